What follows belongs to an exercise in optimizing a design on an open flow for small area; a production flow would make more cautious choices. Where RTL was checked, it was by simulation tests only, not by an equivalence proof against the original. Order is by start time. A run may have started before the one above it ended, and the first run may already hold edits. Some runs may be left out. An edit can pass the tests and still lose a function that they never use. For runs 4 to 6, only the layout was checked, not whether the RTL still works. No activity file was given, so power comes from the tool's default toggle rates.

--- design/flow/config.mk ---
export PLATFORM = sky130hd
export DESIGN_NAME = P14_Pong
export DESIGN_NICKNAME = P14_Pong
export VERILOG_FILES = /design/flow/design.v
export SDC_FILE = /design/flow/constraint.sdc
export NUM_CORES = 4
export LEC_CHECK = 0
export CAP_MARGIN = 20
export CORE_MARGIN = 2
export CORE_UTILIZATION = 40
export SLEW_MARGIN = 20
--- design/flow/constraint.sdc ---
create_clock -name core_clock -period 10.0 [get_ports {CLK}]
set_input_delay 2.0000 -clock core_clock [delete_from_list [all_inputs] [get_ports {CLK}]]
set_output_delay 2.0000 -clock core_clock [all_outputs]
set_load 0.01 [all_outputs]
--- design/flow/design.v ---
module hvsync_generator(clk, rst, vga_h_sync, vga_v_sync, inDisplayArea, CounterX, CounterY);
input clk;   
input rst;   
output vga_h_sync, vga_v_sync;
output inDisplayArea;
output [9:0] CounterX;
output [8:0] CounterY;
reg [9:0] CounterX;
reg [8:0] CounterY;
wire CounterXmaxed = (CounterX == 10'h2FF);  
always @(posedge clk)
if(rst)
	CounterX <= 0;
else if(CounterXmaxed)       
	CounterX <= 0;
else
	CounterX <= CounterX + 1;  
always @(posedge clk)
	if(rst) CounterY <= 0;
	else if(CounterXmaxed) CounterY <= CounterY + 1;  
reg	vga_HS, vga_VS;
always @(posedge clk)
if(rst)
begin
	vga_HS <= 1'b0;
	vga_VS <= 1'b0;
end
else
begin
	vga_HS <= (CounterX[9:4] == 6'h28);  
	vga_VS <= (CounterY == 479);  
end
reg inDisplayArea;
always @(posedge clk)
if(rst)
	inDisplayArea <= 1'b0;
else if(inDisplayArea == 0)
	inDisplayArea <= (CounterXmaxed) && (CounterY < 480);  
else
	inDisplayArea <= !(CounterX == 639);  
assign vga_h_sync = ~vga_HS;  
assign vga_v_sync = ~vga_VS;
endmodule
module P14_Pong(
    output VGA_RED,
    output VGA_GREEN,
    output VGA_BLUE,
    output VGA_HSYNC,
    output VGA_VSYNC,
	 output LED_0,
	 output LED_1,
	 output LED_2,
	 output LED_3,
	 output LED_4,
	 output LED_5,
	 output LED_6,
	 output LED_7,
	 input  ROT_A,
	 input  ROT_B,
	 input  SW_0,
	 input  SW_1,
	 input  SW_2,
	 input  SW_3,
	 input  RST,
	 input  CLK
);
wire clk = CLK;
wire inDisplayArea;
wire [9:0] CounterX;
wire [8:0] CounterY;
hvsync_generator syncgen(.clk(clk), .rst(RST), .vga_h_sync(VGA_HSYNC), .vga_v_sync(VGA_VSYNC), 
  .inDisplayArea(inDisplayArea), .CounterX(CounterX), .CounterY(CounterY));
reg [9:0] BouncerPosition, AutoBouncerPosition;
reg [2:0] quadAr, quadBr;
always @(posedge clk) if(RST) quadAr <= 3'b000; else quadAr <= {quadAr[1:0], ROT_A};
always @(posedge clk) if(RST) quadBr <= 3'b000; else quadBr <= {quadBr[1:0], ROT_B};
always @(posedge clk)
if(RST)
	BouncerPosition <= 10'd256;
else if(quadAr[2] ^ quadAr[1] ^ quadBr[2] ^ quadBr[1])
begin
	if(quadAr[2] ^ quadBr[1])
	begin
		if(~&BouncerPosition)         
			BouncerPosition <= BouncerPosition + 1;
	end
	else
	begin
		if(|BouncerPosition)         
			BouncerPosition <= BouncerPosition - 1;
	end
end
reg [9:0] ballX;
reg [8:0] ballY;
reg ball_inX, ball_inY;
always @(posedge clk)
if(RST) ball_inX <= 1'b0;
else if(ball_inX==0) ball_inX <= (CounterX==ballX) & ball_inY; else ball_inX <= !(CounterX==ballX+16);
always @(posedge clk)
if(RST) ball_inY <= 1'b0;
else if(ball_inY==0) ball_inY <= (CounterY==ballY); else ball_inY <= !(CounterY==ballY+16);
wire ball = ball_inX & ball_inY;
wire border = (CounterX[9:3]==0) || (CounterX[9:3]==72) || (CounterY[8:3]==0) || (CounterY[8:3]==59);
wire manualBouncer = (CounterX>=BouncerPosition+8) && (CounterX<=BouncerPosition+120) && (CounterY[8:4]==27);
wire autoBouncer = (CounterX>=(AutoBouncerPosition-60)+8) && (CounterX<=(AutoBouncerPosition-60)+120) && (CounterY[8:4]==27);
wire Bouncer = (SW_0 ? (autoBouncer) : manualBouncer);  
wire BouncingObject = border | Bouncer;  
reg ball_dirX, ball_dirY;
reg ResetCollision;
always @(posedge clk) if(RST) ResetCollision <= 1'b0; else ResetCollision <= (CounterY==500) & (CounterX==0);   
reg CollisionX1, CollisionX2, CollisionY1, CollisionY2;
always @(posedge clk) if(RST | ResetCollision) CollisionX1<=0; else if(BouncingObject & (CounterX==ballX   ) & (CounterY==ballY+ 8)) CollisionX1<=1;
always @(posedge clk) if(RST | ResetCollision) CollisionX2<=0; else if(BouncingObject & (CounterX==ballX+16) & (CounterY==ballY+ 8)) CollisionX2<=1;
always @(posedge clk) if(RST | ResetCollision) CollisionY1<=0; else if(BouncingObject & (CounterX==ballX+ 8) & (CounterY==ballY   )) CollisionY1<=1;
always @(posedge clk) if(RST | ResetCollision) CollisionY2<=0; else if(BouncingObject & (CounterX==ballX+ 8) & (CounterY==ballY+16)) CollisionY2<=1;
assign LED_0 = CollisionX1;
assign LED_1 = CollisionX2;
assign LED_2 = CollisionY1;
assign LED_3 = CollisionY2;
assign LED_7 = ROT_A;
assign LED_6 = ROT_B;
assign LED_5 = ball_dirX;
assign LED_4 = ball_dirY;
wire UpdateBallPosition = ResetCollision;   
always @(posedge clk)
if(RST)
begin
	ballX <= 10'd536;
	ballY <= 9'd400;
	ball_dirX <= 1'b0;
	ball_dirY <= 1'b0;
	AutoBouncerPosition <= 10'd60;
end
else if(UpdateBallPosition & SW_3)  
begin
	if(~(CollisionX1 & CollisionX2))         
	begin
		ballX <= ballX + (ball_dirX ? (SW_1 ? -3 : -1) : (SW_1 ? 3 : 1));   
		if(CollisionX2) ball_dirX <= 1; else if(CollisionX1) ball_dirX <= 0;
	end
	if(~(CollisionY1 & CollisionY2))         
	begin
		ballY <= ballY + (ball_dirY ? (SW_1 ? -3 : -1) : (SW_1 ? 3 : 1));  
		if(CollisionY2) ball_dirY <= 1; else if(CollisionY1) ball_dirY <= 0;
	end
	AutoBouncerPosition <= ((ballX<=60) ? 60 : (ballX>=520) ? 520 : ballX);   
end 
wire R = ((~SW_2 & (border | Bouncer | ball)) | (SW_2 & (border | Bouncer)));
wire G = ((~SW_2 & (border | Bouncer | ball)) | (SW_2 & (border)));
wire B = ((~SW_2 & (border | Bouncer | ball)) | (SW_2 & (ball)));
reg VGA_R, VGA_G, VGA_B;
assign VGA_RED   = VGA_R;
assign VGA_GREEN = VGA_G;
assign VGA_BLUE  = VGA_B;
always @(posedge clk)
if(RST)
begin
  VGA_R <= 1'b0;
  VGA_G <= 1'b0;
  VGA_B <= 1'b0;
end
else
begin
  VGA_R <= R & inDisplayArea;
  VGA_G <= G & inDisplayArea;
  VGA_B <= B & inDisplayArea;
end
endmodule
--- design/flow/run.sh ---
#!/bin/bash
# synth_recipe.tcl (not shown) runs the flow's synth.tcl, then flattens the netlist and writes it again
# the make line also repeats each setting of config.mk as NAME=value (left out here)
make -C /OpenROAD-flow-scripts/flow DESIGN_CONFIG=/design/flow/config.mk WORK_HOME=/design/flow/orfs CLKGATE_MAP_FILE= SYNTH_SCRIPT=/design/flow/synth_recipe.tcl finish
==> key figures, run 1 <==
Critical path
  • Crit path cell chain: clkdlybuf4s50_1, clkdlybuf4s50_1
  • Top cell by count, worst path: clkdlybuf4s50_1
  • CP top delay family: buffers and inverters
  • Setup Crit Path Kind: in -> out
  • CP bufs+invs: 2
  • CP arrival: 3.00 ns
  • Crit path max fanout: 2
  • Critical Path Sink Type: primary output
  • Critical path's slowest cell: clkdlybuf4s50_1
  • Max incr delay on CP: 0.53 ns
  • R2R depth: 14
  • Critical path startpoint: ROT_A
  • CP required: approximately 8.0 ns
  • Reg2reg start: AutoBouncerPosition[2]
  • Startpoint Class: input port
  • Worst path depth: 2

Synth
  • Yosys warns: 2
  • Synth Area in Compound Gates: 17.6%
  • EDFF count, synth: 0
  • Distinct cells, synth: 66
  • Top cell type's share of synthesized area: about a quarter
  • Flops & latches, synth: between 70 and 80
  • Post-synthesis xor/xnor area fraction: 12.9%
  • Dominant cell type by area after synthesis: dfxtp_1
  • Sequential share of the synthesized area: between 20% and 30%
  • Synth Area in Simple Gates: 23.3%
  • Synth area leaders: dfxtp_1 (24%), ha_1 (15%), xnor2_1 (7.1%)
  • Primary FF master, synth: dfxtp_1
  • Asr flop ratio synth: 0%
  • Syn Area/Cell: between 8 and 9 sq um
  • Main combinational cell family by area after synthesis: simple AND/OR/NAND/NOR gates
  • Mux contribution to synthesized area: under 10%
  • Post-Syn Area: 0.00651 sq mm
  • Post-Synth Adder-Cell Area: 15.9%
  • Syn nets: 899
  • Mapped Cells: slightly above 800

Placed design
  • Routability cong.: 0.804
  • Hpwl dp: approximately 11000 microns
  • I/O Buffers: 20

Min path
  • Hold Crit Start: quadBr[0]
  • Hold Crit Depth: 1
  • Hold Path Class: reg -> reg

Final layout
  • Area Overhead vs Synth: 9.49%
  • Most frequent cells in the layout: dfxtp_1 (79), ha_1 (78), nand2_1 (71), nor2_1 (71), xnor2_1 (53)
  • Multi-input logic area: 0.00463 sq mm
  • Commonest non-fill, non-tap cell in the layout: dfxtp_1
  • Sequential cell area: 0.00158 sq mm
  • Nets: 891
  • Filler instances: 1656
  • Finished Core Util: 44.9%
  • Diode count: 0
  • Share of post-route cells with drive strength above 1: 3.85%

Drt
  • Vias/cell: around 5.4
  • 1st-iter DRT viols: 420
  • Wire per inst: 14.0 microns
  • Top sig layer: met4
  • # DRC: 0
  • Detailed Routing Iterations Pass 1: 5
  • Vias: 5499
  • Routed Antenna Nets: 0
  • Met1 Wirelength: 7250 microns
  • WL final: 14300 microns
  • Met3 WL: 411 microns
  • Met2 WL: 6490 microns

Clocking
  • H-tree depth: 3
  • Post-CTS Resized: 0
  • Clk latency of the worst-skew pair: 0.34 ns
  • CTS Buf Count: 9
  • CTS tree: built
  • CTS root buf: clkbuf_16
  • Clk buf depth: 2
  • CTS clk-pin slew, worst paths: 0.06 ns
  • Post-CTS Setup Inserts: 0
  • Clock sinks: 79
  • Cts hold-fix bufs: 0

Timing
  • Final hold vios: 0
  • # setup viols final: 0
  • Worst slew pin tran: roughly 0.75 ns
  • Final period util: 50.0%
  • Worst slew margin: 49.5%
  • Achievable Freq: 0.200 GHz
  • Clock skew: 0.00719 ns
  • Max Slew Vio Count: 0
  • RSZ-0062 raised after global routing: no
  • Tmin final: 5.00 ns
  • WHS: roughly 0.44 ns
  • Setup TNS Final: 0 ns

Power
  • Max VDD drop: 0.0880 mV
  • Leakage: approximately 2.8 nW
  • Final Power: around 0.86 mW
  • Pwr/cell area: 120 mW/mm^2

Global routing
  • Vias in the first global route: 5017
  • First-pass GRT wire length: 24300 microns
  • Pin count of the biggest net entering global routing: 66
  • Grt total ovfl: 0
  • Initial antenna violation count: 0
  • GRT Overall Usage: 16.8%

Status
  • Status: timing/DRC/antenna clean

Floorplan
  • Die Wd: around 130 microns
  • Top Ports: 21
  • Starting Density: 41.0%
  • Die ar.: 0.0173 sq mm
  • CORE AREA: 0.0159 sq mm
  • Row count: 46
  • Die Height: 132 microns

Flow run
  • Max cap viols: 0
-- power breakdown --
part | internal (mW) | switching, mW | leakage (nW)
Combinational | 0.0785 | 0.0821 | 2.02
Sequential | 0.325 | 0.0219 | 0.640
Clock | 0.217 | 0.134 | 0.151
Total | 0.620 | 0.238 | 2.81
-- cells in the mapped netlist, types with 12 or more instances --
library cell,count
a21o_1,12
xor2_1,41
nor2b_1,20
ha_1,78
nor2_1,71
o21ai_0,26
a21oi_1,52
nor3_1,16
clkbuf_1,31
nand3_1,33
nand2_1,71
nand4_1,13
dfxtp_1,79
nand2b_1,17
xnor2_1,53
inv_1,34
-- worst paths after layout --
path                  to  slack [ns]
max                LED_7        5.00
min            quadBr[1]        0.44
max reg2reg  CollisionY2        5.63
min reg2reg    quadBr[1]        0.44
-- area by class of cell --
type,instances,share of cell area [%]
Sequential cell,79,22.2
Timing Repair Buffer,22,2.95
Clock inverter,6,1.21
Inverter,34,1.79
Clock buffer,9,3.16
Tap cell,216,3.79
Multi-Input combinational cell,656,64.9
-- per-layer routing --
layer	vias up	global-route usage, %
met4	0	5.13
met1	2549	22.8
li1	2859	-
met5	-	0
met3	14	2.04
met2	77	27.8
-- state kept, by name, indices dropped and copies added (netlist names) --
register and flops:
AutoBouncerPosition 10, BouncerPosition 10, CollisionX1 1, CollisionX2 1, CollisionY1 1, CollisionY2 1, ResetCollision 1, VGA_B 1
VGA_G 1, VGA_R 1, ballX 10, ballY 9, ball_dirX 1, ball_dirY 1, ball_inX 1, ball_inY 1
quadAr 3, quadBr 3, syncgen.CounterX 10, syncgen.CounterY 9, syncgen.inDisplayArea 1, syncgen.vga_HS 1, syncgen.vga_VS 1
-- metrics by stage --
step	cells	instance area [sq um]	worst slack [ns]
5_1_grt	1022	7130	4.96
4_1_cts	1022	7130	5.00
6_report	1022	7130	5.00
3_3_place_gp	1007	6820	5.00
2_1_floorplan	810	6510	5.79
3_5_place_dp	1007	6820	5.00
-- cell families after synthesis --
logic type | Yosys count
buf+inv | 75
fa+ha+maj | 81
mux | 9
compound gates | 169
simple gates | 302
flops | 79
xor+xnor | 95
==> inputs of run 2 (changes only) <==
==> design/flow/design.v (replaced) <==
module hvsync_generator(clk, rst, vga_h_sync, vga_v_sync, inDisplayArea, CounterX, CounterY, CounterXmaxed);
input clk;   
input rst;   
output vga_h_sync, vga_v_sync;
output inDisplayArea;
output [9:0] CounterX;
output [8:0] CounterY;
output CounterXmaxed;
reg [9:0] CounterX;
reg [8:0] CounterY;
assign CounterXmaxed = CounterX[9] & (&CounterX[7:0]);
always @(posedge clk)
if(rst | CounterXmaxed)
	CounterX <= 0;
else
	CounterX <= CounterX + 1;
always @(posedge clk)
	if(rst) CounterY <= 0;
	else if(CounterXmaxed) CounterY <= CounterY + 1;
reg vga_HS, vga_VS;
always @(posedge clk)
if(rst)
begin
	vga_HS <= 1'b0;
	vga_VS <= 1'b0;
end
else
begin
	vga_HS <= CounterX[9] & CounterX[7] & ~|CounterX[6:4];   
	vga_VS <= (CounterY == 479);
end
assign inDisplayArea = ~(CounterX[9] & CounterX[7]) & (|CounterY) &
                       ~((&CounterY[8:5]) & (|CounterY[4:0]));
assign vga_h_sync = ~vga_HS;
assign vga_v_sync = ~vga_VS;
endmodule
module P14_Pong(
    output VGA_RED,
    output VGA_GREEN,
    output VGA_BLUE,
    output VGA_HSYNC,
    output VGA_VSYNC,
	 output LED_0,
	 output LED_1,
	 output LED_2,
	 output LED_3,
	 output LED_4,
	 output LED_5,
	 output LED_6,
	 output LED_7,
	 input  ROT_A,
	 input  ROT_B,
	 input  SW_0,
	 input  SW_1,
	 input  SW_2,
	 input  SW_3,
	 input  RST,
	 input  CLK
);
wire clk = CLK;
wire inDisplayArea;
wire [9:0] CounterX;
wire [8:0] CounterY;
wire CounterXmaxed;
hvsync_generator syncgen(.clk(clk), .rst(RST), .vga_h_sync(VGA_HSYNC), .vga_v_sync(VGA_VSYNC),
  .inDisplayArea(inDisplayArea), .CounterX(CounterX), .CounterY(CounterY), .CounterXmaxed(CounterXmaxed));
reg [9:0] BouncerPosition;
reg [2:0] quadAr, quadBr;
always @(posedge clk) if(RST) quadAr <= 3'b000; else quadAr <= {quadAr[1:0], ROT_A};
always @(posedge clk) if(RST) quadBr <= 3'b000; else quadBr <= {quadBr[1:0], ROT_B};
always @(posedge clk)
if(RST)
	BouncerPosition <= 10'd256;
else if(quadAr[2] ^ quadAr[1] ^ quadBr[2] ^ quadBr[1])
begin
	if(quadAr[2] ^ quadBr[1])
	begin
		if(~&BouncerPosition)
			BouncerPosition <= BouncerPosition + 1;
	end
	else
	begin
		if(|BouncerPosition)
			BouncerPosition <= BouncerPosition - 1;
	end
end
reg [10:0] relX;
reg [8:0]  relY;
wire xAt0  = &relX;              
wire xAt8  = (relX == 11'd7);    
wire xAt16 = (relX == 11'd15);   
wire yAt0  = (relY == 9'd0);     
wire yAt8  = (relY == 9'd8);
wire yAt16 = (relY == 9'd16);
wire ball = (relX[10:4] == 0) & (relY[8:4] == 0);
reg [8:0] AutoBouncerOfs;
wire [9:0] bpos = SW_0 ? {1'b0, AutoBouncerOfs} : BouncerPosition;
wire [10:0] bd = {1'b0, CounterX} - {1'b0, bpos};    
wire Bouncer = ~bd[10] & (bd[9:7] == 0) & (|bd[6:3]) & ~((&bd[6:3]) & (|bd[2:0])) & (CounterY[8:4] == 27);
wire border = (CounterX[9:3]==0) || (CounterX[9:3]==72) || (CounterY[8:3]==0) || (CounterY[8:3]==59);
wire BouncingObject = border | Bouncer;
reg ball_dirX, ball_dirY;
wire ResetCollision = (CounterX == 10'd1) & (CounterY == 9'd500);
reg CollisionX1, CollisionX2, CollisionY1, CollisionY2;
always @(posedge clk) if(RST | ResetCollision) CollisionX1<=0; else if(BouncingObject & xAt0  & yAt8 ) CollisionX1<=1;
always @(posedge clk) if(RST | ResetCollision) CollisionX2<=0; else if(BouncingObject & xAt16 & yAt8 ) CollisionX2<=1;
always @(posedge clk) if(RST | ResetCollision) CollisionY1<=0; else if(BouncingObject & xAt8  & yAt0 ) CollisionY1<=1;
always @(posedge clk) if(RST | ResetCollision) CollisionY2<=0; else if(BouncingObject & xAt8  & yAt16) CollisionY2<=1;
assign LED_0 = CollisionX1;
assign LED_1 = CollisionX2;
assign LED_2 = CollisionY1;
assign LED_3 = CollisionY2;
assign LED_7 = ROT_A;
assign LED_6 = ROT_B;
assign LED_5 = ball_dirX;
assign LED_4 = ball_dirY;
wire UpdateBallPosition = ResetCollision & SW_3;
wire moveX = UpdateBallPosition & ~(CollisionX1 & CollisionX2);
wire moveY = UpdateBallPosition & ~(CollisionY1 & CollisionY2);
wire [10:0] stepX = ball_dirX ? (SW_1 ? -11'd3 : -11'd1) : (SW_1 ? 11'd3 : 11'd1);
wire [8:0]  stepY = ball_dirY ? (SW_1 ? -9'd3 : -9'd1) : (SW_1 ? 9'd3 : 9'd1);
wire [10:0] kX = CounterXmaxed ? -11'd767 : moveX ? 11'd1 - stepX : 11'd1;
wire [8:0]  kY = CounterXmaxed ? 9'd1 : moveY ? -stepY : 9'd0;
always @(posedge clk)
if(RST) begin
	relX <= 11'd1511;    
	relY <= 9'd112;      
end else begin
	relX <= relX + kX;
	relY <= relY + kY;
end
wire [10:0] ballX = -relX;
wire [10:0] bx60 = ballX - 11'd60;
always @(posedge clk)
if(RST)
begin
	ball_dirX <= 1'b0;
	ball_dirY <= 1'b0;
	AutoBouncerOfs <= 9'd0;
end
else if(UpdateBallPosition)
begin
	if(~(CollisionX1 & CollisionX2))
	begin
		if(CollisionX2) ball_dirX <= 1; else if(CollisionX1) ball_dirX <= 0;
	end
	if(~(CollisionY1 & CollisionY2))
	begin
		if(CollisionY2) ball_dirY <= 1; else if(CollisionY1) ball_dirY <= 0;
	end
	AutoBouncerOfs <= (ballX[9:0]<=60) ? 9'd0 : (ballX[9:0]>=520) ? 9'd460 : bx60[8:0];
end
wire R = ((~SW_2 & (border | Bouncer | ball)) | (SW_2 & (border | Bouncer)));
wire G = ((~SW_2 & (border | Bouncer | ball)) | (SW_2 & (border)));
wire B = ((~SW_2 & (border | Bouncer | ball)) | (SW_2 & (ball)));
reg VGA_R, VGA_G, VGA_B;
assign VGA_RED   = VGA_R;
assign VGA_GREEN = VGA_G;
assign VGA_BLUE  = VGA_B;
always @(posedge clk)
if(RST)
begin
  VGA_R <= 1'b0;
  VGA_G <= 1'b0;
  VGA_B <= 1'b0;
end
else
begin
  VGA_R <= R & inDisplayArea;
  VGA_G <= G & inDisplayArea;
  VGA_B <= B & inDisplayArea;
end
endmodule
==> run 2 against run 1 <==
Compared with the run above: still clean on timing, DRC and antenna; via count is 26% lower; clock-buffer cell count increased by 4; first-iteration DRC count is 66% lower; sequential share of layout area is 5.5 points higher; worst setup slack got worse by 0.14 ns; routed wire length is 23% lower; combinational power increased by 7%; synthesized cell count decreased by 28%; power shrank 6.6%; global-route usage grew 1.4 points; area after synthesis down 26%; largest cell class unchanged; largest power group is now sequential cells.
==> key figures, run 2 <==
Status
  • Status: timing/DRC/antenna clean

Synth
  • Dominant cell type by area after synthesis: dfxtp_1
  • Distinct cells, synth: 61 (-7.6%)
  • Post-Syn Area: 0.00484 sq mm (-26%)
  • Top-count cell post-synth: dfxtp_1
  • EDFF count, synth: 0 (unchanged)
  • Syn Area/Cell: 8.27 sq um (+2.8%)
  • Asr flop ratio synth: 0% (unchanged)
  • Synth cell count leaders: dfxtp_1 (75), nor2_1 (61), nand2_1 (59)
  • Flops & latches, synth: 75 (-5.1%)
  • Top cell type's share of synthesized area: 31.0% (+6.7 points)
  • Sequential share of the synthesized area: 31.0% (+6.7 points)
  • Synth area leaders: dfxtp_1 (31%), ha_1 (12%), xor2_1 (5.4%)
  • Primary FF master, synth: dfxtp_1
  • Yosys warns: 2 (unchanged)
  • Syn nets: 646 (-28%)
  • Mapped Cells: 586 (-28%)

Min path
  • Hold Path Class: reg -> reg
  • Hold Crit Depth: 1 (unchanged)
  • Hold Crit Start: quadAr[0]
  • Hold EP: quadAr[1]

Clocking
  • H-tree depth: 3 (unchanged)
  • Clk latency of the worst-skew pair: 0.35 ns (about the same)
  • Post-CTS Resized: 0 (unchanged)
  • CTS clk-pin slew, worst paths: 0.06 ns (about the same)
  • Clock sinks: 75 (-5.1%)
  • CTS tree: built
  • Clk buf depth: 2 (unchanged)
  • Post-CTS Setup Inserts: 0 (unchanged)
  • Cts hold-fix bufs: 0 (unchanged)
  • CTS Buf Count: 9 (unchanged)
  • CTS root buf: clkbuf_16

Timing
  • # setup viols final: 0 (unchanged)
  • RSZ-0062 raised after global routing: no
  • Achievable Freq: 0.195 GHz (-2.7%)
  • Final hold vios: 0 (unchanged)
  • Max Slew Vio Count: 0 (unchanged)
  • Setup TNS Final: 0 ns (unchanged)
  • Tmin final: 5.13 ns (+0.139 ns)
  • Worst slew margin: 37.0% (-12 points)
  • Clock skew: 0.0103 ns (+0.00315 ns)
  • Final WS setup: 4.87 ns (-0.139 ns)
  • Worst slew pin tran: 0.937 ns (+0.183 ns)
  • Final period util: 51.3% (+1.4 points)

Final layout
  • Max FFs per register: 11
  • Sequential cell area: 0.00150 sq mm (-5.1%)
  • Commonest non-fill, non-tap cell in the layout: dfxtp_1
  • Most flops, register: relX
  • Share of post-route cells with drive strength above 1: 4.28% (+0.44 points)
  • Most frequent cells in the layout: dfxtp_1 (75), nor2_1 (61), nand2_1 (59), ha_1 (48)
  • Area Overhead vs Synth: 12.2%
  • Diode count: 0 (unchanged)
  • Filler instances: 1208 (-27%)
  • Multi-input logic area: 0.00315 sq mm (-32%)
  • Nets: 663 (-26%)
  • Largest regs: relX: 11 flops, BouncerPosition: 10 flops, syncgen.CounterX: 10 flops

Flow run
  • Max cap viols: 0 (unchanged)

Global routing
  • GRT Overall Usage: 18.2% (+1.4 points)
  • Grt total ovfl: 0 (unchanged)
  • Vias in the first global route: 3983 (-21%)
  • Initial antenna violation count: 0 (unchanged)
  • First-pass GRT wire length: 19000 microns (-22%)
  • Pin count of the biggest net entering global routing: 43 (-35%)

Drt
  • WL final: 11000 microns (-23%)
  • Routed Antenna Nets: 0 (unchanged)
  • Detailed Routing Iterations Pass 1: 4 (-1)
  • Vias: 4083 (-26%)
  • Wire per inst: 14.6 microns (+3.7%)
  • Vias/cell: 5.42 (+0.64%)
  • 1st-iter DRT viols: 142 (-66%)
  • # DRC: 0 (unchanged)

Critical path
  • Setup Crit Path Kind: in -> reg
  • Reg2reg start: syncgen.CounterY[0]
  • Startpoint Class: input port
  • R2R Path End: relX[10]
  • Crit path max fanout: 11 (+9)
  • R2R depth: 15 (+1)
  • CP required: 10.26 ns (+2.26 ns)
  • Critical Path Sink Type: flop
  • CP arrival: 5.40 ns (+2.40 ns)
  • FF-to-FF setup slack: 5.68 ns (+0.05 ns)
  • Critical path startpoint: SW_0

Floorplan
  • Die ar.: 0.0130 sq mm (-25%)
  • Die Height: 114 microns (-13%)
  • Row count: 40 (-13%)
  • Top Ports: 21 (unchanged)
  • Die Wd: 114 microns (-13%)
  • CORE AREA: 0.0119 sq mm (-25%)
  • Starting Density: 40.7% (-0.33 points)

Power
  • Pwr/cell area: 147 mW/mm^2 (+23%)
  • Leakage: 2.16 nW (-23%)
  • Max VDD drop: 0.0612 mV (-31%)

Placed design
  • Pre-CTS setup slack: 4.55 ns (-0.449 ns)
  • I/O Buffers: 20 (unchanged)
  • Hpwl dp: 8210 microns (-22%)
  • Routability cong.: 0.819 (+1.9%)
run 2: final cells by class:
class,count,area share [%]
Clock buffer,13,4.61
Clock inverter,2,0.230
Inverter,33,2.28
Multi-Input combinational cell,463,58.0
Sequential cell,75,27.6
Tap cell,147,3.39
Timing Repair Buffer,21,3.82
run 2: how the worst max path moves through the flow:
stage,end,slack (ns),cells past startpoint
2_1_floorplan,VGA_G,5.20,10
3_3_place_gp,VGA_G,4.62,13
3_5_place_dp,VGA_G,4.55,13
4_1_cts,VGA_G,4.90,13
5_1_grt,VGA_G,4.66,13
6_report,VGA_G,4.87,13
run 2: stage by stage:
step / instance area [sq um] / cells / utilization, % / hold WS (ns) / power, mW
4_1_cts: 5430 / 754 / 45.6 / 0.442 / 0.808
2_1_floorplan: 4840 / 586 / - / 0.414 / 0.471
5_1_grt: 5430 / 754 / 45.6 / 0.463 / 0.848
3_3_place_gp: 5170 / 739 / 43.4 / 0.435 / 0.505
6_report: 5430 / 754 / 45.6 / 0.439 / 0.801
3_5_place_dp: 5170 / 739 / 43.4 / 0.430 / 0.508
run 2: power by group:
group,internal [mW],total [mW],switching (mW),leakage (nW)
registers,0.311,0.332,0.0208,0.609
clock network,0.173,0.297,0.124,0.126
logic,0.0771,0.172,0.0947,1.43
run 2: layer usage:
metal / GRT usage, % / vias to the layer above / wire, microns
li1: - / 2105 / -
met1: 22.8 / 1932 / 5130
met2: 30.8 / 33 / 5390
met3: 3.77 / 13 / 236
met4: 6.99 / 0 / 212
met5: 0 / - / 0
run 2: worst max-delay path, stage by stage:
cell and delay [ns]:
clkdlybuf4s50_1 0.82, nand2_1 0.12, o21ai_0 0.11, ha_1 0.20, inv_1 0.05, fa_1 0.41
a211oi_1 0.28, o21ai_0 0.14, a31oi_1 0.21, xor2_1 0.17, nand4_1 0.09, o41a_1 0.55
a221oi_2 0.24
run 2: kinds of logic after synthesis:
kind of cell,Yosys count,share of synthesized area [%]
AO/OA/AOI/OAI,115,15.8
buffers and inverters,48,3.90
adder cells (fa/ha/maj),52,14.1
XOR/XNOR,54,9.76
flip-flops,75,31.0
multiplexers,11,2.30
AND/OR/NAND/NOR,231,23.2
==> inputs of run 3 (changes only) <==
==> design/flow/flow/run.sh (new file) <==
#!/bin/bash
# Own layout flow: the standard flow (standard.sh) with an area-oriented
# synthesis: ABC maps with flow/area.abc, adders are left to ABC instead of
# being mapped to full/half-adder cells, and the Kogge-Stone carry lookahead
# map is not used. Everything after synthesis is the standard flow.
set -euo pipefail
W=$(pwd)
export AREA_ABC_SCRIPT=$W/flow/area.abc
bash standard.sh SYNTH_SCRIPT=$W/flow/area_synth.tcl ADDER_MAP_FILE= SYNTH_OPERATIONS_ARGS=-booth finish > $W/standard.log 2>&1
==> design/flow/flow/area.abc (new file) <==
strash
dc2
dch -f
amap
mfs2 -a
strash
dc2
dch -f
amap
mfs2 -a
strash
dch -f
amap
topo
==> design/flow/flow/area_synth.tcl (new file) <==
# The standard flow's synthesis (synth_recipe.tcl, unchanged) with ABC's cell-mapping script
# replaced by an area-oriented one. Only the mapping of combinational logic
# changes: the registers, their names and their cell types stay as in the
# standard synthesis.
proc abc {args} {
  set i [lsearch -exact $args -script]
  if { $i >= 0 } {
    set args [lreplace $args $i [expr {$i + 1}] -script $::env(AREA_ABC_SCRIPT)]
  }
  yosys abc {*}$args
}
source [file join [file dirname $::env(FLOW_CONFIG)] synth_recipe.tcl]
==> design/flow/standard.sh (new file) <==
#!/bin/bash
# synth_recipe.tcl (not shown) runs the flow's synth.tcl, then flattens the netlist and writes it again
# the make line also repeats each setting of config.mk as NAME=value (left out here)
make -C /OpenROAD-flow-scripts/flow DESIGN_CONFIG=/design/flow/config.mk WORK_HOME=/design/flow/orfs CLKGATE_MAP_FILE= SYNTH_SCRIPT=/design/flow/synth_recipe.tcl "${@:-finish}"
removed: design/flow/run.sh
==> run 3 against run 2 <==
Compared with the run above: first-iteration DRC count grew 4.2%; core utilization grew 1.5 points; highest routed layer unchanged; sequential cell count is the same; design area shrank 17%; worst setup slack lost 1.1 ns; register-to-register slack lost 0.49 ns; power shrank 9.6%; hold slack lost 0.0018 ns; via count shrank 7.0%; clock power grew 5%; largest power group unchanged.
==> key figures, run 3 <==
Critical path
  • Startpoint Class: input port
  • R2R depth: 22 (+7)
  • Top cell by count, worst path: o21ai_0
  • Critical path's slowest cell: clkdlybuf4s50_1
  • Crit path cell chain: clkdlybuf4s50_1, clkinv_1, o22ai_1, nor2b_1, nor2_1, a21oi_1, nand2_1, o21ai_0, nand2_1, o21ai_0, nand2_1, o21ai_0, o21ai_0, and4b_1, nor4_1, o211ai_1, o21bai_1, nor2_1, a2111oi_0, o21a_1
  • CP arrival: 6.52 ns (+1.12 ns)
  • Setup Crit Path Kind: in -> reg
  • Crit path max fanout: 13 (+2)
  • Worst path depth: 20 (+7)
  • Max incr delay on CP: 0.73 ns (-0.09 ns)
  • CP bufs+invs: 2 (unchanged)
  • Critical Path Sink Type: flop
  • CP top delay family: compound AO/OA/AOI/OAI gates
  • CP required: 10.29 ns (+0.03 ns)

Clocking
  • H-tree depth: 3 (unchanged)
  • CTS clk-pin slew, worst paths: 0.08 ns (+0.02 ns)
  • CTS Buf Count: 9 (unchanged)
  • Clk buf depth: 2 (unchanged)
  • Cts hold-fix bufs: 0 (unchanged)
  • CTS root buf: clkbuf_8
  • Clk latency of the worst-skew pair: 0.35 ns (about the same)
  • Clock sinks: 75 (unchanged)
  • CTS tree: built
  • Post-CTS Resized: 0 (unchanged)
  • Post-CTS Setup Inserts: 0 (unchanged)

Synth
  • Synth cell count leaders: nor2_1 (118), dfxtp_1 (75), clkinv_1 (71)
  • Mapped Cells: 556 (-5.1%)
  • Distinct cells, synth: 41 (-33%)
  • Primary FF master, synth: dfxtp_1
  • Flops & latches, synth: 75 (unchanged)
  • Syn nets: 564 (-13%)
  • Top cell type's share of synthesized area: 38.6% (+7.6 points)
  • Sequential share of the synthesized area: 38.6% (+7.6 points)
  • Yosys warns: 2 (unchanged)
  • Top-count cell post-synth: nor2_1
  • Dominant cell type by area after synthesis: dfxtp_1
  • Synth area leaders: dfxtp_1 (39%), nor2_1 (11%), clkinv_1 (6.8%)
  • Asr flop ratio synth: 0% (unchanged)
  • Post-Syn Area: 0.00389 sq mm (-20%)
  • EDFF count, synth: 0 (unchanged)
  • Syn Area/Cell: 7.00 sq um (-15%)

Placed design
  • I/O Buffers: 20 (unchanged)
  • Hpwl dp: 6800 microns (-17%)
  • Cell Area, Placed: 0.00426 sq mm (-18%)
  • Routability cong.: 0.842 (+2.8%)

Final layout
  • Finished Core Util: 47.1% (+1.5 points)
  • Most frequent cells in the layout: nor2_1 (118), dfxtp_1 (75), clkinv_1 (71), o21ai_0 (49), nand2_1 (46)
  • Share of post-route cells with drive strength above 1: 3.04% (-1.2 points)
  • Largest regs: relX: 11 flops, BouncerPosition: 10 flops, syncgen.CounterX: 10 flops
  • Area Overhead vs Synth: 16.1%
  • Nets: 595 (-10%)
  • Max FFs per register: 11 (unchanged)
  • Diode count: 0 (unchanged)
  • Most flops, register: relX
  • Post-route cell area: 0.00452 sq mm (-17%)
  • Commonest non-fill, non-tap cell in the layout: nor2_1

Timing
  • Final period util: 62.3% (+11 points)
  • Tmin final: 6.23 ns (+1.10 ns)
  • Worst slew pin tran: 0.864 ns (-0.0727 ns)
  • RSZ-0062 raised after global routing: no
  • Setup TNS Final: 0 ns (unchanged)
  • Clock skew: 0.0124 ns (+0.00202 ns)
  • Worst slew margin: 40.9% (+3.8 points)
  • Achievable Freq: 0.160 GHz (-18%)
  • Final hold vios: 0 (unchanged)
  • # setup viols final: 0 (unchanged)
  • Max Slew Vio Count: 0 (unchanged)

Global routing
  • GRT Overall Usage: 18.7% (+0.52 points)
  • Pin count of the biggest net entering global routing: 48 (+12%)
  • Grt total ovfl: 0 (unchanged)
  • First-pass GRT wire length: 15500 microns (-18%)
  • Initial antenna violation count: 0 (unchanged)
  • Vias in the first global route: 3355 (-16%)

Drt
  • # DRC: 0 (unchanged)
  • Wire per inst: 12.9 microns (-11%)
  • WL final: 9370 microns (-15%)
  • Detailed Routing Iterations Pass 1: 5 (+1)
  • Vias: 3797 (-7.0%)
  • Vias/cell: 5.24 (-3.3%)
  • 1st-iter DRT viols: 148 (+4.2%)
  • Routed Antenna Nets: 0 (unchanged)

Power
  • Max VDD drop: 0.0669 mV (+9.3%)
  • Leakage: 1.54 nW (-29%)
  • Pwr/cell area: 160 mW/mm^2 (+8.6%)

Floorplan
  • Die Height: 103 microns (-10%)
  • Starting Density: 40.6% (-0.078 points)
  • Die ar.: 0.0105 sq mm (-19%)
  • Top Ports: 21 (unchanged)
  • Row count: 36 (-10%)
  • Die Wd: 103 microns (-10%)
  • CORE AREA: 0.00959 sq mm (-19%)

Min path
  • Hold Path Class: reg -> reg
  • Hold Crit Depth: 1 (unchanged)

Flow run
  • Max cap viols: 0 (unchanged)

Status
  • Status: timing/DRC/antenna clean
[run 3: cell type report]
type	count	area [sq um]
Sequential cell	75	1500
Timing Repair Buffer	22	210
Fill cell	949	5070
Tap cell	133	166
Clock inverter	6	136
Multi-Input combinational cell	408	2110
Inverter	71	267
Clock buffer	10	128
[run 3: cell families (layout without fill, tap and decap cells)]
group	count (synthesis)	count (layout)	share of synthesized area [%]
AND/OR/NAND/NOR	234	234	26.4
AO/OA/AOI/OAI	173	173	27.6
flip-flops	75	75	38.6
XOR/XNOR	1	1	0.225
buffers and inverters	73	109	7.23
[run 3: path summary, 6_finish.rpt]
path                                          start        end  slack [ns]
worst max-delay path                           SW_0      VGA_G        3.77
worst min-delay path                      quadAr[0]  quadAr[1]        0.44
worst max register to register  syncgen.CounterX[9]   relX[10]        5.19
worst min register to register            quadAr[0]  quadAr[1]        0.44
[run 3: power by group]
group	internal, mW	total, mW	switching [mW]
combinational	0.0355	0.0920	0.0565
sequential	0.308	0.320	0.0118
clock	0.192	0.312	0.120
[run 3: per-layer routing]
metal | track usage (%) | up-vias | part of all wire, %
met2 | 29.5 | 63 | 45
met4 | 6.97 | 0 | 1.4
met3 | 4.14 | 10 | 2.8
met1 | 25.2 | 1679 | 51
li1 | - | 2045 | -
met5 | 0 | - | 0
[run 3: metrics by stage]
step           power, mW  setup WS [ns]  hold WS (ns)  instances
6_report           0.724           3.77         0.437        725
5_1_grt            0.761           3.45         0.456        725
4_1_cts            0.731           3.87         0.441        725
3_5_place_dp       0.418           3.51         0.424        709
3_3_place_gp       0.416           3.91         0.417        709
2_1_floorplan      0.393           5.08         0.414        556
==> inputs of run 4 (changes only) <==
--- a/design/flow/design.v
+++ b/design/flow/design.v
@@ -94,8 +94,17 @@
 wire yAt16 = (relY == 9'd16);
 wire ball = (relX[10:4] == 0) & (relY[8:4] == 0);
-reg [8:0] AutoBouncerOfs;
-wire [9:0] bpos = SW_0 ? {1'b0, AutoBouncerOfs} : BouncerPosition;
-wire [10:0] bd = {1'b0, CounterX} - {1'b0, bpos};    
-wire Bouncer = ~bd[10] & (bd[9:7] == 0) & (|bd[6:3]) & ~((&bd[6:3]) & (|bd[2:0])) & (CounterY[8:4] == 27);
+wire [10:0] bd = {1'b0, CounterX} - {1'b0, BouncerPosition};
+wire manualBouncer = ~bd[10] & (bd[9:7] == 0) & (|bd[6:3]) & ~((&bd[6:3]) & (|bd[2:0]));
+reg abLo, abHi;
+reg [2:0] abT;
+wire relMid = ((relX[10:6] == 5'b11111) & (relX[5:4] != 2'b00)) |
+              ((relX[10:6] == 5'b11111) & (relX[5:3] == 3'b010)) |
+              ((relX[10:6] == 5'b00000) & (relX[5:3] != 3'b111));
+wire relLo  = (relX[10:3] == 8'b11111001) & (relX[2:0] >= abT);
+wire relHi  = (relX[10:3] == 8'b00000111) & (relX[2:0] <= abT);
+wire xIn8   = (CounterX[9:7] == 0) & (|CounterX[6:3]) & ~((&CounterX[6:3]) & (|CounterX[2:0]));   
+wire xIn468 = (CounterX >= 10'd468) & (CounterX <= 10'd580);
+wire autoBouncer = abLo ? xIn8 : abHi ? xIn468 : (relMid | relLo | relHi);
+wire Bouncer = (SW_0 ? autoBouncer : manualBouncer) & (CounterY[8:4] == 27);
 wire border = (CounterX[9:3]==0) || (CounterX[9:3]==72) || (CounterY[8:3]==0) || (CounterY[8:3]==59);
 wire BouncingObject = border | Bouncer;
@@ -130,6 +139,4 @@
 	relY <= relY + kY;
 end
-wire [10:0] ballX = -relX;
-wire [10:0] bx60 = ballX - 11'd60;
 always @(posedge clk)
 if(RST)
@@ -137,5 +144,7 @@
 	ball_dirX <= 1'b0;
 	ball_dirY <= 1'b0;
-	AutoBouncerOfs <= 9'd0;
+	abLo <= 1'b1;    
+	abHi <= 1'b0;
+	abT  <= 3'd3;
 end
 else if(UpdateBallPosition)
@@ -149,5 +158,7 @@
 		if(CollisionY2) ball_dirY <= 1; else if(CollisionY1) ball_dirY <= 0;
 	end
-	AutoBouncerOfs <= (ballX[9:0]<=60) ? 9'd0 : (ballX[9:0]>=520) ? 9'd460 : bx60[8:0];
+	abLo <= ($signed(relX) >= -11'sd60);     
+	abHi <= ($signed(relX) <= -11'sd520);    
+	abT  <= ~moveX ? 3'd3 : ball_dirX ? (SW_1 ? 3'd6 : 3'd4) : (SW_1 ? 3'd0 : 3'd2);
 end
 wire R = ((~SW_2 & (border | Bouncer | ball)) | (SW_2 & (border | Bouncer)));
==> design/flow/flow/run.sh (replaced) <==
#!/bin/bash
# Own layout flow: the standard flow (standard.sh) with
#  - an area-oriented synthesis: ABC maps with flow/area.abc, adders are left
#    to ABC instead of full/half-adder cells, no Kogge-Stone carry lookahead;
#  - port buffers of the smallest buffer cell;
#  - a clock tree of small clock buffers without dummy loads.
# Each tool's output is in standard.log and in orfs/logs/.
set -euo pipefail
W=$(pwd)
export AREA_ABC_SCRIPT=$W/flow/area.abc
export BUFFER_PORTS_ARGS="-buffer_cell sky130_fd_sc_hd__buf_1"
export CTS_ARGS="-sink_clustering_enable -repair_clock_nets -dont_use_dummy_load -buf_list sky130_fd_sc_hd__clkbuf_4 -sink_clustering_size 16 -sink_clustering_max_diameter 100"
bash standard.sh SYNTH_SCRIPT=$W/flow/area_synth.tcl ADDER_MAP_FILE= SYNTH_OPERATIONS_ARGS=-booth finish > $W/standard.log 2>&1
==> run 4 against run 3 <==
Compared with the run above: still clean; global-route usage rose by 1.1 points; clock power down 57%; synthesized cell count fell by 4.0%; combinational power rose by 5.3%; die area decreased by 3.1%; power shrank 26%; critical path type unchanged.
==> key figures, run 4 <==
Status
  • Status: timing/DRC/antenna clean

Global routing
  • Grt met1 use: 27.4% (+2.2 points)
  • Initial antenna violation count: 0 (unchanged)
  • Grt peak-use layer: met2
  • Grt total ovfl: 0 (unchanged)
  • Met3 usage: 3.95% (-0.18 points)
  • Pin count of the biggest net entering global routing: 37 (-23%)
  • Met2 Resource Use GR: 30.9% (+1.4 points)
  • Vias in the first global route: 3449 (+2.8%)
  • First-pass GRT wire length: 16100 microns (+4.0%)
  • GRT Overall Usage: 19.9% (+1.1 points)

Clocking
  • Clk buf depth: 2 (unchanged)
  • Clk latency of the worst-skew pair: 0.43 ns (+0.08 ns)
  • CTS tree: built
  • H-tree depth: 3 (unchanged)
  • Cts hold-fix bufs: 0 (unchanged)
  • Post-CTS Setup Inserts: 0 (unchanged)
  • Clock sinks: 71 (-5.3%)
  • CTS clk-pin slew, worst paths: 0.10 ns (+0.02 ns)
  • CTS Buf Count: 9 (unchanged)
  • CTS root buf: clkbuf_4
  • Post-CTS Resized: 0 (unchanged)

Power
  • Max VDD drop: 0.0557 mV (-17%)
  • Leakage: 1.35 nW (-12%)
  • Pwr/cell area: 132 mW/mm^2 (-17%)

Critical path
  • CP required: 10.30 ns (about the same)
  • Crit path max fanout: 8 (-5)
  • Setup Crit Path Kind: in -> reg
  • CP arrival: 6.31 ns (-0.21 ns)
  • Reg2reg start: syncgen.CounterY[5]
  • Startpoint Class: input port
  • Critical Path Sink Type: flop
  • Critical path startpoint: SW_3
  • R2R depth: 25 (+14%)

Final layout
  • Most flops, register: relX
  • Area Overhead vs Synth: 7.27%
  • Max FFs per register: 11 (unchanged)
  • Share of post-route cells with drive strength above 1: 1.78% (-1.3 points)
  • Nets: 572 (-3.9%)
  • Largest regs: relX: 11 flops, BouncerPosition: 10 flops, syncgen.CounterX: 10 flops
  • Filler instances: 980 (+3.3%)
  • Non-filler cells, final: 673 (-7.2%)
  • Most frequent cells in the layout: nor2_1 (104), clkinv_1 (76), dfxtp_1 (71), o21ai_0 (44), nand2_1 (39)
  • Commonest non-fill, non-tap cell in the layout: nor2_1
  • Diode count: 0 (unchanged)

Synth
  • EDFF count, synth: 0 (unchanged)
  • Top cell type's share of synthesized area: 37.7% (-0.83 points)
  • Post-Syn Area: 0.00377 sq mm (-3.2%)
  • Asr flop ratio synth: 0% (unchanged)
  • Syn nets: 542 (-3.9%)
  • Flops & latches, synth: 71 (-5.3%)
  • Dominant cell type by area after synthesis: dfxtp_1
  • Top-count cell post-synth: nor2_1
  • Post-Synth Adder-Cell Area: 0% (unchanged)
  • Synth area leaders: dfxtp_1 (38%), nor2_1 (10%), clkinv_1 (7.6%)
  • Synth Area in Compound Gates: 28.1% (+0.53 points)
  • Main combinational cell family by area after synthesis: compound AO/OA/AOI/OAI gates
  • Yosys warns: 2 (unchanged)
  • Syn Area/Cell: 7.05 sq um (+0.74%)
  • Primary FF master, synth: dfxtp_1
  • Distinct cells, synth: 35 (-15%)
  • Post-synthesis xor/xnor area fraction: 0% (-0.22 points)
  • Sequential share of the synthesized area: 37.7% (-0.83 points)
  • Synth Area in Simple Gates: 26.2% (-0.21 points)
  • Synth cell count leaders: nor2_1 (104), clkinv_1 (76), dfxtp_1 (71)
  • Mapped Cells: 534 (-4.0%)
  • Mux contribution to synthesized area: 0% (unchanged)

Timing
  • RSZ-0062 raised after global routing: no
  • Final hold vios: 0 (unchanged)
  • Achievable Freq: 0.167 GHz (+3.8%)
  • Tmin final: 6.00 ns (-0.230 ns)
  • Worst slew pin tran: 1.00 ns (+0.140 ns)
  • Clock skew: 0.0303 ns (+0.0180 ns)
  • Setup TNS Final: 0 ns (unchanged)
  • Final period util: 60.0% (-2.3 points)
  • Max Slew Vio Count: 0 (unchanged)
  • Worst slew margin: 33.0% (-7.8 points)
  • WHS: 0.455 ns (+0.0175 ns)
  • # setup viols final: 0 (unchanged)

Drt
  • 1st-iter DRT viols: 232 (+57%)
  • Detailed Routing Iterations Pass 1: 5 (unchanged)
  • Vias/cell: 5.74 (+9.6%)
  • Wire per inst: 14.2 microns (+9.5%)
  • # DRC: 0 (unchanged)
  • WL final: 9530 microns (+1.6%)
  • Routed Antenna Nets: 0 (unchanged)
  • Vias: 3862 (+1.7%)

Min path
  • Hold Path Class: reg -> reg
  • Hold Crit Depth: 2 (+1)
  • Hold Crit Start: quadBr[1]

Floorplan
  • Die Wd: 101 microns (-1.6%)
  • Row count: 35 (-2.8%)
  • CORE AREA: 0.00920 sq mm (-4.1%)
  • Die Height: 101 microns (-1.6%)
  • Die ar.: 0.0102 sq mm (-3.1%)
  • Starting Density: 41.0% (+0.38 points)
  • Top Ports: 21 (unchanged)

Placed design
  • I/O Buffers: 20 (unchanged)
  • Hpwl dp: 7040 microns (+3.5%)
  • Routability cong.: 0.871 (+3.5%)
  • Placed insts: 664 (-6.3%)

Flow run
  • Max cap viols: 0 (unchanged)
==> run 4: cell types whose count changed in the layout (fill, tap and decap cells not counted), sizes merged, moves of 5 or more <==
cell and change:
o21ai -5, clkinv +5, clkdlybuf4s50 -19, nor2 -14
nand3 -8, a21oi -8, buf +19, nor4 +6
nand4 +6, nand2 -7
==> run 4: layout make-up <==
type	count	area, sq um	share of cell area (%)
Clock buffer	9	67.6	1.67
Timing Repair Buffer	21	82.6	2.04
Inverter	76	285	7.06
Tap cell	111	139	3.44
Sequential cell	71	1420	35.2
Multi-Input combinational cell	385	2050	50.6
==> run 4: through the flow <==
stage,util [%],cell area (sq um),worst slack [ns],total power [mW]
after floorplan,-,3770,4.29,0.383
after global placement,43.2,3970,3.78,0.404
after detailed placement,43.2,3970,3.64,0.406
after CTS,43.9,4040,4.07,0.539
after global routing,43.9,4040,3.38,0.571
final,43.9,4040,4.00,0.534
==> run 4: worst paths after layout <==
check	slack, ns	end
worst min register to register	0.45	quadBr[2]
worst max register to register	4.69	relX[10]
worst max-delay path	4.00	relX[10]
worst min-delay path	0.45	quadBr[2]
==> run 4: logic make-up (layout without fill, tap and decap cells) <==
group	Yosys count	count (layout)
flip-flops	71	71
AO/OA/AOI/OAI	166	166
AND/OR/NAND/NOR	219	219
buffers and inverters	78	106
==> run 4: per-layer routing <==
| metal | routed length, microns | vias up | share of wire [%] |
|---|---|---|---|
| met1 | 4630 | 1770 | 49 |
| met4 | 179 | 0 | 1.9 |
| met2 | 4300 | 99 | 45 |
| met3 | 417 | 15 | 4.4 |
| met5 | 0 | - | 0 |
| li1 | - | 1978 | - |
==> run 4: critical path: stages <==
cell	delay, ns
buf_1	0.09
clkinv_1	0.09
or3_1	0.35
or2_0	0.26
nor2_1	0.20
clkinv_1	0.17
nor2_1	0.18
clkinv_1	0.08
nor2_1	0.40
a21oi_1	0.14
a22oi_1	0.22
nand2_1	0.10
o21ai_0	0.11
nand2_1	0.10
o21ai_0	0.15
clkinv_1	0.11
o22ai_1	0.19
and2_0	0.21
nand2_1	0.08
o311ai_0	0.39
nand2_1	0.12
o21ai_0	0.16
o22ai_1	0.15
a21oi_1	0.14
o21ai_0	0.09
==> run 4: where the power goes <==
| part | internal, mW | switching [mW] |
|---|---|---|
| logic | 0.0360 | 0.0608 |
| registers | 0.292 | 0.0126 |
| clock network | 0.0419 | 0.0913 |
| total | 0.370 | 0.165 |
==> inputs of run 5 (changes only) <==
--- a/design/flow/flow/run.sh
+++ b/design/flow/flow/run.sh
@@ -10,4 +10,4 @@
 export AREA_ABC_SCRIPT=$W/flow/area.abc
 export BUFFER_PORTS_ARGS="-buffer_cell sky130_fd_sc_hd__buf_1"
-export CTS_ARGS="-sink_clustering_enable -repair_clock_nets -dont_use_dummy_load -buf_list sky130_fd_sc_hd__clkbuf_4 -sink_clustering_size 16 -sink_clustering_max_diameter 100"
+export CTS_ARGS="-sink_clustering_enable -repair_clock_nets -dont_use_dummy_load -buf_list sky130_fd_sc_hd__clkbuf_8 -sink_clustering_size 40 -sink_clustering_max_diameter 200"
 bash standard.sh SYNTH_SCRIPT=$W/flow/area_synth.tcl ADDER_MAP_FILE= SYNTH_OPERATIONS_ARGS=-booth finish > $W/standard.log 2>&1
==> run 5 against run 4 <==
Compared with the run above: still clean; sequential share of layout area decreased by 0.48 points; routed wire length decreased by 0.10%; via count decreased by 0.54%; final cell count unchanged; sequential cell count unchanged; synthesized cell count unchanged; critical path type unchanged; critical endpoint unchanged; largest cell class unchanged; largest power group unchanged.
==> key figures, run 5 <==
Status
  • Status: timing/DRC/antenna clean

Final layout
  • Nets: 572 (unchanged)
  • Most flops, register: relX
  • Commonest non-fill, non-tap cell in the layout: nor2_1
  • Largest regs: relX: 11 flops, BouncerPosition: 10 flops, syncgen.CounterX: 10 flops
  • Most frequent cells in the layout: nor2_1 (104), clkinv_1 (76), dfxtp_1 (71), o21ai_0 (44), nand2_1 (39)
  • Area Overhead vs Synth: 8.77%
  • Diode count: 0 (unchanged)
  • Share of post-route cells with drive strength above 1: 1.78% (unchanged)
  • Max FFs per register: 11 (unchanged)
  • Filler instances: 980 (unchanged)

Clocking
  • CTS Buf Count: 9 (unchanged)
  • Clock sinks: 71 (unchanged)
  • Clk buf depth: 2 (unchanged)
  • Post-CTS Resized: 0 (unchanged)
  • H-tree depth: 3 (unchanged)
  • CTS clk-pin slew, worst paths: 0.06 ns (-0.04 ns)
  • Cts hold-fix bufs: 0 (unchanged)
  • CTS tree: built
  • Post-CTS Setup Inserts: 0 (unchanged)
  • CTS root buf: clkbuf_8
  • Clk latency of the worst-skew pair: 0.34 ns (-0.09 ns)

Drt
  • 1st-iter DRT viols: 251 (+8.2%)
  • WL final: 9520 microns (-0.10%)
  • Routed Antenna Nets: 0 (unchanged)
  • # DRC: 0 (unchanged)
  • Vias/cell: 5.71 (-0.54%)
  • Detailed Routing Iterations Pass 1: 5 (unchanged)
  • Vias: 3841 (-0.54%)
  • Wire per inst: 14.1 microns (-0.10%)

Critical path
  • Reg2reg start: syncgen.CounterY[5]
  • R2R Path End: relX[10]
  • Setup Crit Path Kind: in -> reg
  • Critical Path Sink Type: flop
  • CP arrival: 6.29 ns (-0.02 ns)
  • R2R depth: 25 (unchanged)
  • CP required: 10.22 ns (-0.08 ns)
  • Startpoint Class: input port
  • FF-to-FF setup slack: 4.70 ns (about the same)
  • Crit path max fanout: 8 (unchanged)

Synth
  • Sequential share of the synthesized area: 37.7% (unchanged)
  • Asr flop ratio synth: 0% (unchanged)
  • Yosys warns: 2 (unchanged)
  • Distinct cells, synth: 35 (unchanged)
  • Top cell type's share of synthesized area: 37.7% (unchanged)
  • Flops & latches, synth: 71 (unchanged)
  • Primary FF master, synth: dfxtp_1
  • Post-synthesis xor/xnor area fraction: 0% (unchanged)
  • Dominant cell type by area after synthesis: dfxtp_1
  • Synth cell count leaders: nor2_1 (104), clkinv_1 (76), dfxtp_1 (71)
  • Synth Area in Compound Gates: 28.1% (unchanged)
  • Main combinational cell family by area after synthesis: compound AO/OA/AOI/OAI gates
  • Post-Syn Area: 0.00377 sq mm (unchanged)
  • EDFF count, synth: 0 (unchanged)
  • Mapped Cells: 534 (unchanged)
  • Syn nets: 542 (unchanged)
  • Synth area leaders: dfxtp_1 (38%), nor2_1 (10%), clkinv_1 (7.6%)
  • Post-Synth Adder-Cell Area: 0% (unchanged)
  • Mux contribution to synthesized area: 0% (unchanged)
  • Top-count cell post-synth: nor2_1
  • Syn Area/Cell: 7.05 sq um (unchanged)
  • Synth Area in Simple Gates: 26.2% (unchanged)

Timing
  • Worst slew pin tran: 1.00 ns (-0.00247 ns)
  • Setup TNS Final: 0 ns (unchanged)
  • Tmin final: 6.07 ns (+0.0651 ns)
  • # setup viols final: 0 (unchanged)
  • Max Slew Vio Count: 0 (unchanged)
  • WHS: 0.447 ns (-0.00714 ns)
  • Final period util: 60.7% (+0.65 points)
  • Clock skew: 0.0188 ns (-0.0116 ns)
  • Achievable Freq: 0.165 GHz (-1.1%)
  • Worst slew margin: 33.2% (+0.16 points)
  • Final hold vios: 0 (unchanged)
  • RSZ-0062 raised after global routing: no

Power
  • P_int: 0.408 mW (+10%)
  • Max VDD drop: 0.0612 mV (+9.9%)
  • Comb power frac: 16.8% (-1.3 points)
  • Pwr/cell area: 141 mW/mm^2 (+6.7%)
  • Net switching power: 0.170 mW (+3.1%)
  • Clock power frac: 30.6% (+5.7 points)
  • Seq pwr share: 52.7% (-4.3 points)
  • Leakage: 1.37 nW (+1.7%)
  • Switching portion of total power: 29.4% (-1.4 points)

Floorplan
  • Die Height: 101 microns (unchanged)
  • Top Ports: 21 (unchanged)
  • Die ar.: 0.0102 sq mm (unchanged)
  • CORE AREA: 0.00920 sq mm (unchanged)
  • Starting Density: 41.0% (unchanged)
  • Die Wd: 101 microns (unchanged)
  • Row count: 35 (unchanged)

Global routing
  • Grt total ovfl: 0 (unchanged)
  • Initial antenna violation count: 0 (unchanged)
  • Vias in the first global route: 3437 (-0.35%)
  • Pin count of the biggest net entering global routing: 37 (unchanged)
  • GRT Overall Usage: 19.7% (-0.20 points)
  • First-pass GRT wire length: 16100 microns (about the same)

Placed design
  • Routability cong.: 0.871 (unchanged)
  • I/O Buffers: 20 (unchanged)
  • Hpwl dp: 7040 microns (unchanged)

Flow run
  • Max cap viols: 0 (unchanged)

Min path
  • Hold EP: quadAr[1]
  • Hold Path Class: reg -> reg
  • Hold Crit Depth: 1 (-1)
  • Hold Crit Start: quadAr[0]
==> run 5: cell counts after synthesis <==
No cell type changed its count.
==> run 5: cell type report <==
cell class                      count  area (sq um)  share of cell area (%)
Clock buffer                        9           124                    3.02
Inverter                           76           285                    6.96
Multi-Input combinational cell    385          2050                    49.9
Sequential cell                    71          1420                    34.7
Tap cell                          111           139                    3.39
Timing Repair Buffer               21          82.6                    2.02
==> run 5: logic make-up (layout without fill, tap and decap cells) <==
kind of cell | count (synthesis) | count (layout)
simple gates | 219 | 219
buf+inv | 78 | 106
compound gates | 166 | 166
flops | 71 | 71
==> run 5: critical path, stage by stage <==
cell,delay [ns]
buf_1,0.09
clkinv_1,0.09
or3_1,0.35
or2_0,0.26
nor2_1,0.20
clkinv_1,0.17
nor2_1,0.18
clkinv_1,0.08
nor2_1,0.39
a21oi_1,0.14
a22oi_1,0.22
nand2_1,0.10
o21ai_0,0.11
nand2_1,0.10
o21ai_0,0.15
clkinv_1,0.11
o22ai_1,0.19
and2_0,0.21
nand2_1,0.08
o311ai_0,0.38
nand2_1,0.12
o21ai_0,0.16
o22ai_1,0.15
a21oi_1,0.14
o21ai_0,0.09
==> run 5: worst max-delay path by stage <==
| stage | startpoint | end | slack [ns] |
|---|---|---|---|
| after floorplan | SW_3 | relX[10] | 4.29 |
| after global placement | SW_3 | relX[10] | 3.78 |
| after detailed placement | SW_3 | relX[10] | 3.64 |
| after CTS | SW_3 | relX[10] | 3.98 |
| after global routing | SW_3 | relX[10] | 3.28 |
| final | SW_3 | relX[10] | 3.93 |
==> run 5: stage by stage <==
| step | setup slack [ns] | util [%] | total power, mW | instances | area, sq um |
|---|---|---|---|---|---|
| after global routing | 3.28 | 44.6 | 0.612 | 673 | 4100 |
| after floorplan | 4.29 | - | 0.383 | 534 | 3770 |
| after CTS | 3.98 | 44.6 | 0.582 | 673 | 4100 |
| after global placement | 3.78 | 43.2 | 0.404 | 664 | 3970 |
| after detailed placement | 3.64 | 43.2 | 0.406 | 664 | 3970 |
| final | 3.93 | 44.6 | 0.578 | 673 | 4100 |
==> run 5: layer usage <==
layer,vias up,part of all wire [%],track usage [%]
li1,1977,-,-
met1,1774,50,27.1
met2,77,45,31.3
met3,13,3.2,3.33
met4,0,1.6,6.34
met5,-,0,0
==> run 5: power groups by stage <==
| stage | combinational [mW] | clock, mW | sequential, mW |
|---|---|---|---|
| after floorplan | 0.0759 | 0 | 0.307 |
| after detailed placement | 0.0954 | 0 | 0.311 |
| after CTS | 0.0958 | 0.182 | 0.304 |
| final | 0.0969 | 0.177 | 0.305 |
| after global placement | 0.0930 | 0 | 0.311 |
| after global routing | 0.110 | 0.196 | 0.306 |
==> inputs of run 6 (changes only) <==
--- a/design/flow/design.v
+++ b/design/flow/design.v
@@ -69,41 +69,40 @@
 always @(posedge clk) if(RST) quadAr <= 3'b000; else quadAr <= {quadAr[1:0], ROT_A};
 always @(posedge clk) if(RST) quadBr <= 3'b000; else quadBr <= {quadBr[1:0], ROT_B};
+wire quadStep = quadAr[2] ^ quadAr[1] ^ quadBr[2] ^ quadBr[1];
+wire quadUp = quadAr[2] ^ quadBr[1];
+wire [9:0] bpSat = ~(BouncerPosition ^ {10{quadUp}});
+wire [10:0] bpLow;
+assign bpLow[0] = 1'b1;
+genvar gi;
+generate for (gi = 0; gi < 10; gi = gi + 1) begin : bpchain
+	assign bpLow[gi+1] = bpLow[gi] & bpSat[gi];
+end endgenerate
+wire bpGo = quadStep & ~bpLow[10];
 always @(posedge clk)
 if(RST)
 	BouncerPosition <= 10'd256;
-else if(quadAr[2] ^ quadAr[1] ^ quadBr[2] ^ quadBr[1])
-begin
-	if(quadAr[2] ^ quadBr[1])
-	begin
-		if(~&BouncerPosition)
-			BouncerPosition <= BouncerPosition + 1;
-	end
-	else
-	begin
-		if(|BouncerPosition)
-			BouncerPosition <= BouncerPosition - 1;
-	end
-end
-reg [10:0] relX;
-reg [8:0]  relY;
-wire xAt0  = &relX;              
-wire xAt8  = (relX == 11'd7);    
-wire xAt16 = (relX == 11'd15);   
-wire yAt0  = (relY == 9'd0);     
+else
+	BouncerPosition <= BouncerPosition ^ ({10{bpGo}} & bpLow[9:0]);
+reg [9:0] relX;
+reg [8:0] relY;
+wire relXmax = relX[9] & (&relX[7:0]);    
+wire xAt0  = relXmax;                     
+wire xAt8  = (relX == 10'd7);             
+wire xAt16 = (relX == 10'd15);            
+wire yAt0  = (relY == 9'd0);              
 wire yAt8  = (relY == 9'd8);
 wire yAt16 = (relY == 9'd16);
-wire ball = (relX[10:4] == 0) & (relY[8:4] == 0);
-wire [10:0] bd = {1'b0, CounterX} - {1'b0, BouncerPosition};
-wire manualBouncer = ~bd[10] & (bd[9:7] == 0) & (|bd[6:3]) & ~((&bd[6:3]) & (|bd[2:0]));
-reg abLo, abHi;
-reg [2:0] abT;
-wire relMid = ((relX[10:6] == 5'b11111) & (relX[5:4] != 2'b00)) |
-              ((relX[10:6] == 5'b11111) & (relX[5:3] == 3'b010)) |
-              ((relX[10:6] == 5'b00000) & (relX[5:3] != 3'b111));
-wire relLo  = (relX[10:3] == 8'b11111001) & (relX[2:0] >= abT);
-wire relHi  = (relX[10:3] == 8'b00000111) & (relX[2:0] <= abT);
+wire ball = (relX[9:4] == 0) & (relY[8:4] == 0);
+wire [10:0] bd = {1'b0, CounterX} + {1'b1, ~BouncerPosition};   
+wire manualBouncer = ~bd[10] & (bd[9:7] == 0) & ((bd[6:3] != 0) | (bd[2:0] == 7)) & (bd[6:3] != 4'hf);   
+reg [2:0] abS;
+wire abClamp = abS[2] & abS[0];
+wire relMid = (relX[9] & relX[7] & relX[6] & (relX[5] | relX[4])) |    
+              ((relX[9:6] == 4'b0000) & (relX[5:3] != 3'b111));         
+wire relLo  = relX[9] & (relX[7:3] == 5'b11001) & (relX[2:0] >= abS);   
+wire relHi  = (relX[9:3] == 7'b0000111) & (relX[2:0] <= abS);           
 wire xIn8   = (CounterX[9:7] == 0) & (|CounterX[6:3]) & ~((&CounterX[6:3]) & (|CounterX[2:0]));   
 wire xIn468 = (CounterX >= 10'd468) & (CounterX <= 10'd580);
-wire autoBouncer = abLo ? xIn8 : abHi ? xIn468 : (relMid | relLo | relHi);
+wire autoBouncer = abClamp ? (abS[1] ? xIn8 : xIn468) : (relMid | relLo | relHi);
 wire Bouncer = (SW_0 ? autoBouncer : manualBouncer) & (CounterY[8:4] == 27);
 wire border = (CounterX[9:3]==0) || (CounterX[9:3]==72) || (CounterY[8:3]==0) || (CounterY[8:3]==59);
@@ -127,14 +126,14 @@
 wire moveX = UpdateBallPosition & ~(CollisionX1 & CollisionX2);
 wire moveY = UpdateBallPosition & ~(CollisionY1 & CollisionY2);
-wire [10:0] stepX = ball_dirX ? (SW_1 ? -11'd3 : -11'd1) : (SW_1 ? 11'd3 : 11'd1);
-wire [8:0]  stepY = ball_dirY ? (SW_1 ? -9'd3 : -9'd1) : (SW_1 ? 9'd3 : 9'd1);
-wire [10:0] kX = CounterXmaxed ? -11'd767 : moveX ? 11'd1 - stepX : 11'd1;
-wire [8:0]  kY = CounterXmaxed ? 9'd1 : moveY ? -stepY : 9'd0;
+wire [9:0] stepX = ball_dirX ? (SW_1 ? -10'd3 : -10'd1) : (SW_1 ? 10'd3 : 10'd1);
+wire [8:0] stepY = ball_dirY ? (SW_1 ? -9'd3 : -9'd1) : (SW_1 ? 9'd3 : 9'd1);
+wire [9:0] kX = moveX ? 10'd1 - stepX : 10'd1;
+wire [8:0] kY = CounterXmaxed ? 9'd1 : moveY ? -stepY : 9'd0;
 always @(posedge clk)
 if(RST) begin
-	relX <= 11'd1511;    
+	relX <= 10'd231;     
 	relY <= 9'd112;      
 end else begin
-	relX <= relX + kX;
+	relX <= relXmax ? 10'd0 : relX + kX;
 	relY <= relY + kY;
 end
@@ -144,7 +143,5 @@
 	ball_dirX <= 1'b0;
 	ball_dirY <= 1'b0;
-	abLo <= 1'b1;    
-	abHi <= 1'b0;
-	abT  <= 3'd3;
+	abS <= 3'd7;    
 end
 else if(UpdateBallPosition)
@@ -158,7 +155,7 @@
 		if(CollisionY2) ball_dirY <= 1; else if(CollisionY1) ball_dirY <= 0;
 	end
-	abLo <= ($signed(relX) >= -11'sd60);     
-	abHi <= ($signed(relX) <= -11'sd520);    
-	abT  <= ~moveX ? 3'd3 : ball_dirX ? (SW_1 ? 3'd6 : 3'd4) : (SW_1 ? 3'd0 : 3'd2);
+	abS <= (relX >= 10'd708) ? 3'd7 :                  
+	       (relX <= 10'd248) ? 3'd5 :                  
+	       ~moveX ? 3'd3 : ball_dirX ? (SW_1 ? 3'd6 : 3'd4) : (SW_1 ? 3'd0 : 3'd2);
 end
 wire R = ((~SW_2 & (border | Bouncer | ball)) | (SW_2 & (border | Bouncer)));
--- a/design/flow/flow/run.sh
+++ b/design/flow/flow/run.sh
@@ -10,4 +10,4 @@
 export AREA_ABC_SCRIPT=$W/flow/area.abc
 export BUFFER_PORTS_ARGS="-buffer_cell sky130_fd_sc_hd__buf_1"
-export CTS_ARGS="-sink_clustering_enable -repair_clock_nets -dont_use_dummy_load -buf_list sky130_fd_sc_hd__clkbuf_8 -sink_clustering_size 40 -sink_clustering_max_diameter 200"
+export CTS_ARGS="-sink_clustering_enable -repair_clock_nets -dont_use_dummy_load -buf_list sky130_fd_sc_hd__clkbuf_4 -root_buf sky130_fd_sc_hd__clkbuf_8 -sink_clustering_size 12"
 bash standard.sh SYNTH_SCRIPT=$W/flow/area_synth.tcl ADDER_MAP_FILE= SYNTH_OPERATIONS_ARGS=-booth finish > $W/standard.log 2>&1
==> run 6 against run 5 <==
Compared with the run above: still clean; maximum frequency down 1.6%; routed wire length down 12%; clock skew up 0.0051 ns; synthesized cell count down 5.2%; critical endpoint is now relX[7]; largest cell class unchanged; highest routed layer unchanged.
==> key figures, run 6 <==
Global routing
  • Vias in the first global route: 3235 (-5.9%)
  • Grt total ovfl: 0 (unchanged)
  • Initial antenna violation count: 0 (unchanged)
  • GRT Overall Usage: 18.3% (-1.4 points)
  • First-pass GRT wire length: 14400 microns (-10%)
  • Pin count of the biggest net entering global routing: 35 (-5.4%)

Critical path
  • R2R Path End: relX[7]
  • Critical Path Sink Type: flop
  • Crit path cell chain: buf_1, or4b_1, a21oi_1, clkinv_1, nor2_1, clkinv_1, nor2_1, clkinv_1, nand2_1, nor2_1, or3_1, o21ai_0, clkinv_1, o22ai_1, nand2_1, nor2_1, a211oi_1, or2_0, o21a_1, o211ai_1, nand2_1
  • FF-to-FF setup slack: 4.40 ns (-0.30 ns)
  • R2R depth: 23 (-8.0%)
  • Crit path max fanout: 13 (+5)
  • CP arrival: 6.38 ns (+0.09 ns)
  • Startpoint Class: input port
  • Setup Crit Path Kind: in -> reg
  • Max incr delay on CP: 0.48 ns (+0.09 ns)
  • CP required: 10.21 ns (about the same)
  • Critical path's slowest cell: or4b_1
  • Reg2reg start: syncgen.CounterX[5]

Timing
  • Worst slew margin: 45.5% (+12 points)
  • Achievable Freq: 0.162 GHz (-1.6%)
  • Setup TNS Final: 0 ns (unchanged)
  • Final WS setup: 3.83 ns (-0.101 ns)
  • Clock skew: 0.0239 ns (+0.00512 ns)
  • Tmin final: 6.17 ns (+0.101 ns)
  • # setup viols final: 0 (unchanged)
  • Max Slew Vio Count: 0 (unchanged)
  • Final hold vios: 0 (unchanged)
  • Final period util: 61.7% (+1.0 points)
  • Worst slew pin tran: 0.797 ns (-0.205 ns)
  • RSZ-0062 raised after global routing: no
  • WHS: 0.437 ns (-0.0102 ns)

Synth
  • Synth area leaders: dfxtp_1 (39%), nor2_1 (11%), clkinv_1 (7.7%)
  • Syn Area/Cell: 6.97 sq um (-1.2%)
  • Post-Synth Adder-Cell Area: 0% (unchanged)
  • Synth Area in Compound Gates: 24.9% (-3.2 points)
  • Yosys warns: 2 (unchanged)
  • EDFF count, synth: 0 (unchanged)
  • Post-synthesis xor/xnor area fraction: 0% (unchanged)
  • Distinct cells, synth: 38 (+8.6%)
  • Main combinational cell family by area after synthesis: simple AND/OR/NAND/NOR gates
  • Top-count cell post-synth: nor2_1
  • Sequential share of the synthesized area: 38.6% (+0.87 points)
  • Mux contribution to synthesized area: 0% (unchanged)
  • Flops & latches, synth: 68 (-4.2%)
  • Post-Syn Area: 0.00353 sq mm (-6.4%)
  • Synth Area in Simple Gates: 28.4% (+2.2 points)
  • Syn nets: 514 (-5.2%)
  • Asr flop ratio synth: 0% (unchanged)
  • Synth cell count leaders: nor2_1 (106), clkinv_1 (72), dfxtp_1 (68)
  • Mapped Cells: 506 (-5.2%)
  • Primary FF master, synth: dfxtp_1
  • Top cell type's share of synthesized area: 38.6% (+0.87 points)
  • Dominant cell type by area after synthesis: dfxtp_1

Drt
  • Detailed Routing Iterations Pass 1: 4 (-1)
  • 1st-iter DRT viols: 187 (-25%)
  • # DRC: 0 (unchanged)
  • Routed Antenna Nets: 0 (unchanged)
  • Wire per inst: 13.0 microns (-7.8%)
  • WL final: 8370 microns (-12%)
  • Vias: 3439 (-10%)
  • Vias/cell: 5.36 (-6.1%)

Floorplan
  • CORE AREA: 0.00864 sq mm (-6.1%)
  • Die Wd: 97.9 microns (-3.1%)
  • Row count: 34 (-2.9%)
  • Die Height: 97.9 microns (-3.1%)
  • Die ar.: 0.00959 sq mm (-6.1%)
  • Top Ports: 21 (unchanged)
  • Starting Density: 40.8% (-0.12 points)

Final layout
  • Post-route cell area: 0.00385 sq mm (-6.0%)
  • Most frequent cells in the layout: nor2_1 (106), clkinv_1 (72), dfxtp_1 (68), nand2_1 (51), o21ai_0 (33)
  • Finished Core Util: 44.6% (+0.067 points)
  • Largest regs: BouncerPosition: 10 flops, relX: 10 flops, syncgen.CounterX: 10 flops
  • Diode count: 0 (unchanged)
  • Nets: 544 (-4.9%)
  • Share of post-route cells with drive strength above 1: 1.87% (+0.093 points)
  • Area Overhead vs Synth: 9.26%
  • Filler instances: 907 (-7.4%)
  • Commonest non-fill, non-tap cell in the layout: nor2_1

Clocking
  • H-tree depth: 3 (unchanged)
  • CTS root buf: clkbuf_8
  • Post-CTS Resized: 0 (unchanged)
  • CTS clk-pin slew, worst paths: 0.08 ns (+0.02 ns)
  • Clk buf depth: 2 (unchanged)
  • CTS Buf Count: 9 (unchanged)
  • Clock sinks: 68 (-4.2%)
  • CTS tree: built
  • Cts hold-fix bufs: 0 (unchanged)
  • Post-CTS Setup Inserts: 0 (unchanged)
  • Clk latency of the worst-skew pair: 0.34 ns (about the same)

Placed design
  • Pre-CTS setup slack: 3.56 ns (-0.0821 ns)
  • Hpwl dp: 6270 microns (-11%)
  • Cell Area, Placed: 0.00373 sq mm (-6.1%)
  • Routability cong.: 0.877 (+0.65%)
  • I/O Buffers: 20 (unchanged)

Min path
  • Hold Crit Depth: 2 (+1)
  • Hold Path Class: reg -> reg
  • Hold EP: quadBr[2]
  • Hold Crit Start: quadBr[1]

Power
  • Max VDD drop: 0.0785 mV (+28%)
  • Switching portion of total power: 27.3% (-2.1 points)
  • Seq pwr share: 54.8% (+2.1 points)
  • Leakage: 1.36 nW (-1.2%)
  • Comb power frac: 12.5% (-4.3 points)
  • Net switching power: 0.144 mW (-15%)
  • Pwr/cell area: 136 mW/mm^2 (-3.3%)
  • Clock power frac: 32.7% (+2.1 points)
  • P_int: 0.382 mW (-6.4%)

Status
  • Status: timing/DRC/antenna clean

Flow run
  • Max cap viols: 0 (unchanged)
[run 6: cell types whose count changed after synthesis, moves of 5 or more]
| cell | previous run | this run |
|---|---|---|
| nor4_1 | 10 | 5 |
| nand2_1 | 39 | 51 |
| a211oi_1 | 15 | 21 |
| o21ai_0 | 44 | 33 |
| a22oi_1 | 15 | 5 |
| a21oi_1 | 33 | 24 |
| nand4_1 | 10 | 1 |
| nand3_1 | 6 | 18 |
[run 6: worst max path at each step]
stage               to  startpoint  slack, ns
2_1_floorplan  relX[7]        SW_3       4.29
3_5_place_dp   relX[7]        SW_3       3.56
3_3_place_gp   relX[7]        SW_3       3.70
4_1_cts        relX[7]        SW_3       3.91
6_report       relX[7]        SW_3       3.83
5_1_grt        relX[9]        SW_3       3.17
[run 6: per-layer routing]
metal / track usage (%) / share of wire, % / routed length (microns) / vias up
met4: 5.66 / 1.0 / 87 / 0
li1: - / - / - / 1825
met3: 3.87 / 4.1 / 341 / 5
met2: 29.3 / 44 / 3720 / 62
met1: 24.8 / 50 / 4220 / 1547
met5: 0 / 0 / 0 / -
[run 6: through the flow]
stage / cells / total power, mW
after CTS: 642 / 0.530
after floorplan: 506 / 0.341
final: 642 / 0.526
after global routing: 642 / 0.554
after detailed placement: 633 / 0.359
after global placement: 633 / 0.358
[run 6: kinds of logic after synthesis]
logic type      Yosys count
compound gates          135
simple gates            229
buf+inv                  74
flops                    68
[run 6: critical path: cells and delay by family]
kind            cells  cell delay [ns]
simple gates       10             2.34
compound gates      6             1.02
buf+inv             5             1.01
[run 6: cell type report]
cell class	instances	area, sq um	share of cell area [%]
clock buffer	9	124	3.21
inverter	72	270	7.01
multi-input combinational	364	1880	48.8
sequential	68	1360	35.3
tap	108	135	3.51
timing repair buffer	21	82.6	2.14
[run 6: power by group through the flow]
| stage | Sequential [mW] | Clock (mW) | Combinational, mW |
|---|---|---|---|
| floorplan | 0.292 | 0 | 0.0498 |
| global placement | 0.294 | 0 | 0.0634 |
| detailed placement | 0.294 | 0 | 0.0646 |
| CTS | 0.288 | 0.177 | 0.0650 |
| global route | 0.290 | 0.189 | 0.0748 |
| finish | 0.288 | 0.172 | 0.0657 |
==> inputs of run 7 (changes only) <==
--- a/design/flow/design.v
+++ b/design/flow/design.v
@@ -66,8 +66,12 @@
   .inDisplayArea(inDisplayArea), .CounterX(CounterX), .CounterY(CounterY), .CounterXmaxed(CounterXmaxed));
 reg [9:0] BouncerPosition;
-reg [2:0] quadAr, quadBr;
+reg [2:0] quadAr;
+reg [1:0] quadBr;
+reg quadX;
 always @(posedge clk) if(RST) quadAr <= 3'b000; else quadAr <= {quadAr[1:0], ROT_A};
-always @(posedge clk) if(RST) quadBr <= 3'b000; else quadBr <= {quadBr[1:0], ROT_B};
-wire quadStep = quadAr[2] ^ quadAr[1] ^ quadBr[2] ^ quadBr[1];
+always @(posedge clk) if(RST) quadBr <= 2'b00; else quadBr <= {quadBr[0], ROT_B};
+wire quadX1 = quadAr[1] ^ quadBr[1];
+always @(posedge clk) if(RST) quadX <= 1'b0; else quadX <= quadX1;
+wire quadStep = quadX ^ quadX1;
 wire quadUp = quadAr[2] ^ quadBr[1];
 wire [9:0] bpSat = ~(BouncerPosition ^ {10{quadUp}});
--- a/design/flow/flow/run.sh
+++ b/design/flow/flow/run.sh
@@ -10,4 +10,4 @@
 export AREA_ABC_SCRIPT=$W/flow/area.abc
 export BUFFER_PORTS_ARGS="-buffer_cell sky130_fd_sc_hd__buf_1"
-export CTS_ARGS="-sink_clustering_enable -repair_clock_nets -dont_use_dummy_load -buf_list sky130_fd_sc_hd__clkbuf_4 -root_buf sky130_fd_sc_hd__clkbuf_8 -sink_clustering_size 12"
+export CTS_ARGS="-sink_clustering_enable -repair_clock_nets -dont_use_dummy_load -buf_list sky130_fd_sc_hd__clkbuf_16 -sink_clustering_size 80 -sink_clustering_max_diameter 500"
 bash standard.sh SYNTH_SCRIPT=$W/flow/area_synth.tcl ADDER_MAP_FILE= SYNTH_OPERATIONS_ARGS=-booth finish > $W/standard.log 2>&1
==> run 7 against run 6 <==
Compared with the run above: non-clock buffer count rose by 1; clock-buffer cell count did not move; worst setup slack improved by 0.50 ns; final cell count fell by 1.7%; first-iteration DRC count fell by 33%; die area fell by 0.99%; clock power rose by 51%; core utilization rose by 1.1 points.
==> key figures, run 7 <==
Status
  • Status: timing/DRC/antenna clean

Synth
  • Mux contribution to synthesized area: 0% (unchanged)
  • Distinct cells, synth: 39 (+2.6%)
  • Yosys warns: 2 (unchanged)
  • Syn Area/Cell: 7.07 sq um (+1.4%)
  • Top-count cell post-synth: nor2_1
  • Asr flop ratio synth: 0% (unchanged)
  • Post-Synth Adder-Cell Area: 0% (unchanged)
  • Sequential share of the synthesized area: 39.0% (+0.40 points)
  • Main combinational cell family by area after synthesis: simple AND/OR/NAND/NOR gates
  • Post-Syn Area: 0.00349 sq mm (-1.0%)
  • Flops & latches, synth: 68 (unchanged)
  • Dominant cell type by area after synthesis: dfxtp_1
  • Primary FF master, synth: dfxtp_1
  • Synth Area in Compound Gates: 26.3% (+1.4 points)
  • Synth area leaders: dfxtp_1 (39%), nor2_1 (12%), clkinv_1 (7.5%)
  • Synth Area in Simple Gates: 26.5% (-1.9 points)
  • EDFF count, synth: 0 (unchanged)
  • Mapped Cells: 494 (-2.4%)
  • Syn nets: 502 (-2.3%)
  • Top cell type's share of synthesized area: 39.0% (+0.40 points)
  • Post-synthesis xor/xnor area fraction: 0.251% (+0.25 points)
  • Synth cell count leaders: nor2_1 (109), clkinv_1 (70), dfxtp_1 (68)

Clocking
  • CTS clk-pin slew, worst paths: 0.05 ns (-0.03 ns)
  • Post-CTS Resized: 0 (unchanged)
  • Clk buf depth: 2 (unchanged)
  • Clk latency of the worst-skew pair: 0.33 ns (about the same)
  • CTS Buf Count: 9 (unchanged)
  • Cts hold-fix bufs: 0 (unchanged)
  • CTS tree: built
  • Clock sinks: 68 (unchanged)
  • Post-CTS Setup Inserts: 0 (unchanged)
  • CTS root buf: clkbuf_16
  • H-tree depth: 3 (unchanged)

Critical path
  • Crit path max fanout: 12 (-1)
  • Setup Crit Path Kind: in -> reg
  • Startpoint Class: input port
  • Critical path startpoint: SW_3
  • CP required: 10.21 ns (about the same)
  • CP arrival: 5.88 ns (-0.50 ns)
  • Critical Path Sink Type: flop
  • Reg2reg start: syncgen.CounterX[9]

Timing
  • Worst slew margin: 39.1% (-6.4 points)
  • Worst slew pin tran: 0.891 ns (+0.0937 ns)
  • # setup viols final: 0 (unchanged)
  • Achievable Freq: 0.176 GHz (+8.7%)
  • Setup TNS Final: 0 ns (unchanged)
  • Final period util: 56.7% (-5.0 points)
  • Max Slew Vio Count: 0 (unchanged)
  • Clock skew: 0.0101 ns (-0.0138 ns)
  • Final hold vios: 0 (unchanged)
  • Tmin final: 5.67 ns (-0.496 ns)
  • RSZ-0062 raised after global routing: no

Min path
  • Hold Path Class: reg -> reg
  • Hold Crit Start: quadAr[0]

Final layout
  • Commonest non-fill, non-tap cell in the layout: nor2_1
  • Area Overhead vs Synth: 12.5%
  • Largest regs: BouncerPosition: 10 flops, relX: 10 flops, syncgen.CounterX: 10 flops
  • Post-route cell area: 0.00393 sq mm (+1.9%)
  • Filler instances: 897 (-1.1%)
  • Share of post-route cells with drive strength above 1: 2.10% (+0.23 points)
  • Nets: 533 (-2.0%)
  • Most frequent cells in the layout: nor2_1 (109), clkinv_1 (70), dfxtp_1 (68), nand2_1 (43), o21ai_0 (34)
  • Diode count: 0 (unchanged)

Placed design
  • Routability cong.: 0.864 (-1.6%)
  • I/O Buffers: 20 (unchanged)
  • Cell Area, Placed: 0.00370 sq mm (-0.77%)
  • Hpwl dp: 6420 microns (+2.4%)

Power
  • Comb power frac: 11.3% (-1.2 points)
  • Seq pwr share: 46.9% (-7.9 points)
  • Clock power frac: 41.8% (+9.1 points)
  • P_int: 0.463 mW (+21%)
  • Leakage: 1.35 nW (-0.27%)
  • Switching portion of total power: 25.2% (-2.1 points)
  • Max VDD drop: 0.103 mV (+31%)
  • Final Power: 0.619 mW (+18%)
  • Pwr/cell area: 158 mW/mm^2 (+16%)
  • Net switching power: 0.156 mW (+8.5%)

Drt
  • Routed Antenna Nets: 0 (unchanged)
  • 1st-iter DRT viols: 125 (-33%)
  • Wire per inst: 13.4 microns (+2.6%)
  • Vias: 3469 (+0.87%)
  • WL final: 8430 microns (+0.80%)
  • Detailed Routing Iterations Pass 1: 4 (unchanged)
  • # DRC: 0 (unchanged)
  • Vias/cell: 5.50 (+2.6%)

Global routing
  • Initial antenna violation count: 0 (unchanged)
  • First-pass GRT wire length: 14200 microns (-2.1%)
  • Grt met1 use: 22.5% (-2.3 points)
  • Met3 usage: 4.53% (+0.67 points)
  • Grt total ovfl: 0 (unchanged)
  • Vias in the first global route: 3148 (-2.7%)
  • GRT Overall Usage: 18.2% (-0.12 points)
  • Grt peak-use layer: met2
  • Pin count of the biggest net entering global routing: 21 (-40%)
  • Met2 Resource Use GR: 30.9% (+1.6 points)

Floorplan
  • Starting Density: 40.6% (-0.22 points)
  • Die Wd: 97.4 microns (-0.50%)
  • Die Height: 97.4 microns (-0.50%)
  • Die ar.: 0.00949 sq mm (-0.99%)
  • Row count: 34 (unchanged)
  • CORE AREA: 0.00859 sq mm (-0.49%)
  • Top Ports: 21 (unchanged)

Flow run
  • Max cap viols: 0 (unchanged)
==> run 7: cell count changes after synthesis, sizes merged, moves of 3 or more <==
cell    previous run  this run
nand4              1         7
a22oi              5         9
nand2             51        43
o211ai             2         5
o22ai             17        20
nor4               5         2
or3                6         3
nand3             18        10
a21oi             24        21
a211oi            21        17
nor2             106       109
==> run 7: worst max-delay path: stages <==
cell	delay, ns
buf_1	0.09
nand2_1	0.14
clkinv_1	0.11
o21ai_0	0.20
nor2_1	0.20
clkinv_1	0.12
nor2_1	0.55
clkinv_1	0.44
o21ai_0	0.24
nor2_1	0.10
or3_1	0.38
o21a_1	0.13
nand2_1	0.07
o21ai_0	0.11
nor2_1	0.20
nand2_1	0.09
o32ai_1	0.29
nand2_1	0.11
o21ai_0	0.10
xnor2_1	0.15
nor2_1	0.05
==> run 7: worst paths after layout <==
check | endpoint | slack (ns) | cells after the start
setup / recovery | relX[9] | 4.33 | 21
hold reg to reg | quadAr[1] | 0.43 | 1
setup reg to reg | relX[9] | 5.02 | 25
hold / removal | quadAr[1] | 0.43 | 1
==> run 7: layout make-up <==
class                      instances  area [sq um]  area share (%)
clock buffer                       9           225            5.74
inverter                          70           263            6.69
multi-input combinational        354          1850            47.2
sequential                        68          1360            34.7
tap                              108           135            3.44
timing repair buffer              22          90.1            2.29
==> run 7: power by group through the flow <==
stage	logic (mW)	clock network (mW)	registers [mW]
global route	0.0790	0.277	0.291
floorplan	0.0528	0	0.293
global placement	0.0675	0	0.295
detailed placement	0.0686	0	0.296
finish	0.0700	0.259	0.290
CTS	0.0690	0.266	0.290
==> run 7: logic make-up (layout without fill, tap and decap cells) <==
family,after synthesis,in the layout
and+or+nand+nor,213,213
buffers and inverters,72,101
DFF,68,68
xor gates and xnor gates,1,1
AOI/OAI and AO/OA,140,140
==> run 7: stage by stage <==
| step | utilization (%) | hold slack (ns) | std cells | setup slack, ns |
|---|---|---|---|---|
| after floorplan | - | 0.414 | 494 | 4.80 |
| after global placement | 43.1 | 0.428 | 622 | 4.25 |
| after detailed placement | 43.1 | 0.425 | 622 | 4.08 |
| after CTS | 45.7 | 0.438 | 631 | 4.40 |
| after global routing | 45.7 | 0.459 | 631 | 3.90 |
| final | 45.7 | 0.433 | 631 | 4.33 |
==> run 7: per-layer routing <==
| metal | share of wire, % | vias to the layer above |
|---|---|---|
| met3 | 3.1 | 19 |
| met2 | 47 | 61 |
| met5 | 0 | - |
| met4 | 1.6 | 0 |
| li1 | - | 1810 |
| met1 | 48 | 1579 |
==> inputs of run 8 (changes only) <==
--- a/design/flow/flow/run.sh
+++ b/design/flow/flow/run.sh
@@ -10,4 +10,4 @@
 export AREA_ABC_SCRIPT=$W/flow/area.abc
 export BUFFER_PORTS_ARGS="-buffer_cell sky130_fd_sc_hd__buf_1"
-export CTS_ARGS="-sink_clustering_enable -repair_clock_nets -dont_use_dummy_load -buf_list sky130_fd_sc_hd__clkbuf_16 -sink_clustering_size 80 -sink_clustering_max_diameter 500"
+export CTS_ARGS="-sink_clustering_enable -repair_clock_nets -dont_use_dummy_load -buf_list sky130_fd_sc_hd__clkbuf_8 -sink_clustering_size 40 -sink_clustering_max_diameter 500 -sink_clustering_levels 1"
 bash standard.sh SYNTH_SCRIPT=$W/flow/area_synth.tcl ADDER_MAP_FILE= SYNTH_OPERATIONS_ARGS=-booth finish > $W/standard.log 2>&1
==> run 8 against run 7 <==
Compared with the run above: critical path depth is the same; sequential share of layout area up 0.92 points; core utilization is 1.2 points lower; highest routed layer unchanged; power shrank 15%; design area is 2.6% lower; non-clock buffer count unchanged; largest cell class unchanged; clock-buffer cell count did not move; die area did not move; hold slack better by 0.0035 ns; maximum frequency up 0.78%.
==> key figures, run 8 <==
Floorplan
  • Die Height: 97.4 microns (unchanged)
  • Die ar.: 0.00949 sq mm (unchanged)
  • Top Ports: 21 (unchanged)
  • Starting Density: 40.6% (unchanged)
  • Die Wd: 97.4 microns (unchanged)
  • Row count: 34 (unchanged)
  • CORE AREA: 0.00859 sq mm (unchanged)

Power
  • Comb power frac: 13.2% (+1.9 points)
  • Clock power frac: 32.1% (-9.7 points)
  • Seq pwr share: 54.8% (+7.9 points)
  • P_int: 0.386 mW (-17%)
  • Max VDD drop: 0.0916 mV (-11%)
  • Leakage: 1.31 nW (-3.4%)
  • Switching portion of total power: 27.1% (+1.9 points)
  • Pwr/cell area: 138 mW/mm^2 (-12%)
  • Net switching power: 0.143 mW (-8.1%)

Synth
  • Sequential share of the synthesized area: 39.0% (unchanged)
  • Yosys warns: 2 (unchanged)
  • Synth cell count leaders: nor2_1 (109), clkinv_1 (70), dfxtp_1 (68)
  • Synth area leaders: dfxtp_1 (39%), nor2_1 (12%), clkinv_1 (7.5%)
  • EDFF count, synth: 0 (unchanged)
  • Mapped Cells: 494 (unchanged)
  • Distinct cells, synth: 39 (unchanged)
  • Primary FF master, synth: dfxtp_1
  • Flops & latches, synth: 68 (unchanged)
  • Top-count cell post-synth: nor2_1
  • Syn Area/Cell: 7.07 sq um (unchanged)
  • Post-Syn Area: 0.00349 sq mm (unchanged)
  • Top cell type's share of synthesized area: 39.0% (unchanged)
  • Syn nets: 502 (unchanged)
  • Dominant cell type by area after synthesis: dfxtp_1
  • Asr flop ratio synth: 0% (unchanged)

Clocking
  • H-tree depth: 3 (unchanged)
  • Clock sinks: 68 (unchanged)
  • Clk buf depth: 2 (unchanged)
  • CTS root buf: clkbuf_8
  • Cts hold-fix bufs: 0 (unchanged)
  • CTS tree: built
  • Post-CTS Resized: 0 (unchanged)
  • Clk latency of the worst-skew pair: 0.34 ns (about the same)
  • Post-CTS Setup Inserts: 0 (unchanged)
  • CTS clk-pin slew, worst paths: 0.07 ns (+0.02 ns)
  • CTS Buf Count: 9 (unchanged)

Critical path
  • Startpoint Class: input port
  • Crit path cell chain: buf_1, nand2_1, clkinv_1, o21ai_0, nor2_1, clkinv_1, nor2_1, clkinv_1, o21ai_0, nor2_1, or3_1, o21a_1, nand2_1, o21ai_0, nor2_1, nand2_1, o32ai_1, nand2_1, o21ai_0, xnor2_1, nor2_1
  • Critical Path Sink Type: flop
  • Critical path's slowest cell: nor2_1
  • Top cell by count, worst path: nor2_1
  • CP arrival: 5.85 ns (-0.03 ns)
  • CP required: 10.23 ns (+0.02 ns)
  • CP top delay family: simple AND/OR/NAND/NOR gates
  • Max incr delay on CP: 0.54 ns (about the same)
  • CP bufs+invs: 4 (unchanged)
  • Crit path max fanout: 12 (unchanged)
  • Setup Crit Path Kind: in -> reg

Timing
  • RSZ-0062 raised after global routing: no
  • Achievable Freq: 0.178 GHz (+0.78%)
  • Final period util: 56.3% (-0.44 points)
  • WHS: 0.436 ns (+0.00352 ns)
  • Worst slew pin tran: 0.855 ns (-0.0364 ns)
  • Tmin final: 5.63 ns (-0.0440 ns)
  • Clock skew: 0.0128 ns (+0.00268 ns)
  • Setup TNS Final: 0 ns (unchanged)
  • Final WS setup: 4.37 ns (+0.0440 ns)
  • Worst slew margin: 41.6% (+2.5 points)
  • Final hold vios: 0 (unchanged)
  • # setup viols final: 0 (unchanged)
  • Max Slew Vio Count: 0 (unchanged)

Placed design
  • Hpwl dp: 6420 microns (unchanged)
  • I/O Buffers: 20 (unchanged)
  • Cell Area, Placed: 0.00370 sq mm (unchanged)
  • Pre-CTS setup slack: 4.08 ns (unchanged)
  • Routability cong.: 0.864 (unchanged)

Final layout
  • Diode count: 0 (unchanged)
  • Most frequent cells in the layout: nor2_1 (109), clkinv_1 (70), dfxtp_1 (68), nand2_1 (43), o21ai_0 (34)
  • Share of post-route cells with drive strength above 1: 2.10% (unchanged)
  • Finished Core Util: 44.5% (-1.2 points)
  • Post-route cell area: 0.00382 sq mm (-2.6%)
  • Area Overhead vs Synth: 9.57%
  • Commonest non-fill, non-tap cell in the layout: nor2_1
  • Nets: 533 (unchanged)
  • Largest regs: BouncerPosition: 10 flops, relX: 10 flops, syncgen.CounterX: 10 flops

Flow run
  • Max cap viols: 0 (unchanged)

Min path
  • Hold Path Class: reg -> reg

Status
  • Status: timing/DRC/antenna clean

Drt
  • # DRC: 0 (unchanged)
  • Wire per inst: 13.2 microns (-0.97%)
  • Top sig layer: met4
  • WL final: 8350 microns (-0.97%)
  • Met3 WL: 329 microns (+27%)
  • Detailed Routing Iterations Pass 1: 6 (+2)
  • Met2 WL: 3900 microns (-1.3%)
  • Vias: 3459 (-0.29%)
  • Vias/cell: 5.48 (-0.29%)
  • 1st-iter DRT viols: 139 (+11%)
  • Met1 Wirelength: 4030 microns (-1.2%)
  • Routed Antenna Nets: 0 (unchanged)

Global routing
  • Pin count of the biggest net entering global routing: 21 (unchanged)
  • GRT Overall Usage: 17.9% (-0.28 points)
  • Vias in the first global route: 3128 (-0.64%)
  • Initial antenna violation count: 0 (unchanged)
  • First-pass GRT wire length: 14000 microns (-0.88%)
  • Grt total ovfl: 0 (unchanged)
run 8: cell counts after synthesis:
No cell type changed its count.
run 8: final timing paths:
check / start / to / slack [ns] / cells after the start
min: quadAr[0] / quadAr[1] / 0.44 / 1
max: SW_3 / relX[9] / 4.37 / 21
max reg2reg: syncgen.CounterX[9] / relX[9] / 5.05 / 25
min reg2reg: quadAr[0] / quadAr[1] / 0.44 / 1
run 8: per-layer routing:
| layer | up-vias | GRT usage [%] |
|---|---|---|
| li1 | 1806 | - |
| met2 | 63 | 30.6 |
| met1 | 1581 | 22.4 |
| met3 | 9 | 4.96 |
| met4 | 0 | 4.49 |
| met5 | - | 0 |
run 8: per-stage QoR:
| stage | instances | total power, mW |
|---|---|---|
| 2_1_floorplan | 494 | 0.345 |
| 3_3_place_gp | 622 | 0.363 |
| 3_5_place_dp | 622 | 0.364 |
| 4_1_cts | 631 | 0.536 |
| 5_1_grt | 631 | 0.557 |
| 6_report | 631 | 0.529 |
run 8: area by class of cell:
cell class | instances | area [sq um]
fill | 909 | 4770
timing repair buffer | 22 | 90.1
inverter | 70 | 263
multi-input combinational | 354 | 1850
tap | 108 | 135
clock buffer | 9 | 124
sequential | 68 | 1360
run 8: cells by family (layout without fill, tap and decap cells):
group | count (synthesis) | after routing | share of synthesized area (%)
AOI/OAI and AO/OA | 140 | 140 | 26.3
xor gates and xnor gates | 1 | 1 | 0.251
buffers and inverters | 72 | 101 | 7.96
and+or+nand+nor | 213 | 213 | 26.5
DFF | 68 | 68 | 39.0
run 8: power groups by stage:
stage          registers (mW)  logic, mW  clock network [mW]
4_1_cts                 0.289     0.0689               0.177
5_1_grt                 0.291     0.0789               0.187
2_1_floorplan           0.293     0.0528                   0
6_report                0.290     0.0697               0.170
3_3_place_gp            0.295     0.0675                   0
3_5_place_dp            0.296     0.0686                   0
==> inputs of run 9 (changes only) <==
==> design/flow/flow/run.sh (replaced) <==
#!/bin/bash
# Own layout flow: the standard flow (standard.sh) with
#  - an area-oriented synthesis: synth_recipe.tcl unchanged, except that ABC
#    maps the combinational logic with flow/area.abc, adders are left to ABC
#    instead of full/half-adder cells, and the Kogge-Stone carry lookahead map
#    is not used (the registers come out exactly as in the standard synthesis);
#  - port buffers of the smallest buffer cell (every port is still buffered);
#  - a clock tree of clkbuf_8 cells without dummy loads.
# The make output is in standard.log; each ORFS step's log is in orfs/logs/.
set -euo pipefail
W=$(pwd)
export AREA_ABC_SCRIPT=$W/flow/area.abc
export BUFFER_PORTS_ARGS="-buffer_cell sky130_fd_sc_hd__buf_1"
export CTS_ARGS="-sink_clustering_enable -repair_clock_nets -dont_use_dummy_load -buf_list sky130_fd_sc_hd__clkbuf_8"
bash standard.sh SYNTH_SCRIPT=$W/flow/area_synth.tcl ADDER_MAP_FILE= SYNTH_OPERATIONS_ARGS=-booth finish > $W/standard.log 2>&1
==> run 9 against run 8 <==
Compared with the run above: critical path type unchanged; clock power about the same; final cell count unchanged; register-to-register slack about the same; still clean; clock skew unchanged; maximum frequency unchanged; sequential cell count unchanged; area after synthesis unchanged.
==> key figures, run 9 <==
Placed design
  • I/O Buffers: 20 (unchanged)
  • Hpwl dp: 6420 microns (unchanged)
  • Routability cong.: 0.864 (unchanged)

Critical path
  • CP required: 10.23 ns (about the same)
  • Setup Crit Path Kind: in -> reg
  • Startpoint Class: input port
  • FF-to-FF setup slack: 5.05 ns (about the same)
  • Critical Path Sink Type: flop
  • R2R depth: 25 (unchanged)
  • Reg2reg start: syncgen.CounterX[9]
  • Crit path max fanout: 12 (unchanged)
  • R2R Path End: relX[9]
  • CP arrival: 5.85 ns (about the same)

Timing
  • Setup TNS Final: 0 ns (unchanged)
  • Clock skew: 0.0128 ns (unchanged)
  • Final hold vios: 0 (unchanged)
  • # setup viols final: 0 (unchanged)
  • Final period util: 56.3% (unchanged)
  • Worst slew margin: 41.6% (unchanged)
  • Max Slew Vio Count: 0 (unchanged)
  • RSZ-0062 raised after global routing: no
  • Achievable Freq: 0.178 GHz (unchanged)
  • Tmin final: 5.63 ns (unchanged)
  • Worst slew pin tran: 0.855 ns (unchanged)

Drt
  • 1st-iter DRT viols: 139 (unchanged)
  • Vias: 3459 (unchanged)
  • WL final: 8350 microns (unchanged)
  • # DRC: 0 (unchanged)
  • Routed Antenna Nets: 0 (unchanged)
  • Vias/cell: 5.48 (unchanged)
  • Wire per inst: 13.2 microns (unchanged)
  • Detailed Routing Iterations Pass 1: 6 (unchanged)

Global routing
  • Grt total ovfl: 0 (unchanged)
  • Initial antenna violation count: 0 (unchanged)
  • Grt met1 use: 22.4% (unchanged)
  • Vias in the first global route: 3128 (unchanged)
  • GRT Overall Usage: 17.9% (unchanged)
  • Met2 Resource Use GR: 30.6% (unchanged)
  • Met3 usage: 4.96% (unchanged)
  • Grt peak-use layer: met2
  • Pin count of the biggest net entering global routing: 21 (unchanged)
  • First-pass GRT wire length: 14000 microns (unchanged)

Final layout
  • Most frequent cells in the layout: nor2_1 (109), clkinv_1 (70), dfxtp_1 (68), nand2_1 (43), o21ai_0 (34)
  • Finished Core Util: 44.5% (unchanged)
  • Nets: 533 (unchanged)
  • Share of post-route cells with drive strength above 1: 2.10% (unchanged)
  • Area Overhead vs Synth: 9.57% (unchanged)
  • Diode count: 0 (unchanged)
  • Commonest non-fill, non-tap cell in the layout: nor2_1
  • Largest regs: BouncerPosition: 10 flops, relX: 10 flops, syncgen.CounterX: 10 flops
  • Filler instances: 909 (unchanged)

Clocking
  • CTS tree: built
  • CTS root buf: clkbuf_8
  • Clk latency of the worst-skew pair: 0.34 ns (about the same)
  • Cts hold-fix bufs: 0 (unchanged)
  • CTS clk-pin slew, worst paths: 0.07 ns (about the same)
  • Post-CTS Resized: 0 (unchanged)
  • Clk buf depth: 2 (unchanged)
  • Clock sinks: 68 (unchanged)
  • H-tree depth: 3 (unchanged)
  • CTS Buf Count: 9 (unchanged)
  • Post-CTS Setup Inserts: 0 (unchanged)

Power
  • Comb power frac: 13.2% (about the same)
  • Leakage: 1.31 nW (unchanged)
  • Final Power: 0.529 mW (unchanged)
  • Pwr/cell area: 138 mW/mm^2 (unchanged)
  • Switching portion of total power: 27.1% (unchanged)
  • Max VDD drop: 0.0916 mV (unchanged)
  • Seq pwr share: 54.8% (about the same)
  • Net switching power: 0.143 mW (unchanged)
  • Clock power frac: 32.1% (about the same)
  • P_int: 0.386 mW (unchanged)

Synth
  • Distinct cells, synth: 39 (unchanged)
  • Syn nets: 502 (unchanged)
  • Synth Area in Simple Gates: 26.5% (unchanged)
  • Asr flop ratio synth: 0% (unchanged)
  • Synth area leaders: dfxtp_1 (39%), nor2_1 (12%), clkinv_1 (7.5%)
  • Post-synthesis xor/xnor area fraction: 0.251% (unchanged)
  • Top cell type's share of synthesized area: 39.0% (unchanged)
  • Synth cell count leaders: nor2_1 (109), clkinv_1 (70), dfxtp_1 (68)
  • Mux contribution to synthesized area: 0% (unchanged)
  • Dominant cell type by area after synthesis: dfxtp_1
  • Sequential share of the synthesized area: 39.0% (unchanged)
  • Mapped Cells: 494 (unchanged)
  • EDFF count, synth: 0 (unchanged)
  • Yosys warns: 2 (unchanged)
  • Top-count cell post-synth: nor2_1
  • Syn Area/Cell: 7.07 sq um (unchanged)
  • Post-Syn Area: 0.00349 sq mm (unchanged)
  • Primary FF master, synth: dfxtp_1
  • Post-Synth Adder-Cell Area: 0% (unchanged)
  • Flops & latches, synth: 68 (unchanged)
  • Synth Area in Compound Gates: 26.3% (unchanged)
  • Main combinational cell family by area after synthesis: simple AND/OR/NAND/NOR gates

Min path
  • Hold EP: quadAr[1]
  • Hold Path Class: reg -> reg
  • Hold Crit Depth: 1 (unchanged)
  • Hold Crit Start: quadAr[0]

Floorplan
  • Row count: 34 (unchanged)
  • Die Wd: 97.4 microns (unchanged)
  • CORE AREA: 0.00859 sq mm (unchanged)
  • Die Height: 97.4 microns (unchanged)
  • Starting Density: 40.6% (unchanged)
  • Die ar.: 0.00949 sq mm (unchanged)
  • Top Ports: 21 (unchanged)

Flow run
  • Max cap viols: 0 (unchanged)

Status
  • Status: timing/DRC/antenna clean
-- run 9: power groups by stage --
stage / logic [mW] / clock network (mW) / registers (mW)
after floorplan: 0.0528 / 0 / 0.293
after global placement: 0.0675 / 0 / 0.295
after detailed placement: 0.0686 / 0 / 0.296
after CTS: 0.0689 / 0.177 / 0.289
after global routing: 0.0789 / 0.187 / 0.291
final: 0.0697 / 0.170 / 0.290
-- run 9: cells by family after synthesis --
| logic type | count (synthesis) |
|---|---|
| xor+xnor | 1 |
| compound gates | 140 |
| flops | 68 |
| buf+inv | 72 |
| simple gates | 213 |
-- run 9: per-stage QoR --
| step | setup slack, ns | area (sq um) | hold slack (ns) | std cells |
|---|---|---|---|---|
| floorplan | 4.80 | 3490 | 0.414 | 494 |
| global placement | 4.25 | 3700 | 0.428 | 622 |
| detailed placement | 4.08 | 3700 | 0.425 | 622 |
| CTS | 4.42 | 3820 | 0.443 | 631 |
| global route | 3.93 | 3820 | 0.462 | 631 |
| finish | 4.37 | 3820 | 0.436 | 631 |
-- run 9: worst max-delay path: stages --
cell	delay, ns
buf_1	0.09
nand2_1	0.14
clkinv_1	0.11
o21ai_0	0.20
nor2_1	0.20
clkinv_1	0.12
nor2_1	0.54
clkinv_1	0.44
o21ai_0	0.24
nor2_1	0.10
or3_1	0.38
o21a_1	0.13
nand2_1	0.07
o21ai_0	0.11
nor2_1	0.19
nand2_1	0.09
o32ai_1	0.29
nand2_1	0.11
o21ai_0	0.10
xnor2_1	0.15
nor2_1	0.05
-- run 9: final cells by class --
class | count | area [sq um] | area share (%)
Multi-Input combinational cell | 354 | 1850 | 48.4
Sequential cell | 68 | 1360 | 35.6
Inverter | 70 | 263 | 6.87
Tap cell | 108 | 135 | 3.53
Clock buffer | 9 | 124 | 3.24
Timing Repair Buffer | 22 | 90.1 | 2.36
-- run 9: how the worst max path moves through the flow --
stage          startpoint  cells after the start  endpoint
2_1_floorplan        SW_3                     20   relX[9]
3_3_place_gp         SW_3                     21   relX[9]
3_5_place_dp         SW_3                     21   relX[9]
4_1_cts              SW_3                     21   relX[9]
5_1_grt              SW_3                     21   relX[9]
6_report             SW_3                     21   relX[9]
-- run 9: metal layers --
layer  share of wire [%]  vias up  wire length (microns)
met5                   0        -                      0
met4                 1.0        0                     85
met3                 3.9        9                    329
met2                  47       63                   3900
met1                  48     1581                   4030
li1                    -     1806                      -
==> inputs of run 10 (changes only) <==
--- a/design/flow/flow/run.sh
+++ b/design/flow/flow/run.sh
@@ -12,4 +12,4 @@
 export AREA_ABC_SCRIPT=$W/flow/area.abc
 export BUFFER_PORTS_ARGS="-buffer_cell sky130_fd_sc_hd__buf_1"
-export CTS_ARGS="-sink_clustering_enable -repair_clock_nets -dont_use_dummy_load -buf_list sky130_fd_sc_hd__clkbuf_8"
+export CTS_ARGS="-repair_clock_nets -dont_use_dummy_load -buf_list sky130_fd_sc_hd__clkbuf_4"
 bash standard.sh SYNTH_SCRIPT=$W/flow/area_synth.tcl ADDER_MAP_FILE= SYNTH_OPERATIONS_ARGS=-booth finish > $W/standard.log 2>&1
==> run 10 against run 9 <==
Compared with the run above: combinational power barely moved; via count fell by 0.26%; register-to-register slack improved by 0.03 ns; first-iteration DRC count fell by 11%; area after synthesis did not move; critical endpoint unchanged; global-route usage fell by 0.17 points; critical path type unchanged; hold slack improved by 0.0083 ns; sequential cell count did not move; die area did not move.
==> key figures, run 10 <==
Synth
  • Mapped Cells: 494 (unchanged)
  • Distinct cells, synth: 39 (unchanged)
  • Flops & latches, synth: 68 (unchanged)
  • Yosys warns: 2 (unchanged)
  • Top-count cell post-synth: nor2_1
  • Synth area leaders: dfxtp_1 (39%), nor2_1 (12%), clkinv_1 (7.5%)
  • Syn Area/Cell: 7.07 sq um (unchanged)
  • Post-Syn Area: 0.00349 sq mm (unchanged)
  • Asr flop ratio synth: 0% (unchanged)
  • Post-Synth Adder-Cell Area: 0% (unchanged)
  • Mux contribution to synthesized area: 0% (unchanged)
  • Post-synthesis xor/xnor area fraction: 0.251% (unchanged)
  • Main combinational cell family by area after synthesis: simple AND/OR/NAND/NOR gates
  • Synth Area in Simple Gates: 26.5% (unchanged)
  • EDFF count, synth: 0 (unchanged)
  • Synth cell count leaders: nor2_1 (109), clkinv_1 (70), dfxtp_1 (68)
  • Top cell type's share of synthesized area: 39.0% (unchanged)
  • Syn nets: 502 (unchanged)
  • Sequential share of the synthesized area: 39.0% (unchanged)
  • Dominant cell type by area after synthesis: dfxtp_1
  • Primary FF master, synth: dfxtp_1
  • Synth Area in Compound Gates: 26.3% (unchanged)

Timing
  • Final hold vios: 0 (unchanged)
  • Achievable Freq: 0.181 GHz (+1.6%)
  • Tmin final: 5.54 ns (-0.0889 ns)
  • Setup TNS Final: 0 ns (unchanged)
  • Clock skew: 0.0209 ns (+0.00815 ns)
  • Worst slew margin: 41.5% (about the same)
  • Final period util: 55.4% (-0.89 points)
  • # setup viols final: 0 (unchanged)
  • Worst slew pin tran: 0.855 ns (+0.000164 ns)
  • Max Slew Vio Count: 0 (unchanged)
  • RSZ-0062 raised after global routing: no

Global routing
  • Pin count of the biggest net entering global routing: 21 (unchanged)
  • Grt total ovfl: 0 (unchanged)
  • GRT Overall Usage: 17.7% (-0.17 points)
  • Vias in the first global route: 3103 (-0.80%)
  • Initial antenna violation count: 0 (unchanged)
  • First-pass GRT wire length: 14000 microns (-0.44%)

Critical path
  • Startpoint Class: input port
  • Setup Crit Path Kind: in -> reg
  • CP required: 10.30 ns (+0.07 ns)
  • Critical path startpoint: SW_3
  • Critical Path Sink Type: flop
  • R2R depth: 25 (unchanged)
  • Crit path max fanout: 12 (unchanged)
  • R2R Path End: relX[9]
  • Reg2reg start: syncgen.CounterX[9]
  • CP arrival: 5.84 ns (about the same)
  • FF-to-FF setup slack: 5.08 ns (+0.03 ns)
  • Critical Path End: relX[9]

Placed design
  • Routability cong.: 0.864 (unchanged)
  • Cell Area, Placed: 0.00370 sq mm (unchanged)
  • I/O Buffers: 20 (unchanged)
  • Hpwl dp: 6420 microns (unchanged)

Drt
  • 1st-iter DRT viols: 124 (-11%)
  • Vias/cell: 5.47 (-0.26%)
  • # DRC: 0 (unchanged)
  • Routed Antenna Nets: 0 (unchanged)
  • Detailed Routing Iterations Pass 1: 4 (-2)
  • WL final: 8310 microns (-0.50%)
  • Vias: 3450 (-0.26%)
  • Wire per inst: 13.2 microns (-0.50%)

Clocking
  • Post-CTS Setup Inserts: 0 (unchanged)
  • CTS clk-pin slew, worst paths: 0.11 ns (+0.04 ns)
  • H-tree depth: 3 (unchanged)
  • Post-CTS Resized: 0 (unchanged)
  • Cts hold-fix bufs: 0 (unchanged)
  • Clock sinks: 68 (unchanged)
  • Clk latency of the worst-skew pair: 0.40 ns (+0.06 ns)
  • CTS tree: built
  • CTS root buf: clkbuf_4
  • CTS Buf Count: 9 (unchanged)
  • Clk buf depth: 2 (unchanged)

Floorplan
  • Row count: 34 (unchanged)
  • CORE AREA: 0.00859 sq mm (unchanged)
  • Top Ports: 21 (unchanged)
  • Die ar.: 0.00949 sq mm (unchanged)
  • Starting Density: 40.6% (unchanged)
  • Die Wd: 97.4 microns (unchanged)
  • Die Height: 97.4 microns (unchanged)

Flow run
  • Max cap viols: 0 (unchanged)

Final layout
  • Share of post-route cells with drive strength above 1: 2.10% (unchanged)
  • Post-route cell area: 0.00377 sq mm (-1.5%)
  • Nets: 533 (unchanged)
  • Most frequent cells in the layout: nor2_1 (109), clkinv_1 (70), dfxtp_1 (68), nand2_1 (43), o21ai_0 (34)
  • Finished Core Util: 43.9% (-0.66 points)
  • Area Overhead vs Synth: 7.96%
  • Diode count: 0 (unchanged)
  • Commonest non-fill, non-tap cell in the layout: nor2_1
  • Largest regs: BouncerPosition: 10 flops, relX: 10 flops, syncgen.CounterX: 10 flops

Min path
  • Hold Path Class: reg -> reg

Power
  • Final Power: 0.486 mW (-8.2%)
  • Max VDD drop: 0.0638 mV (-30%)
  • Pwr/cell area: 129 mW/mm^2 (-6.8%)
  • Leakage: 1.28 nW (-1.8%)

Status
  • Status: timing/DRC/antenna clean
run 10: cell counts after synthesis:
Identical to the previous run, type by type.
run 10: stage by stage:
stage	hold WS (ns)	worst slack, ns	cells
3_5_place_dp	0.425	4.08	622
4_1_cts	0.452	4.51	631
2_1_floorplan	0.414	4.80	494
5_1_grt	0.468	4.02	631
6_report	0.444	4.46	631
3_3_place_gp	0.428	4.25	622
run 10: logic make-up (layout without fill, tap and decap cells):
group	count (synthesis)	after routing
xor+xnor	1	1
compound gates	140	140
buf+inv	72	101
flops	68	68
simple gates	213	213
run 10: final cells by class:
type / count / area (sq um)
multi-input combinational: 354 / 1850
fill: 915 / 4820
tap: 108 / 135
sequential: 68 / 1360
timing repair buffer: 22 / 90.1
clock buffer: 9 / 67.6
inverter: 70 / 263
run 10: where the power goes:
part           switching (mW)  internal [mW]
sequential            0.00988          0.279
combinational          0.0439         0.0258
clock                  0.0847         0.0419
total                   0.138          0.347
run 10: worst min path at each step:
stage | slack, ns | to | cells after the start | start
finish | 0.44 | quadAr[1] | 1 | quadAr[0]
global route | 0.47 | quadAr[1] | 1 | quadAr[0]
CTS | 0.45 | quadAr[1] | 1 | quadAr[0]
detailed placement | 0.42 | quadAr[1] | 1 | quadAr[0]
global placement | 0.43 | quadBr[1] | 1 | quadBr[0]
floorplan | 0.41 | quadAr[1] | 1 | quadAr[0]
run 10: routing by layer:
layer	vias up	routed length [microns]	track usage, %
met1	1581	3990	22.4
li1	1805	-	-
met3	10	319	4.75
met2	54	3910	30.4
met4	0	89	3.85
met5	-	0	0
run 10: worst max-delay path, stage by stage:
cell and delay [ns]:
buf_1 0.09, nand2_1 0.14, clkinv_1 0.11, o21ai_0 0.20
nor2_1 0.20, clkinv_1 0.12, nor2_1 0.54, clkinv_1 0.43
o21ai_0 0.24, nor2_1 0.10, or3_1 0.38, o21a_1 0.13
nand2_1 0.07, o21ai_0 0.11, nor2_1 0.19, nand2_1 0.09
o32ai_1 0.29, nand2_1 0.11, o21ai_0 0.10, xnor2_1 0.15
nor2_1 0.05
==> inputs of run 11 (changes only) <==
--- a/design/flow/flow/run.sh
+++ b/design/flow/flow/run.sh
@@ -12,4 +12,4 @@
 export AREA_ABC_SCRIPT=$W/flow/area.abc
 export BUFFER_PORTS_ARGS="-buffer_cell sky130_fd_sc_hd__buf_1"
-export CTS_ARGS="-repair_clock_nets -dont_use_dummy_load -buf_list sky130_fd_sc_hd__clkbuf_4"
+export CTS_ARGS="-sink_clustering_enable -repair_clock_nets -dont_use_dummy_load -buf_list sky130_fd_sc_hd__clkbuf_4 -distance_between_buffers 500 -branching_point_buffers_distance 500"
 bash standard.sh SYNTH_SCRIPT=$W/flow/area_synth.tcl ADDER_MAP_FILE= SYNTH_OPERATIONS_ARGS=-booth finish > $W/standard.log 2>&1
==> run 11 against run 10 <==
Compared with the run above: via count unchanged; die area unchanged; non-clock buffer count unchanged; combinational power hardly changed; core utilization unchanged; routed wire length stayed put; sequential cell count is the same; sequential power hardly changed; critical path depth unchanged; sequential share of layout area stayed put; hold slack stayed put; design area unchanged.
==> key figures, run 11 <==
Status
  • Status: timing/DRC/antenna clean

Clocking
  • Clk buf depth: 2 (unchanged)
  • Post-CTS Resized: 0 (unchanged)
  • CTS root buf: clkbuf_4
  • Post-CTS Setup Inserts: 0 (unchanged)
  • H-tree depth: 3 (unchanged)
  • CTS Buf Count: 9 (unchanged)
  • CTS clk-pin slew, worst paths: 0.11 ns (about the same)
  • CTS tree: built
  • Cts hold-fix bufs: 0 (unchanged)
  • Clock sinks: 68 (unchanged)
  • Clk latency of the worst-skew pair: 0.40 ns (about the same)

Timing
  • WHS: 0.444 ns (unchanged)
  • Final period util: 55.4% (unchanged)
  • Tmin final: 5.54 ns (unchanged)
  • Worst slew margin: 41.5% (unchanged)
  • Max Slew Vio Count: 0 (unchanged)
  • Clock skew: 0.0209 ns (unchanged)
  • # setup viols final: 0 (unchanged)
  • Setup TNS Final: 0 ns (unchanged)
  • Achievable Freq: 0.181 GHz (unchanged)
  • RSZ-0062 raised after global routing: no
  • Worst slew pin tran: 0.855 ns (unchanged)
  • Final hold vios: 0 (unchanged)

Power
  • Comb power frac: 14.4% (about the same)
  • Net switching power: 0.138 mW (unchanged)
  • Leakage: 1.28 nW (unchanged)
  • Pwr/cell area: 129 mW/mm^2 (unchanged)
  • Final Power: 0.486 mW (unchanged)
  • Max VDD drop: 0.0638 mV (unchanged)
  • P_int: 0.347 mW (unchanged)
  • Clock power frac: 26.1% (about the same)
  • Switching portion of total power: 28.5% (unchanged)
  • Seq pwr share: 59.6% (about the same)

Final layout
  • Diode count: 0 (unchanged)
  • Share of post-route cells with drive strength above 1: 2.10% (unchanged)
  • Most frequent cells in the layout: nor2_1 (109), clkinv_1 (70), dfxtp_1 (68), nand2_1 (43), o21ai_0 (34)
  • Commonest non-fill, non-tap cell in the layout: nor2_1
  • Finished Core Util: 43.9% (unchanged)
  • Nets: 533 (unchanged)
  • Area Overhead vs Synth: 7.96% (unchanged)
  • Largest regs: BouncerPosition: 10 flops, relX: 10 flops, syncgen.CounterX: 10 flops
  • Non-filler cells, final: 631 (unchanged)

Synth
  • Syn nets: 502 (unchanged)
  • Synth area leaders: dfxtp_1 (39%), nor2_1 (12%), clkinv_1 (7.5%)
  • Flops & latches, synth: 68 (unchanged)
  • Sequential share of the synthesized area: 39.0% (unchanged)
  • Post-synthesis xor/xnor area fraction: 0.251% (unchanged)
  • Synth Area in Compound Gates: 26.3% (unchanged)
  • Syn Area/Cell: 7.07 sq um (unchanged)
  • Dominant cell type by area after synthesis: dfxtp_1
  • Post-Syn Area: 0.00349 sq mm (unchanged)
  • Synth cell count leaders: nor2_1 (109), clkinv_1 (70), dfxtp_1 (68)
  • Yosys warns: 2 (unchanged)
  • Post-Synth Adder-Cell Area: 0% (unchanged)
  • Synth Area in Simple Gates: 26.5% (unchanged)
  • Distinct cells, synth: 39 (unchanged)
  • Asr flop ratio synth: 0% (unchanged)
  • Mapped Cells: 494 (unchanged)
  • Top cell type's share of synthesized area: 39.0% (unchanged)
  • Main combinational cell family by area after synthesis: simple AND/OR/NAND/NOR gates
  • EDFF count, synth: 0 (unchanged)
  • Mux contribution to synthesized area: 0% (unchanged)
  • Top-count cell post-synth: nor2_1
  • Primary FF master, synth: dfxtp_1

Critical path
  • Crit path max fanout: 12 (unchanged)
  • Crit path cell chain: buf_1, nand2_1, clkinv_1, o21ai_0, nor2_1, clkinv_1, nor2_1, clkinv_1, o21ai_0, nor2_1, or3_1, o21a_1, nand2_1, o21ai_0, nor2_1, nand2_1, o32ai_1, nand2_1, o21ai_0, xnor2_1, nor2_1
  • Critical path's slowest cell: nor2_1
  • Max incr delay on CP: 0.54 ns (about the same)
  • CP arrival: 5.84 ns (about the same)
  • FF-to-FF setup slack: 5.08 ns (about the same)
  • R2R depth: 25 (unchanged)
  • Critical Path Sink Type: flop
  • Startpoint Class: input port
  • Reg2reg start: syncgen.CounterX[9]
  • CP required: 10.30 ns (about the same)
  • Critical Path End: relX[9]
  • Setup Crit Path Kind: in -> reg
  • Top cell by count, worst path: nor2_1
  • Critical path startpoint: SW_3
  • R2R Path End: relX[9]

Flow run
  • Max cap viols: 0 (unchanged)

Global routing
  • Vias in the first global route: 3103 (unchanged)
  • First-pass GRT wire length: 14000 microns (unchanged)
  • Initial antenna violation count: 0 (unchanged)
  • Pin count of the biggest net entering global routing: 21 (unchanged)
  • Grt total ovfl: 0 (unchanged)
  • GRT Overall Usage: 17.7% (unchanged)

Floorplan
  • Starting Density: 40.6% (unchanged)
  • Die Height: 97.4 microns (unchanged)
  • Die Wd: 97.4 microns (unchanged)
  • Top Ports: 21 (unchanged)
  • Row count: 34 (unchanged)
  • CORE AREA: 0.00859 sq mm (unchanged)
  • Die ar.: 0.00949 sq mm (unchanged)

Placed design
  • Hpwl dp: 6420 microns (unchanged)
  • I/O Buffers: 20 (unchanged)
  • Placed insts: 622 (unchanged)
  • Routability cong.: 0.864 (unchanged)

Drt
  • # DRC: 0 (unchanged)
  • 1st-iter DRT viols: 124 (unchanged)
  • Detailed Routing Iterations Pass 1: 4 (unchanged)
  • Vias: 3450 (unchanged)
  • WL final: 8310 microns (unchanged)
  • Routed Antenna Nets: 0 (unchanged)
  • Wire per inst: 13.2 microns (unchanged)
  • Vias/cell: 5.47 (unchanged)

Min path
  • Hold Path Class: reg -> reg
  • Hold Crit Depth: 1 (unchanged)
## run 11: critical path, delay by kind of cell
kind	cells	cell delay, ns
AOI/OAI and AO/OA	6	1.07
buffers and inverters	4	0.75
and+or+nand+nor	10	1.87
xor gates and xnor gates	1	0.15
## run 11: kinds of logic after synthesis
group / after synthesis
xor+xnor: 1
flops: 68
buf+inv: 72
compound gates: 140
simple gates: 213
## run 11: power by group through the flow
stage                     logic, mW  registers [mW]  clock network [mW]
after global routing         0.0788           0.291               0.142
after detailed placement     0.0686           0.296                   0
after CTS                    0.0690           0.289               0.133
after floorplan              0.0528           0.293                   0
final                        0.0697           0.289               0.127
after global placement       0.0675           0.295                   0
## run 11: worst min path at each step
stage	slack, ns	from	to
floorplan	0.41	quadAr[0]	quadAr[1]
global placement	0.43	quadBr[0]	quadBr[1]
detailed placement	0.42	quadAr[0]	quadAr[1]
CTS	0.45	quadAr[0]	quadAr[1]
global route	0.47	quadAr[0]	quadAr[1]
finish	0.44	quadAr[0]	quadAr[1]
## run 11: layout make-up
type,count,area [sq um]
Sequential cell,68,1360
Clock buffer,9,67.6
Fill cell,915,4820
Multi-Input combinational cell,354,1850
Tap cell,108,135
Timing Repair Buffer,22,90.1
Inverter,70,263
## run 11: stage by stage
stage	instance area [sq um]	setup slack, ns
after global placement	3700	4.25
after floorplan	3490	4.80
final	3770	4.46
after CTS	3770	4.51
after detailed placement	3700	4.08
after global routing	3770	4.02
## run 11: routing by layer
metal	routed length (microns)	global-route usage (%)	up-vias
li1	-	-	1805
met1	3990	22.4	1581
met2	3910	30.4	54
met3	319	4.75	10
met4	89	3.85	0
met5	0	0	-

re-timing with driven ports:
How much do the figures lean on ideal ports? The routed layouts below were timed once more, with nothing changed but the port constraints. Step 1 (the two cells are an assumption about what drives the block):
set clk [get_ports {CLK}]
set_driving_cell -lib_cell sky130_fd_sc_hd__clkbuf_16 $clk
set_driving_cell -lib_cell sky130_fd_sc_hd__buf_2 [delete_from_list [all_inputs] $clk]
Step 2, shift: input delay + t, output delay - t, t = (earliest + latest rising clock arrival at the registers) / 2. This alone moves slack from input paths to output paths. Slacks: no drivers / after step 1 / after step 2; pairs: no drivers / after step 1.
run | shift t [ns] | slack for setup (ns) | worst data-port slew with drivers (ns)
run 1 | 0.378 | 5.004 / 4.978 / 4.978 | 0.03
run 2 | 0.378 | 4.865 / 4.850 / 4.472 | 0.05
run 3 | 0.374 | 3.767 / 3.772 / 3.397 | 0.03
run 4 | 0.443 | 3.997 / 4.003 / 3.560 | 0.03
run 5 | 0.370 | 3.932 / 3.940 / 3.569 | 0.03
run 6 | 0.363 | 3.831 / 3.844 / 3.481 | 0.03
run 7 | 0.356 | 4.327 / 4.340 / 3.984 | 0.03
run 8 | 0.358 | 4.371 / 4.379 / 4.020 | 0.03
run 9 | 0.358 | 4.371 / 4.379 / 4.020 | 0.03
run 10 | 0.420 | 4.460 / 4.466 / 4.046 | 0.03
run 11 | 0.420 | 4.460 / 4.466 / 4.046 | 0.03
After both steps every run listed still meets setup and hold. The setup slack of run 4, which loses most, moves by +0.006 ns with the drivers and by -0.437 ns with both steps.
